This is an optimization exercise on Yosys and OpenROAD, whose aim is small area, a short achievable clock period and few clock cycles, not a production implementation. At most, simulation tests tie the RTL to the original design; equivalence was not proved. Order is by start time. A run may have started before the one above it ended, and the first run may already hold edits. The series may have gaps, and a smaller design here may also do less where the tests do not look. The RTL of run 2 was laid out without a check of its function. Power and IR drop assume default switching activity.

==> flow/design.v <==
`timescale 1ns / 1ps
module decoder(inst_b,src1_reg,src2_reg,dst_reg,imm,alu_code,alu_op1_type,alu_op2_type,reg_w_enable,is_load,is_store,is_halt);
  input  wire [31:0]  inst_b;            
  output [4:0]	src1_reg;   
  output [4:0]	src2_reg;   
  output [4:0]	dst_reg;    
  output [31:0]	imm;           
  output reg   [5:0]	alu_code;       
  output reg   [1:0]	alu_op1_type;   
  output reg   [1:0]	alu_op2_type;   
  output reg	     	reg_w_enable;        
  output reg		is_load;       
  output reg		is_store;      
  output reg    is_halt;
  reg [31:0]	imm;
  reg [4:0] src1_reg;
  reg [4:0] src2_reg;
  reg [4:0] dst_reg;
  wire [6:0] opcode;
  wire [2:0] opcode_2;
  wire [6:0] opcode_3;
  assign opcode = inst_b[6:0];
  assign opcode_2 = inst_b[14:12];
  assign opcode_3 = inst_b[31:25];
  always@(*) begin
    src1_reg <= 1'd0;
    src2_reg <= 1'd0;
    dst_reg <= 1'd0;
    imm <= 32'd0;
    alu_code <= 6'd63;
    alu_op1_type <= 2'd0;
    alu_op2_type <= 2'd0;
    reg_w_enable <= 1'b0;
    is_load <= 1'b0;
    is_store <= 1'b0;
    is_halt <= 1'b0;
    case (opcode)
      7'b0010011: begin
        alu_op1_type <= 2'd1;
        alu_op2_type <= 2'd2;
        reg_w_enable <= 1'b1;
        is_load <= 1'b0;
        is_store <= 1'b0;
        is_halt <= 1'b0;
        src1_reg <= inst_b[19:15];
        src2_reg <= 0;
        dst_reg <= inst_b[11:7];
        if (opcode_2 != 3'b001 && opcode_2 != 3'b101) begin
          imm <= {{20{inst_b[31]}},inst_b[31:20]};
          case (opcode_2)
            3'b000: begin
              alu_code <= 6'd17;
            end
            3'b010: begin
              alu_code <= 6'd19;
            end
            3'b011: begin
              alu_code <= 6'd20;
            end
            3'b100: begin
              alu_code <= 6'd21;
            end
            3'b110: begin
              alu_code <= 6'd22;
            end
            3'b111: begin
              alu_code <= 6'd23;
            end
          endcase
        end
        else begin
          imm <= {{27{inst_b[24]}},inst_b[24:20]};
          if (opcode_2 == 3'b001) begin
            alu_code <= 6'd24;
          end
          else if (opcode_2 == 3'b101) begin
            if (opcode_3 == 7'b0000000) begin
              alu_code <= 6'd25;
            end
            else begin
              alu_code <= 6'd26;
            end
          end
        end
      end
      7'b0110011: begin
        alu_op1_type <= 2'd1;
        alu_op2_type <= 2'd1;
        reg_w_enable <= 1'b1;
        is_load <= 1'b0;
        is_store <= 1'b0;
        is_halt <= 1'b0;
        src1_reg <= inst_b[19:15];
        src2_reg <= inst_b[24:20];
        dst_reg <= inst_b[11:7];
        imm <= 32'b0;
        case (opcode_2)
          3'b000: begin
            if (opcode_3 == 7'b0000000) begin
              alu_code <= 6'd17;
            end
            else if (opcode_3 == 7'b0100000) begin
              alu_code <= 6'd18;
            end
          end
          3'b001: begin
              alu_code <= 6'd24;
          end
          3'b010: begin
              alu_code <= 6'd19;
          end
          3'b011: begin
              alu_code <= 6'd20;
          end
          3'b100: begin
              alu_code <= 6'd21;
          end
          3'b101: begin
            if (opcode_3 == 7'b0000000) begin
              alu_code <= 6'd25;
            end
            else if (opcode_3 == 7'b0100000) begin
              alu_code <= 6'd26;
            end
          end
          3'b110: begin
              alu_code <= 6'd22;
          end
          3'b111: begin
              alu_code <= 6'd23;
          end
        endcase
      end
    7'b0110111: begin
        alu_op1_type <= 2'd0;
        alu_op2_type <= 2'd2;
        reg_w_enable <= 1'b1;
        is_load <= 1'b0;
        is_store <= 1'b0;
        is_halt <= 1'b0;
        src1_reg <= 0;
        src2_reg <= 0;
        dst_reg <= inst_b[11:7];
        imm <= {inst_b[31:12],{12{1'b0}}};
        alu_code <= 6'd0;
    end
    7'b0010111: begin
        alu_op1_type <= 2'd2;
        alu_op2_type <= 2'd3;
        reg_w_enable <= 1'b1;
        is_load <= 1'b0;
        is_store <= 1'b0;
        is_halt <= 1'b0;
        src1_reg <= 0;
        src2_reg <= 0;
        dst_reg <= inst_b[11:7];
        imm <= {inst_b[31:12],{12{1'b0}}};
        alu_code <= 6'd17;
    end
    7'b1101111: begin
        alu_op1_type <= 2'd0;
        alu_op2_type <= 2'd3;
        reg_w_enable <= 1'b1;
        if (inst_b[11:7] == 5'b00000) begin
          reg_w_enable <= 1'b0; 
        end
        is_load <= 1'b0;
        is_store <= 1'b0;
        is_halt <= 1'b0;
        src1_reg <= 0;
        src2_reg <= 0;
        dst_reg <= inst_b[11:7];
        imm <= {{11{inst_b[31]}},inst_b[31],inst_b[19:12],inst_b[20],inst_b[30:21],{1'b0}};
        alu_code <= 6'd1;
    end
    7'b1100111: begin
        alu_op1_type <= 2'd1;
        alu_op2_type <= 2'd3;
        reg_w_enable <= 1;
        if (inst_b[11:7] == 5'b00000) begin
          reg_w_enable <= 1'b0; 
        end
        is_load <= 1'b0;
        is_store <= 1'b0;
        is_halt <= 1'b0;
        src1_reg <= inst_b[19:15];
        src2_reg <= 0;
        dst_reg <= inst_b[11:7];
        imm <= {{20{inst_b[31]}},inst_b[31:20]};
        alu_code <= 6'd2;
    end
    7'b1100011:begin
        alu_op1_type <= 2'd1;
        alu_op2_type <= 2'd1;
        reg_w_enable <= 1'b0;
        is_load <= 1'b0;
        is_store <= 1'b0;
        is_halt <= 1'b0;
        src1_reg <= inst_b[19:15];
        src2_reg <= inst_b[24:20];
        dst_reg <= 1'd0;
        imm <= {{19{inst_b[31]}},inst_b[31],inst_b[7],inst_b[30:25],inst_b[11:8],{1'b0}};
        case (opcode_2)
          3'b000: begin
            alu_code <= 6'd3;
          end
          3'b001: begin
            alu_code <= 6'd4;
          end
          3'b100: begin
            alu_code <= 6'd5;
          end
          3'b101: begin
            alu_code <= 6'd6;
          end
          3'b110: begin
            alu_code <= 6'd7;
          end
          3'b111: begin
            alu_code <= 6'd8;
          end
        endcase
    end
    7'b0100011: begin
        alu_op1_type <= 2'd1;
        alu_op2_type <= 2'd2;
        reg_w_enable <= 1'b0;
        is_load <= 1'b0;
        is_store <= 1'b1;
        is_halt <= 1'b0;
        src1_reg <= inst_b[19:15];
        src2_reg <= inst_b[24:20];
        dst_reg <= 1'd0;
        imm <= {{20{inst_b[31]}},inst_b[31:25],inst_b[11:7]};
      case (opcode_2)
        3'b000: begin
          alu_code <= 6'd14;
        end
        3'b001: begin
          alu_code <= 6'd15;
        end
        3'b010: begin
          alu_code <= 6'd16;
        end
      endcase
    end
    7'b0000011: begin
        alu_op1_type <= 2'd1;
        alu_op2_type <= 2'd2;
        reg_w_enable <= 1'b1;
        is_load <= 1'b1;
        is_store <= 1'b0;
        is_halt <= 1'b0;
        src1_reg <= inst_b[19:15];
        src2_reg <= 0;
        dst_reg <= inst_b[11:7];
        imm <= {{20{inst_b[31]}},inst_b[31:20]};
        case (opcode_2)
          3'b000: begin
            alu_code <= 6'd9;
          end
          3'b001: begin
            alu_code <= 6'd10;
          end
          3'b010: begin
            alu_code <= 6'd11;
          end
          3'b100: begin
            alu_code <= 6'd12;
          end
          3'b101: begin
            alu_code <= 6'd13;
          end
        endcase
    end
    default: begin
      src1_reg <= 1'd0;
      src2_reg <= 1'd0;
      dst_reg <= 1'd0;
      imm <= 32'd0;
      alu_code <= 6'd63;
      alu_op1_type <= 2'd0;
      alu_op2_type <= 2'd0;
      reg_w_enable <= 1'b0;
      is_load <= 1'b0;
      is_store <= 1'b0;
      is_halt <= 1'b1;
    end
    endcase
  end
endmodule
`timescale 1ns / 1ps
module alu(alucode,op1,op2,alu_result,br_taken,mem_access_width,is_load_unsigned);
  input wire [5:0] alucode;      
  input wire [31:0] op1;         
  input wire [31:0] op2;         
  output reg [31:0] alu_result;  
  output reg br_taken;    
  output reg [1:0] mem_access_width;
  output reg is_load_unsigned;
  wire signed [31:0] op1_signed;
  wire signed [31:0] op2_signed;
  assign op1_signed = $signed(op1);
  assign op2_signed = $signed(op2);
  always@(*) begin
    alu_result <= 32'd0;
    br_taken <= 1'b0;
    mem_access_width <= 2'd0;
    is_load_unsigned <= 1'b0;
    case (alucode)
      6'd0: begin
        alu_result <= op2;
        br_taken <= 1'b0;
        mem_access_width <= 2'd0;
        is_load_unsigned <= 1'b0;
      end
      6'd1: begin
        alu_result <= op2 + 4;
        br_taken <= 1'b1;
        mem_access_width <= 2'd0;
        is_load_unsigned <= 1'b0;
      end
      6'd2: begin
        alu_result <= op2 + 4;
        br_taken <= 1'b1;
        mem_access_width <= 2'd0;
        is_load_unsigned <= 1'b0;
      end
      6'd3: begin
        alu_result <= 0;
        br_taken <= (op1 == op2) ? 1'b1 : 1'b0;
        mem_access_width <= 2'd0;
        is_load_unsigned <= 1'b0;
      end
      6'd4: begin
        alu_result <= 0;
        br_taken <= op1 != op2 ? 1'b1 : 1'b0;
        mem_access_width <= 2'd0;
        is_load_unsigned <= 1'b0;
      end
      6'd5: begin
        alu_result <= 0;
        if (op1_signed < op2_signed) begin
          br_taken <= 1'b1;
        end
        else begin
          br_taken <= 1'b0;
        end
        mem_access_width <= 2'd0;
        is_load_unsigned <= 1'b0;
      end
      6'd6: begin
        alu_result <= 0;
        if (op1_signed >= op2_signed) begin
          br_taken <= 1'b1;
        end
        else begin
          br_taken <= 1'b0;
        end
        mem_access_width <= 2'd0;
        is_load_unsigned <= 1'b0;
      end
      6'd7: begin
        alu_result <= 0;
        br_taken <= op1 < op2 ? 1'b1 : 1'b0;
        mem_access_width <= 2'd0;
        is_load_unsigned <= 1'b0;
      end
      6'd8: begin
        alu_result <= 0;
        br_taken <= op1 >= op2 ? 1'b1 : 1'b0;
        mem_access_width <= 2'd0;
        is_load_unsigned <= 1'b0;
      end
      6'd9: begin
        alu_result <= op1 + op2;
        br_taken <= 1'b0;
        mem_access_width <= 2'd1;
        is_load_unsigned <= 1'b0;
      end
      6'd10: begin
        alu_result <= op1 + op2;
        br_taken <= 1'b0;
        mem_access_width <= 2'd2;
        is_load_unsigned <= 1'b0;
      end
      6'd11: begin
        alu_result <= op1 + op2;
        br_taken <= 1'b0;
        mem_access_width <= 2'd3;
        is_load_unsigned <= 1'b0;
      end
      6'd12: begin
        alu_result <= op1 + op2;
        br_taken <= 1'b0;
        mem_access_width <= 2'd1;
        is_load_unsigned <= 1'b1;
      end
      6'd13: begin
        alu_result <= op1 + op2;
        br_taken <= 1'b0;
        mem_access_width <= 2'd2;
        is_load_unsigned <= 1'b1;
      end
      6'd14: begin
        alu_result <= op1 + op2;
        br_taken <= 1'b0;
        mem_access_width <= 2'd1;
        is_load_unsigned <= 1'b0;
      end
      6'd15: begin
        alu_result <= op1 + op2;
        br_taken <= 1'b0;
        mem_access_width <= 2'd2;
        is_load_unsigned <= 1'b0;
      end
      6'd16: begin
        alu_result <= op1 + op2;
        br_taken <= 1'b0;
        mem_access_width <= 2'd3;
        is_load_unsigned <= 1'b0;
      end
      6'd17: begin
        alu_result <= (op1 + op2) & 32'hffffffff;
        br_taken <= 1'b0;
        mem_access_width <= 2'd0;
        is_load_unsigned <= 1'b0;
      end
      6'd18: begin
        alu_result <= op1 - op2;
        br_taken <= 1'b0;
        mem_access_width <= 2'd0;
        is_load_unsigned <= 1'b0;
      end
      6'd19: begin
        if (op1_signed < op2_signed) begin
          alu_result <= 1;
        end
        else begin
          alu_result <= 0;
        end
        br_taken <= 1'b0;
        mem_access_width <= 2'd0;
        is_load_unsigned <= 1'b0;
      end
      6'd20: begin
        alu_result <= op1 < op2 ? 1 : 0;;
        br_taken <= 1'b0;
        mem_access_width <= 2'd0;
        is_load_unsigned <= 1'b0;
      end
      6'd21: begin
        alu_result <= op1 ^ op2;
        br_taken <= 1'b0;
        mem_access_width <= 2'd0;
        is_load_unsigned <= 1'b0;
      end
      6'd22: begin
        alu_result <= op1 | op2;
        br_taken <= 1'b0;
        mem_access_width <= 2'd0;
        is_load_unsigned <= 1'b0;
      end
      6'd23: begin
        alu_result <= op1 & op2;
        br_taken <= 1'b0;
        mem_access_width <= 2'd0;
        is_load_unsigned <= 1'b0;
      end
      6'd24: begin
        alu_result <= op1 << (op2 & 5'b11111);
        br_taken <= 1'b0;
        mem_access_width <= 2'd0;
        is_load_unsigned <= 1'b0;
      end
      6'd25: begin
        alu_result <= op1 >> (op2 & 5'b11111);
        br_taken <= 1'b0;
        mem_access_width <= 2'd0;
        is_load_unsigned <= 1'b0;
      end
      6'd26: begin
        alu_result <= $signed(op1) >>> ($signed(op2) & 5'b11111);
        br_taken <= 1'b0;
        mem_access_width <= 2'd0;
        is_load_unsigned <= 1'b0;
      end
      6'd63: begin
        alu_result <= 32'd0;
        br_taken <= 1'b0;
        mem_access_width <= 2'd0;
        is_load_unsigned <= 1'b0;
      end
    endcase
  end
endmodule
`timescale 1ns / 1ps
module exec_switcher(pc,rs1,rs2,imm,alu_code,alu_op1_type,alu_op2_type,alu_op1,alu_op2,npc_op1,npc_op2);
  input wire [31:0] pc;
  input wire [31:0] rs1;
  input wire [31:0] rs2;
  input wire [31:0] imm;
  input wire [5:0] alu_code;
  input wire [1:0] alu_op1_type;
  input wire [1:0] alu_op2_type;
  output wire [31:0] alu_op1;
  output wire [31:0] alu_op2;
  output [31:0] npc_op1;
  output [31:0] npc_op2;
  reg [31:0] npc_op1;
  reg [31:0] npc_op2;
  assign alu_op1 = (alu_op1_type == 2'd1) ? rs1 : (alu_op1_type == 2'd2) ? imm : (alu_op1_type == 2'd3) ? pc :  32'd0;
  assign alu_op2 = (alu_op2_type == 2'd1) ? rs2 : (alu_op2_type == 2'd2) ? imm : (alu_op2_type == 2'd3) ? pc :  32'd0;
  always@(*) begin
    case (alu_code)
      6'd1: begin
        npc_op1 <= pc;
        npc_op2 <= imm;
      end
      6'd2: begin
        npc_op1 <= rs1;
        npc_op2 <= imm;
      end
      6'd3: begin
        npc_op1 <= pc;
        npc_op2 <= imm;
      end
      6'd4: begin
        npc_op1 <= pc;
        npc_op2 <= imm;
      end
      6'd5: begin
        npc_op1 <= pc;
        npc_op2 <= imm;
      end
      6'd6: begin
        npc_op1 <= pc;
        npc_op2 <= imm;
      end
      6'd7: begin
        npc_op1 <= pc;
        npc_op2 <= imm;
      end
      6'd8: begin
        npc_op1 <= pc;
        npc_op2 <= imm;
      end
      default : begin
        npc_op1 <= pc;
        npc_op2 <= 32'd4;
      end
    endcase
  end
endmodule
`timescale 1ns / 1ps
module npc_gen(npc_op1,npc_op2,br_taken,npc);
  input wire [31:0] npc_op1;
  input wire [31:0] npc_op2;
  input wire br_taken;
  output wire [31:0] npc;
  assign npc = (br_taken == 1'b1) ? npc_op1 + npc_op2 : npc_op1 + 4;
endmodule
`timescale 1ns / 1ps
module writeback_gen(is_load,mem_r_data,alu_result,writeback_data);
  input wire is_load;
  input wire [31:0] mem_r_data;
  input wire [31:0] alu_result;
  output wire [31:0] writeback_data;
  assign writeback_data = is_load ? mem_r_data : alu_result;
endmodule
`timescale 1ns / 1ps
module reg_file(clk, rstd, w_data, r_addr1, r_addr2, w_addr, w_enable, r_data1, r_data2);
	input	clk, rstd, w_enable;
	input	[31:0]	w_data;
	input	[4:0]	r_addr1, r_addr2, w_addr;
	output	[31:0]	r_data1, r_data2;
	reg		[31:0]	register_file[0:31];
  wire [31:0] sum;
  assign sum = register_file[3];
	assign r_data1 = register_file[r_addr1];
	assign r_data2 = register_file[r_addr2];
	always @(negedge rstd or posedge clk) begin
    if (rstd == 0)	begin
      for (integer i = 0; i < 32; i = i+1) begin
        register_file[i] <= 32'h00000000;
      end
    end
    else if (w_enable == 1)	begin
      register_file[w_addr] <= w_data;
    end
  end
endmodule
`timescale 1ns / 1ps
module risky(
  input  wire        clk,
  input  wire        rst_n,
  output wire [29:0] imem_addr,
  input  wire [31:0] imem_rdata,
  output wire [29:0] dmem_addr,
  output wire [31:0] dmem_wdata,
  output wire [3:0]  dmem_wstrb,
  input  wire [31:0] dmem_rdata
);
  reg [2:0]  stage;
  reg [31:0] pc;
  reg [31:0] inst_reg;
  wire [4:0]  src1_reg;
  wire [4:0]  src2_reg;
  wire [4:0]  dst_reg;
  wire [31:0] imm;
  wire [5:0]  alu_code;
  wire [1:0]  alu_op1_type;
  wire [1:0]  alu_op2_type;
  wire        w_enable;
  wire        is_load;
  wire        is_store;
  wire        is_halt;
  decoder decoder(inst_reg,src1_reg,src2_reg,dst_reg,imm,alu_code,alu_op1_type,alu_op2_type,w_enable,is_load,is_store,is_halt);
  wire [31:0] src1_data;
  wire [31:0] src2_data;
  wire [31:0] writeback_data;
  reg         wb_pending;
  reg  [4:0]  wb_dst;
  wire        wb_w_enable = (stage == 3'd0) && wb_pending;
  reg_file reg_file(clk, rst_n, writeback_data, src1_reg, src2_reg, wb_dst, wb_w_enable, src1_data, src2_data);
  reg [31:0] pc_reg_ex;
  reg [31:0] src1_data_reg;
  reg [31:0] src2_data_reg;
  reg [31:0] imm_reg;
  reg [5:0]  alu_code_reg;
  reg [1:0]  alu_op1_type_reg;
  reg [1:0]  alu_op2_type_reg;
  reg        is_load_ex;
  reg        is_store_ex;
  reg        w_enable_ex;
  reg [4:0]  dst_reg_ex;
  wire [31:0] alu_op1;
  wire [31:0] alu_op2;
  wire [31:0] npc_op1;
  wire [31:0] npc_op2;
  wire [31:0] alu_result;
  wire        br_taken;
  wire [1:0]  mem_access_width;
  wire        is_load_unsigned;
  wire [31:0] npc;
  exec_switcher exec_switcher(pc_reg_ex,src1_data_reg,src2_data_reg,imm_reg,alu_code_reg,alu_op1_type_reg,alu_op2_type_reg,alu_op1,alu_op2,npc_op1,npc_op2);
  alu alu(alu_code_reg,alu_op1,alu_op2,alu_result,br_taken,mem_access_width,is_load_unsigned);
  npc_gen npc_gen(npc_op1,npc_op2,br_taken,npc);
  reg [31:0] alu_result_reg;
  reg [31:0] npc_reg;
  reg [1:0]  mem_access_width_reg;
  reg        is_load_unsigned_reg;
  reg        is_load_ma;
  reg        is_store_ma;
  reg        w_enable_ma;
  reg [4:0]  dst_reg_ma;
  reg [31:0] w_data_reg;
  wire [1:0]  offset = alu_result_reg[1:0];
  reg  [31:0] shifted_w_data;
  reg  [3:0]  w_strb;
  always @(*) begin
    case (mem_access_width_reg)
      2'd1: begin
        shifted_w_data = (w_data_reg & 32'hff) << (offset*8);
        w_strb = 4'b0001 << offset;
      end
      2'd2: begin
        shifted_w_data = (w_data_reg & 32'hffff) << (offset*8);
        w_strb = 4'b0011 << offset;
      end
      2'd3: begin
        shifted_w_data = w_data_reg;
        w_strb = 4'b1111;
      end
      default: begin
        shifted_w_data = 32'd0;
        w_strb = 4'b0000;
      end
    endcase
  end
  assign imem_addr  = pc[31:2];
  assign dmem_addr  = alu_result_reg[31:2];
  assign dmem_wdata = shifted_w_data;
  assign dmem_wstrb = (stage == 3'd4 && is_store_ma) ? w_strb : 4'b0000;
  reg        wb_is_load;
  reg [31:0] wb_result;
  reg [1:0]  wb_width;
  reg        wb_unsigned;
  reg [1:0]  wb_offset;
  function [31:0] r_data_gen;
    input [31:0] row_r_data;
    input [1:0] mem_access_width;
    input is_load_unsigned;
    input [1:0] offset;
    begin
      case (mem_access_width)
        2'd1: begin
          r_data_gen = is_load_unsigned
            ? ({32{1'b0}}) | ((row_r_data >> (offset * 8)) & 8'hff)
            : ({32{row_r_data[(offset+1) * 8 - 1]}} << 8) | ((row_r_data >> (offset * 8)) & 8'hff)
            ;
        end
        2'd2: begin
          r_data_gen = is_load_unsigned
            ? ({32{1'b0}}) | ((row_r_data >> (offset * 8)) & 16'hffff)
            : ({32{row_r_data[(offset + 2) * 8  -1]}} << 16) | ((row_r_data >> (offset * 8)) & 16'hffff)
            ;
        end
        default: begin
          r_data_gen = row_r_data;
        end
      endcase
    end
  endfunction
  wire [31:0] r_data = r_data_gen(dmem_rdata, wb_width, wb_unsigned, wb_offset);
  writeback_gen writeback_gen(wb_is_load, r_data, wb_result, writeback_data);
  always @(posedge clk or negedge rst_n) begin
    if (!rst_n) begin
      stage <= 3'd0;
      pc <= 32'd0;
      wb_pending <= 1'b0;
    end
    else begin
      case (stage)
        3'd0: begin
          stage <= 3'd1;
          wb_pending <= 1'b0;
        end
        3'd1: begin
          stage <= 3'd2;
        end
        3'd2: begin
          stage <= 3'd3;
        end
        3'd3: begin
          stage <= 3'd4;
        end
        3'd4: begin
          stage <= 3'd0;
          pc <= {npc_reg[31:1], 1'b0};
          wb_pending <= w_enable_ma;
        end
        default: begin
          stage <= 3'd0;
        end
      endcase
    end
  end
  always @(posedge clk or negedge rst_n) begin
    if (!rst_n) begin
      alu_result_reg <= 32'd0;
    end
    else if (stage == 3'd3) begin
      alu_result_reg <= alu_result;
    end
  end
  always @(posedge clk) begin
    case (stage)
      3'd1: begin
        inst_reg <= imem_rdata;
      end
      3'd2: begin
        pc_reg_ex <= pc;
        src1_data_reg <= src1_data;
        src2_data_reg <= src2_data;
        imm_reg <= imm;
        alu_code_reg <= alu_code;
        alu_op1_type_reg <= alu_op1_type;
        alu_op2_type_reg <= alu_op2_type;
        is_load_ex <= is_load;
        is_store_ex <= is_store;
        w_enable_ex <= (dst_reg == 5'd0) ? 1'b0 : w_enable;
        dst_reg_ex <= dst_reg;
      end
      3'd3: begin
        npc_reg <= npc;
        mem_access_width_reg <= mem_access_width;
        is_load_unsigned_reg <= is_load_unsigned;
        is_load_ma <= is_load_ex;
        is_store_ma <= is_store_ex;
        w_enable_ma <= w_enable_ex;
        dst_reg_ma <= dst_reg_ex;
        w_data_reg <= src2_data_reg;
      end
      3'd4: begin
        wb_is_load <= is_load_ma;
        wb_result <= alu_result_reg;
        wb_width <= mem_access_width_reg;
        wb_unsigned <= is_load_unsigned_reg;
        wb_offset <= offset;
        wb_dst <= dst_reg_ma;
      end
      default: begin
      end
    endcase
  end
endmodule
==> flow/run.sh <==
#!/bin/bash
# synth_recipe.tcl (not shown) runs the flow's synth.tcl, then flattens the netlist and writes it again
# the make line also repeats each setting of config.mk as NAME=value (left out here)
make -C /OpenROAD-flow-scripts/flow DESIGN_CONFIG=/design/flow/config.mk WORK_HOME=/design/flow/orfs CLKGATE_MAP_FILE= SYNTH_SCRIPT=/design/flow/synth_recipe.tcl finish
==> flow/config.mk <==
export PLATFORM = sky130hd
export DESIGN_NAME = risky
export DESIGN_NICKNAME = risky
export VERILOG_FILES = /design/flow/design.v
export SDC_FILE = /design/flow/constraint.sdc
export NUM_CORES = 4
export LEC_CHECK = 0
export CAP_MARGIN = 20
export CORE_MARGIN = 2
export CORE_UTILIZATION = 30
export PLACE_DENSITY = 0.5
export SLEW_MARGIN = 20
==> flow/constraint.sdc <==
create_clock -name core_clock -period 10.0 [get_ports {clk}]
set_input_delay 2.0000 -clock core_clock [delete_from_list [all_inputs] [get_ports {clk}]]
set_output_delay 2.0000 -clock core_clock [all_outputs]
set_load 0.01 [all_outputs]
==> results of run 1 <==
final cells by class:
class	instances	area [µm²]
multi-input cells	6024	37300
diodes	21	52.6
fillers	25800	165000
inverters	138	520
clock inverters	61	863
flip-flops and latches	1383	36100
well taps	3348	4190
repair buffers	396	3490
clock buffers	239	4790
metal layers:
layer / track usage, % / wire [µm] / part of all wire [%]
met4: 18.9 / 30200 / 7.1
met2: 47.2 / 180000 / 43
met5: 0 / 165 / 0.039
met3: 9.79 / 48500 / 11
met1: 40.4 / 164000 / 39
per-stage QoR:
stage / setup WS (ps) / area [µm²]
5_1_grt: 3440 / 87200
3_5_place_dp: 3790 / 81500
6_report: 3680 / 87300
2_1_floorplan: 4820 / 76100
3_3_place_gp: 3340 / 81500
4_1_cts: 3770 / 87200
cells in the mapped netlist, types with 52 or more instances:
library cell,count
buf_1,67
nand2_1,1452
buf_4,60
nor2_1,372
mux2i_1,196
o21ai_0,1271
a221oi_1,254
dfrtp_1,1091
nor3_1,94
ha_1,139
inv_1,134
clkbuf_1,637
nand4_1,153
edfxtp_1,292
a22oi_1,536
xnor2_1,52
nand3_1,166
a22o_1,274
mux2_2,112
a21oi_1,233
how the worst min path moves through the flow:
| stage | to | slack, ps |
|---|---|---|
| 2_1_floorplan | dst_reg_ma[0] | 400 |
| 3_3_place_gp | wb_dst[1] | 400 |
| 3_5_place_dp | dst_reg_ma[2] | 410 |
| 4_1_cts | wb_dst[0] | 420 |
| 5_1_grt | dst_reg_ma[4] | 430 |
| 6_report | wb_dst[0] | 420 |
worst reg2reg max path, delay by kind of cell, from the launching register on:
kind,cells,cell delay (ps)
AO/OA/AOI/OAI,6,2210
XOR/XNOR,1,100
adder cells (fa/ha/maj),1,430
buffers and inverters,3,1320
flip-flops,1,320
multiplexers,1,330
AND/OR/NAND/NOR,4,1350
power by group through the flow:
stage	logic, W	registers, W	clock network, W
3_5_place_dp	0.000553	0.00603	0
3_3_place_gp	0.000551	0.00603	0
2_1_floorplan	0.000211	0.00598	0
4_1_cts	0.000555	0.00592	0.00637
6_report	0.000573	0.00593	0.00631
5_1_grt	0.000606	0.00593	0.00661
logic make-up (layout without fill, tap and decap cells):
family | Yosys count | in the layout | share of synthesized area, %
adders and majority gates | 142 | 142 | 2.36
buffers and inverters | 924 | 834 | 4.91
muxes | 313 | 313 | 4.38
and+or+nand+nor | 2493 | 2493 | 14.2
DFF | 1383 | 1383 | 47.4
xor gates and xnor gates | 77 | 77 | 0.886
other | 0 | 21 | 0
AOI/OAI and AO/OA | 2999 | 2999 | 25.9
==> results.ini, run 1 <==
[timing]
finalSetupViolCount=0
finClkSkew_ps=73.0
tightest_slew_ps=1260
rsz0062_at_grt=false
tns_ps=0
max_freq_mhz=158
finalCritPeriodShare_pct=63.2
hold_viol=0
slew_viol_final=0
timing.hold.ws_ps=419
slew_headroom_pct=15.9
timing.final.crit_period_ps=6320

[setup_path]
cp-startpoint=alu_op2_type_reg[1]
slowest_delay_ps=630
critPathRequiredTime_ps=10570
r2r_start=alu_op2_type_reg[1]
cp.depth=16
path_common_cell=buf_4
cp-endpoint=npc_reg[31]
startpoint_type=register
critPathKind=reg2reg
path_delay_family=compound AO/OA/AOI/OAI gates
crit_chain=buf_4 > nor2b_2 > buf_4 > a22o_1 > ha_1 > nor2_1 > nand3_1 > or2_2 > a211oi_1 > a21oi_1 > o21ai_1 > o221a_1 > a211o_2 > buf_4 > mux2i_1 > xnor2_1
cp.arrival_ps=6880
crit_buf_inv=3
r2r_setup_slack_ps=3680
path_max_fanout=53
rr_endpoint=npc_reg[31]
worstRegToRegCells=16
cp-end-kind=register
crit_path_top_delay_cell=o21ai_1

[floorplan]
dieHeight_um=508
die_w_um=508
rows=184
coreArea_um2=252000
initial_core_util_pct=30.2
die-area_um2=258000
ioPinCount=162

[clock_tree]
cts_setup_buffers=0
path_clk_slew_ps=60
cts.sinks=1383
ctsResizeCount=0
cts_hold_buf=0
clk_path_buf_depth=3
cts_tree=done
clkLatencyLatePin_ps=890
root_buffer=clkbuf_16
cts_buffers=163
cts-htree-levels=4

[synth]
yosysTopAreaCell=dfrtp_1
synth_cells=8331
dominantRegCellSynth=dfrtp_1
synth_area_leaders=dfrtp_1, edfxtp_1, o21ai_0, nand2_1, a22oi_1
ys_seq_elements=1383
syn_area_um2=76100
syn_nets=8539
synth_top_area_share_pct=35.9
synth.avg_cell_area_um2=9.14
synth-seq-area-share_pct=47.4
postSynth.asyncResetShare_pct=78.9
synth_edf_count=292
yosysWarnings=6
ys_types=86

[power_and_ir_drop]
clkPwrFrac_pct=49.3
p_sw_w=0.00319
switching_share_pct=24.9
intPower_w=0.00962
ir_worst_vdd_mv=0.132
p_leak_nw=36.6
totalPowerFinal_w=0.0128
seqPwrFrac_pct=46.3
p_comb_share_pct=4.5
powerDensity_nw_per_um2=147

[global_route]
antenna_found_initial=47
grt_pass1_vias=69100
grt-ovfl-total=0
grt_usage_pct=31.7
grt_max_degree=165
grt_first_pass_wirelength_mm=577

[outcome]
status=no timing/DRC/antenna violations

[place]
place.gp.congestion=0.992
place_inst=11300
post-dp-hpwl_mm=269
io_buffers=161

[route]
drc=0
finalWirelength_mm=423
firstDrtPassIters=7
num_vias=73800
viasPerCell=6.36
ant_nets=0
drtIter0Drc=12400
post_drt_wl_per_cell_um=36.5

[final_layout]
top_register=reg_file.register_file
area_delta_synth_final_pct=14.6
drive_gt1_share_pct=9.63
final_util_pct=34.6
final_net_count=8314
final_cell_mix=nand2_1, o21ai_0, dfrtp_1
layout.cells.non_filler=11600
largest_register_ffs=1024
final_common_cell=nand2_1

[flow_run]
maxCapViolCount=0

[hold_path]
hold_path.class=reg2reg
min_path_cells=0
min_from=dst_reg_ma[0]

==> inputs of run 2 (changes only) <==
==> flow/design.v (replaced) <==
`timescale 1ns / 1ps
module risky(
  input  wire        clk,
  input  wire        rst_n,
  output wire [29:0] imem_addr,
  input  wire [31:0] imem_rdata,
  output wire [29:0] dmem_addr,
  output wire [31:0] dmem_wdata,
  output wire [3:0]  dmem_wstrb,
  input  wire [31:0] dmem_rdata
);
  reg  [29:0] fa;        
  reg  [29:0] pc_d;      
  reg         v_d;       
  assign imem_addr = fa;
  wire [31:0] ins = imem_rdata;
  wire [6:0]  opc = ins[6:0];
  wire [2:0]  f3  = ins[14:12];
  wire [4:0]  rs1 = ins[19:15];
  wire [4:0]  rs2 = ins[24:20];
  wire [4:0]  rd  = ins[11:7];
  wire op_lui   = (opc == 7'b0110111);
  wire op_auipc = (opc == 7'b0010111);
  wire op_jal   = (opc == 7'b1101111);
  wire op_jalr  = (opc == 7'b1100111);
  wire op_br    = (opc == 7'b1100011);
  wire op_ld    = (opc == 7'b0000011);
  wire op_st    = (opc == 7'b0100011);
  wire op_imm   = (opc == 7'b0010011);
  wire op_reg   = (opc == 7'b0110011);
  wire use1 = op_jalr | op_br | op_ld | op_st | op_imm | op_reg;
  wire use2 = op_br | op_st | op_reg;
  wire wr   = (op_lui | op_auipc | op_jal | op_jalr | op_ld | op_imm | op_reg) & (rd != 5'd0);
  wire [31:0] imm_i = {{20{ins[31]}}, ins[31:20]};
  wire [31:0] imm_s = {{20{ins[31]}}, ins[31:25], ins[11:7]};
  wire [31:0] imm_b = {{19{ins[31]}}, ins[31], ins[7], ins[30:25], ins[11:8], 1'b0};
  wire [31:0] imm_u = {ins[31:12], 12'd0};
  wire [31:0] imm_j = {{11{ins[31]}}, ins[31], ins[19:12], ins[20], ins[30:21], 1'b0};
  wire [31:0] imm_t = op_br ? imm_b : op_jal ? imm_j : imm_u;
  wire [29:0] dsum  = pc_d + imm_t[31:2];
  wire        pred  = op_jal | (op_br & ins[31]);
  reg  [1023:32] rf;              
  reg  [31:1] rv;                  
  reg  [4:0]  rd_w;                
  wire [31:0] wd_w;
  reg  [31:0] rf1, rf2;
  integer k;
  always @(*) begin
    rf1 = 32'd0;
    rf2 = 32'd0;
    for (k = 1; k < 32; k = k + 1) begin
      rf1 = rf1 | ({32{rv[k] && rs1 == k}} & rf[32*k +: 32]);
      rf2 = rf2 | ({32{rv[k] && rs2 == k}} & rf[32*k +: 32]);
    end
  end
  genvar g;
  generate
    for (g = 1; g < 32; g = g + 1) begin : regs
      always @(posedge clk) begin
        if (rd_w == g) rf[32*g +: 32] <= wd_w;
      end
    end
  endgenerate
  always @(posedge clk or negedge rst_n) begin
    if (!rst_n) rv <= 31'd0;
    else if (rd_w != 5'd0) rv[rd_w] <= 1'b1;
  end
  reg  [31:0] a_x, b_x, c_x;
  reg  [4:0]  rd_x;                
  reg         ld_x, st_x, br_x, jr_x, pr_x;
  reg  [2:0]  f3_x;
  reg         s_add, s_sub, s_slt, s_sltu, s_xor, s_or, s_and, s_sh, s_b;
  reg         sl_x, sra_x;
  wire [31:0] res_x;
  reg  [31:0] res_m, res_w, wd_m;
  reg  [4:0]  rd_m;
  reg         ld_m, ld_w;
  reg  [3:0]  strb_m;
  reg  [2:0]  f3_m, f3_w;
  wire hx1 = (rd_x == rs1) && (rs1 != 5'd0);
  wire hx2 = (rd_x == rs2) && (rs2 != 5'd0);
  wire hm1 = (rd_m == rs1) && (rs1 != 5'd0);
  wire hm2 = (rd_m == rs2) && (rs2 != 5'd0);
  wire hw1 = (rd_w == rs1) && (rs1 != 5'd0);
  wire hw2 = (rd_w == rs2) && (rs2 != 5'd0);
  wire [31:0] r1 = hx1 ? res_x : hm1 ? res_m : hw1 ? wd_w : rf1;
  wire [31:0] r2 = hx2 ? res_x : hm2 ? res_m : hw2 ? wd_w : rf2;
  wire        xredir;
  wire [29:0] xtarget;
  wire stall = v_d && !xredir &&
               ((ld_x && ((hx1 && use1) || (hx2 && use2))) ||
                (ld_m && ((hm1 && use1) || (hm2 && use2))));
  wire go    = v_d && !xredir && !stall;
  wire dredir = go && pred;
  always @(posedge clk or negedge rst_n) begin
    if (!rst_n) begin
      fa   <= 30'd0;
      v_d  <= 1'b0;
    end
    else begin
      fa   <= xredir ? xtarget : stall ? pc_d : dredir ? dsum : fa + 30'd1;
      v_d  <= !(xredir || stall || dredir);
    end
  end
  always @(posedge clk) pc_d <= fa;
  always @(posedge clk or negedge rst_n) begin
    if (!rst_n) begin
      rd_x <= 5'd0;
      ld_x <= 1'b0;
      st_x <= 1'b0;
      br_x <= 1'b0;
      jr_x <= 1'b0;
    end
    else begin
      rd_x <= go && wr ? rd : 5'd0;
      ld_x <= go && op_ld;
      st_x <= go && op_st;
      br_x <= go && op_br;
      jr_x <= go && op_jalr;
    end
  end
  wire alu_op = op_imm | op_reg;
  wire i30    = ins[30];
  always @(posedge clk) begin
    a_x    <= r1;
    c_x    <= (op_reg | op_br) ? r2 : op_st ? imm_s : imm_i;
    b_x    <= op_st ? r2 :
              op_lui ? imm_u :
              op_auipc ? {dsum, 2'b00} :
              (op_br && !pred) ? {dsum, 2'b00} : {fa, 2'b00};
    pr_x   <= pred;
    f3_x   <= f3;
    s_b    <= op_lui | op_auipc | op_jal | op_jalr;
    s_add  <= op_ld | op_st | (alu_op && f3 == 3'b000 && !(op_reg && i30));
    s_sub  <= op_reg && f3 == 3'b000 && i30;
    s_slt  <= alu_op && f3 == 3'b010;
    s_sltu <= alu_op && f3 == 3'b011;
    s_xor  <= alu_op && f3 == 3'b100;
    s_or   <= alu_op && f3 == 3'b110;
    s_and  <= alu_op && f3 == 3'b111;
    s_sh   <= alu_op && (f3 == 3'b001 || f3 == 3'b101);
    sl_x   <= f3 == 3'b001;
    sra_x  <= f3 == 3'b101 && i30;
  end
  wire [31:0] sum  = a_x + c_x;
  wire [32:0] diff = {1'b0, a_x} - {1'b0, c_x};
  wire        eq   = (a_x == c_x);
  wire        ltu  = diff[32];
  wire        lt   = (a_x[31] ^ c_x[31]) ? a_x[31] : ltu;
  reg taken;
  always @(*) begin
    case (f3_x[2:1])
      2'b00:   taken = eq  ^ f3_x[0];
      2'b10:   taken = lt  ^ f3_x[0];
      2'b11:   taken = ltu ^ f3_x[0];
      default: taken = 1'b0;
    endcase
  end
  assign xredir  = (br_x && (taken != pr_x)) || jr_x;
  assign xtarget = jr_x ? sum[31:2] : b_x[31:2];
  reg  [31:0] a_rev;
  always @(*) for (k = 0; k < 32; k = k + 1) a_rev[k] = a_x[31 - k];
  wire [31:0] sh_in  = sl_x ? a_rev : a_x;
  wire [32:0] sh_ext = {sra_x & a_x[31], sh_in};
  wire [32:0] sh_out = $signed(sh_ext) >>> c_x[4:0];
  reg  [31:0] sh_rev;
  always @(*) for (k = 0; k < 32; k = k + 1) sh_rev[k] = sh_out[31 - k];
  wire [31:0] shr = sl_x ? sh_rev : sh_out[31:0];
  assign res_x = ({32{s_add}}  & sum) |
                 ({32{s_sub}}  & diff[31:0]) |
                 ({32{s_slt}}  & {31'd0, lt}) |
                 ({32{s_sltu}} & {31'd0, ltu}) |
                 ({32{s_xor}}  & (a_x ^ c_x)) |
                 ({32{s_or}}   & (a_x | c_x)) |
                 ({32{s_and}}  & (a_x & c_x)) |
                 ({32{s_sh}}   & shr) |
                 ({32{s_b}}    & b_x);
  reg [3:0] strb;
  always @(*) begin
    case (f3_x[1:0])
      2'b00:   strb = 4'b0001 << sum[1:0];
      2'b01:   strb = sum[1] ? 4'b1100 : 4'b0011;
      default: strb = 4'b1111;
    endcase
  end
  always @(posedge clk or negedge rst_n) begin
    if (!rst_n) begin
      rd_m   <= 5'd0;
      ld_m   <= 1'b0;
      strb_m <= 4'd0;
      rd_w   <= 5'd0;
      ld_w   <= 1'b0;
    end
    else begin
      rd_m   <= rd_x;
      ld_m   <= ld_x;
      strb_m <= st_x ? strb : 4'd0;
      rd_w   <= rd_m;
      ld_w   <= ld_m;
    end
  end
  always @(posedge clk) begin
    res_m <= res_x;
    f3_m  <= f3_x;
    wd_m  <= {f3_x[1] ? b_x[31:24] : f3_x[0] ? b_x[15:8] : b_x[7:0],
              f3_x[1] ? b_x[23:16] : b_x[7:0],
              (f3_x[1] | f3_x[0]) ? b_x[15:8] : b_x[7:0],
              b_x[7:0]};
    res_w <= res_m;
    f3_w  <= f3_m;
  end
  assign dmem_addr  = res_m[31:2];
  assign dmem_wstrb = strb_m;
  assign dmem_wdata = wd_m;
  wire [1:0]  off_w = res_w[1:0];
  wire [7:0]  lb = off_w[1] ? (off_w[0] ? dmem_rdata[31:24] : dmem_rdata[23:16])
                            : (off_w[0] ? dmem_rdata[15:8]  : dmem_rdata[7:0]);
  wire [15:0] lh = off_w[1] ? dmem_rdata[31:16] : dmem_rdata[15:0];
  wire [31:0] ldata = (f3_w[1:0] == 2'b00) ? {{24{lb[7]  & ~f3_w[2]}}, lb} :
                      (f3_w[1:0] == 2'b01) ? {{16{lh[15] & ~f3_w[2]}}, lh} :
                      dmem_rdata;
  assign wd_w = ld_w ? ldata : res_w;
endmodule
--- a/flow/config.mk
+++ b/flow/config.mk
@@ -8,5 +8,6 @@
 export CAP_MARGIN = 20
 export CORE_MARGIN = 2
-export CORE_UTILIZATION = 30
-export PLACE_DENSITY = 0.5
+export CORE_UTILIZATION = 45
+export PLACE_DENSITY = 0.6
+export SETUP_SLACK_MARGIN = 5
 export SLEW_MARGIN = 20
==> run 2 against run 1 <==
Effect of this change:
- synthesized cell count fell by 32%
- power increased by 12%
- sequential share of layout area is 6.9 points higher
- first-iteration DRC count increased by 8.2%
- combinational power increased to 3.7 times the previous value
- setup slack better by 1100 ps
- critical path depth decreased by 6
- sequential cell count down 61
- clock skew barely moved
- critical path type is now in2reg
- critical endpoint is now a_x[15]
- largest cell class is now sequential cells
- highest routed layer unchanged
==> results.ini, run 2 <==
[final_layout]
final_net_count=5899
area_delta_synth_final_pct=14.7
layout.cells.non_filler=7743
stdcell_area_um2=76300
final_cell_mix=edfxtp_1, a22oi_1, nand2_1
top_register=rf
drive_gt1_share_pct=14.3
largest_register_ffs=992
final_common_cell=edfxtp_1
n_fill_cell=12700

[floorplan]
die-area_um2=151000
ioPinCount=162
dieHeight_um=388
coreArea_um2=147000
die_w_um=388
rows=141
initial_core_util_pct=45.2

[timing]
finClkSkew_ps=72.9
rsz0062_at_grt=true
slew_viol_final=0
tns_ps=0
timing.hold.ws_ps=329
timing.final.crit_period_ps=5210
tightest_slew_ps=1360
slew_headroom_pct=8.26
finalSetupViolCount=0
hold_viol=0
max_freq_mhz=192
setup_ws_ps=4790
finalCritPeriodShare_pct=52.1

[synth]
synth_cells=5669
synth.avg_cell_area_um2=11.7
synth_edf_count=992
syn_nets=5876
synth_area_leaders=edfxtp_1, dfxtp_1, a22oi_1, a221oi_1, a22o_1
yosysMostFrequentCell=edfxtp_1
postSynth.asyncResetShare_pct=6.58
synth_top_area_share_pct=44.8
dominantRegCellSynth=edfxtp_1
ys_seq_elements=1322
synth-seq-area-share_pct=55.4
ys_types=102
yosysWarnings=1
syn_area_um2=66500
ys_top_cells_by_count=edfxtp_1, a22oi_1, clkbuf_1
yosysTopAreaCell=edfxtp_1

[clock_tree]
cts_buffers=142
cts_hold_buf=0
clkLatencyLatePin_ps=840
root_buffer=clkbuf_16
cts.sinks=1322
cts_tree=done
cts-htree-levels=4
path_clk_slew_ps=60
clk_path_buf_depth=3

[power_and_ir_drop]
powerDensity_nw_per_um2=188
ir_worst_vdd_mv=0.158
p_leak_nw=26.9
clkPwrFrac_pct=38.3
intPower_w=0.0102
switching_share_pct=29.0
p_comb_share_pct=14.9
p_sw_w=0.00416
seqPwrFrac_pct=46.8

[route]
drtIter0Drc=13400
viasPerCell=7.70
finalWirelength_mm=338
num_vias=59700
ant_nets=0
firstDrtPassIters=15
post_drt_wl_per_cell_um=43.7
drc=0

[global_route]
grt-ovfl-total=0
grt_pass1_vias=55800
grt_first_pass_wirelength_mm=457
grt_usage_pct=43.5
grt_max_degree=66
antenna_found_initial=14

[place]
place_inst=7448
placed_area_um2=70400
place_ws_ps=3210
place.gp.congestion=1.05
io_buffers=161
post-dp-hpwl_mm=206

[hold_path]
hold_path.class=reg2reg

[setup_path]
cp-end-kind=register
path_max_fanout=20
cp.arrival_ps=5910
crit_chain=clkdlybuf4s15_2 > nor3b_1 > and3_2 > buf_4 > a221oi_1 > nand3_1 > nor3_1 > a211oi_1 > a21oi_1 > mux2i_1
startpoint_type=input pin
critPathRequiredTime_ps=10710
crit_path_top_delay_cell=and3_2
slowest_delay_ps=1120
critPathKind=in2reg

[outcome]
status=no timing/DRC/antenna violations

[flow_run]
maxCapViolCount=0

## run 2: critical path, delay by kind of cell
family,cells,cell delay [ps]
AO/OA/AOI/OAI,3,740
AND/OR/NAND/NOR,4,1980
buffers and inverters,2,930
multiplexers,1,210
## run 2: cell type report
cell class	instances	area, µm²	share of cell area, %
Antenna cell	6	15.0	0.0197
Clock buffer	179	3840	5.03
Clock inverter	80	1010	1.32
Inverter	146	552	0.723
Multi-Input combinational cell	3699	28300	37.0
Sequential cell	1322	36800	48.3
Tap cell	1930	2410	3.16
Timing Repair Buffer	381	3390	4.44
## run 2: worst paths after layout
path | start | endpoint | slack [ps] | cells after the start
worst max-delay path | imem_rdata[17] | a_x[15] | 4790 | 10
worst min-delay path | f3_m[2] | f3_w[2] | 330 | 0
worst max register to register | a_x[5] | fa[16] | 5060 | 12
worst min register to register | f3_m[2] | f3_w[2] | 330 | 0
max in group asynchronous | rst_n | rv[10] | 7640 | 2
min in group asynchronous | rst_n | br_x | 1100 | 1
## run 2: metal layers
layer	global-route usage, %	routed length (µm)	vias to the layer above
li1	-	-	22700
met3	17.2	51300	1893
met4	34.7	35900	24
met1	50.8	110000	28900
met5	0.734	583	-
met2	63.5	141000	6179
## run 2: power groups by stage
stage	Sequential (W)	Combinational [W]	Clock, W
floorplan	0.00656	0.00111	0
global placement	0.00680	0.00194	0
detailed placement	0.00679	0.00194	0
CTS	0.00668	0.00203	0.00548
global route	0.00671	0.00226	0.00570
finish	0.00672	0.00214	0.00550
## run 2: timing repair
| item | in CTS | in global routing |
|---|---|---|
| buffers inserted | 15 | 13 |
| hold endpoints to repair | 0 | 0 |
| gates resized for setup | 103 | 102 |
| gates cloned | 1 | 1 |
| pin swaps | 15 | 13 |
| setup endpoints to repair | 133 | 98 |
## run 2: logic make-up after synthesis
family                   Yosys count  synth area share, %
XOR/XNOR                         128                 1.69
flip-flops                      1322                 55.4
adder cells (fa/ha/maj)          141                 2.69
AO/OA/AOI/OAI                   1931                 22.1
multiplexers                     229                 4.68
AND/OR/NAND/NOR                 1269                 9.41
buffers and inverters            649                 4.08
## run 2: through the flow
stage               total power [W]  util, %
floorplan                   0.00767        -
global placement            0.00874     47.8
detailed placement          0.00874     47.8
CTS                          0.0142     51.4
global route                 0.0147     51.8
finish                       0.0144     51.8
==> inputs of run 3 (changes only) <==
--- a/flow/design.v
+++ b/flow/design.v
@@ -70,6 +70,8 @@
   reg         ld_x, st_x, br_x, jr_x, pr_x;
   reg  [2:0]  f3_x;
-  reg         s_add, s_sub, s_slt, s_sltu, s_xor, s_or, s_and, s_sh, s_b;
+  reg         s_add, s_slt, s_sltu, s_xor, s_or, s_and, s_sh, s_b;
+  reg         sub_x;               
   reg         sl_x, sra_x;
+  reg         fa_x, fb_x, fc_x;    
   wire [31:0] res_x;
   reg  [31:0] res_m, res_w, wd_m;
@@ -84,6 +86,6 @@
   wire hw1 = (rd_w == rs1) && (rs1 != 5'd0);
   wire hw2 = (rd_w == rs2) && (rs2 != 5'd0);
-  wire [31:0] r1 = hx1 ? res_x : hm1 ? res_m : hw1 ? wd_w : rf1;
-  wire [31:0] r2 = hx2 ? res_x : hm2 ? res_m : hw2 ? wd_w : rf2;
+  wire [31:0] r1 = hm1 ? res_m : hw1 ? wd_w : rf1;
+  wire [31:0] r2 = hm2 ? res_m : hw2 ? wd_w : rf2;
   wire        xredir;
   wire [29:0] xtarget;
@@ -99,5 +101,5 @@
     end
     else begin
-      fa   <= xredir ? xtarget : stall ? pc_d : dredir ? dsum : fa + 30'd1;
+      fa   <= dredir ? dsum : xredir ? xtarget : stall ? pc_d : fa + 30'd1;
       v_d  <= !(xredir || stall || dredir);
     end
@@ -130,8 +132,11 @@
               (op_br && !pred) ? {dsum, 2'b00} : {fa, 2'b00};
     pr_x   <= pred;
+    fa_x   <= hx1;
+    fb_x   <= hx2 & op_st;
+    fc_x   <= hx2 & (op_reg | op_br);
     f3_x   <= f3;
     s_b    <= op_lui | op_auipc | op_jal | op_jalr;
-    s_add  <= op_ld | op_st | (alu_op && f3 == 3'b000 && !(op_reg && i30));
-    s_sub  <= op_reg && f3 == 3'b000 && i30;
+    s_add  <= op_ld | op_st | (alu_op && f3 == 3'b000);
+    sub_x  <= op_br | (op_reg && f3 == 3'b000 && i30) | (alu_op && f3[2:1] == 2'b01);
     s_slt  <= alu_op && f3 == 3'b010;
     s_sltu <= alu_op && f3 == 3'b011;
@@ -143,9 +148,11 @@
     sra_x  <= f3 == 3'b101 && i30;
   end
-  wire [31:0] sum  = a_x + c_x;
-  wire [32:0] diff = {1'b0, a_x} - {1'b0, c_x};
-  wire        eq   = (a_x == c_x);
-  wire        ltu  = diff[32];
-  wire        lt   = (a_x[31] ^ c_x[31]) ? a_x[31] : ltu;
+  wire [31:0] xa = fa_x ? res_m : a_x;
+  wire [31:0] xb = fb_x ? res_m : b_x;
+  wire [31:0] xc = fc_x ? res_m : c_x;
+  wire [32:0] sum  = {1'b0, xa} + {1'b0, xc ^ {32{sub_x}}} + {32'd0, sub_x};
+  wire        eq   = (xa == xc);
+  wire        ltu  = ~sum[32];
+  wire        lt   = (xa[31] ^ xc[31]) ? xa[31] : ltu;
   reg taken;
   always @(*) begin
@@ -158,22 +165,21 @@
   end
   assign xredir  = (br_x && (taken != pr_x)) || jr_x;
-  assign xtarget = jr_x ? sum[31:2] : b_x[31:2];
+  assign xtarget = jr_x ? sum[31:2] : xb[31:2];
   reg  [31:0] a_rev;
-  always @(*) for (k = 0; k < 32; k = k + 1) a_rev[k] = a_x[31 - k];
-  wire [31:0] sh_in  = sl_x ? a_rev : a_x;
-  wire [32:0] sh_ext = {sra_x & a_x[31], sh_in};
-  wire [32:0] sh_out = $signed(sh_ext) >>> c_x[4:0];
+  always @(*) for (k = 0; k < 32; k = k + 1) a_rev[k] = xa[31 - k];
+  wire [31:0] sh_in  = sl_x ? a_rev : xa;
+  wire [32:0] sh_ext = {sra_x & xa[31], sh_in};
+  wire [32:0] sh_out = $signed(sh_ext) >>> xc[4:0];
   reg  [31:0] sh_rev;
   always @(*) for (k = 0; k < 32; k = k + 1) sh_rev[k] = sh_out[31 - k];
   wire [31:0] shr = sl_x ? sh_rev : sh_out[31:0];
-  assign res_x = ({32{s_add}}  & sum) |
-                 ({32{s_sub}}  & diff[31:0]) |
+  assign res_x = ({32{s_add}}  & sum[31:0]) |
                  ({32{s_slt}}  & {31'd0, lt}) |
                  ({32{s_sltu}} & {31'd0, ltu}) |
-                 ({32{s_xor}}  & (a_x ^ c_x)) |
-                 ({32{s_or}}   & (a_x | c_x)) |
-                 ({32{s_and}}  & (a_x & c_x)) |
+                 ({32{s_xor}}  & (xa ^ xc)) |
+                 ({32{s_or}}   & (xa | xc)) |
+                 ({32{s_and}}  & (xa & xc)) |
                  ({32{s_sh}}   & shr) |
-                 ({32{s_b}}    & b_x);
+                 ({32{s_b}}    & xb);
   reg [3:0] strb;
   always @(*) begin
@@ -203,8 +209,8 @@
     res_m <= res_x;
     f3_m  <= f3_x;
-    wd_m  <= {f3_x[1] ? b_x[31:24] : f3_x[0] ? b_x[15:8] : b_x[7:0],
-              f3_x[1] ? b_x[23:16] : b_x[7:0],
-              (f3_x[1] | f3_x[0]) ? b_x[15:8] : b_x[7:0],
-              b_x[7:0]};
+    wd_m  <= {f3_x[1] ? xb[31:24] : f3_x[0] ? xb[15:8] : xb[7:0],
+              f3_x[1] ? xb[23:16] : xb[7:0],
+              (f3_x[1] | f3_x[0]) ? xb[15:8] : xb[7:0],
+              xb[7:0]};
     res_w <= res_m;
     f3_w  <= f3_m;
--- a/flow/config.mk
+++ b/flow/config.mk
@@ -8,6 +8,6 @@
 export CAP_MARGIN = 20
 export CORE_MARGIN = 2
-export CORE_UTILIZATION = 45
-export PLACE_DENSITY = 0.6
+export CORE_UTILIZATION = 50
+export PLACE_DENSITY = 0.65
 export SETUP_SLACK_MARGIN = 5
 export SLEW_MARGIN = 20
==> run 3 against run 2 <==
Effect of this change:
- cell count decreased by 3.8%
- count of clock-buffer cells in the layout decreased by 6
- register-to-register slack got worse by 30 ps
- sequential share of layout area increased by 1.1 points
- wire length is 4.6% lower
- hold slack better by 3.8 ps
- maximum frequency rose by 0.77%
- area after synthesis fell by 2.7%
- highest routed layer unchanged
- non-clock buffer count is 35 higher
- setup slack better by 40 ps
- critical path type unchanged
- die area down 12%
==> results.ini, run 3 <==
[outcome]
status=no timing/DRC/antenna violations

[setup_path]
worstRegToRegCells=13
path_max_fanout=18
crit_buf_inv=2
cp-end-kind=register
r2r_start=fa_x
critPathRequiredTime_ps=10670
r2r_setup_slack_ps=5030
path_common_cell=o21ai_0
slowest_delay_ps=760
crit_chain=dlygate4sd2_1 > nor2_1 > and3_2 > buf_4 > a22o_1 > a221oi_1 > nand3_1 > nor4_1 > nand2_1 > o21ai_0 > o21ai_0
path_delay_family=simple AND/OR/NAND/NOR gates
cp.arrival_ps=5840
crit_path_top_delay_cell=nor4_1
cp.depth=11
startpoint_type=input pin
rr_endpoint=fa[27]
critPathKind=in2reg

[timing]
setup_ws_ps=4830
rsz0062_at_grt=true
finalSetupViolCount=0
hold_viol=0
slew_viol_final=0
finalCritPeriodShare_pct=51.7
timing.hold.ws_ps=333
finClkSkew_ps=49.1
max_freq_mhz=194
slew_headroom_pct=14.9
timing.final.crit_period_ps=5170
tightest_slew_ps=1240
tns_ps=0

[synth]
yosysWarnings=1
synth.avg_cell_area_um2=11.8
synthXorXnorAreaFrac_pct=1.90
synth_top_area_share_pct=46.0
synth_cells=5505
yosysMostFrequentCell=edfxtp_1
ys_seq_elements=1325
synth_top_family_by_area=compound AO/OA/AOI/OAI gates
postSynth.asyncResetShare_pct=6.57
synth_simple_gate_area_share_pct=9.41
dominantRegCellSynth=edfxtp_1
syn_area_um2=64700
ys_top_cells_by_count=edfxtp_1, a22oi_1, clkbuf_1
muxShareOfSynthArea_pct=4.42
ys_types=90
synth_fa_ha_area_share_pct=2.71
synth_area_leaders=edfxtp_1, dfxtp_1, a22oi_1, a221oi_1, a22o_1
synth_compound_area_share_pct=20.8
synth_edf_count=992
syn_nets=5710
yosysTopAreaCell=edfxtp_1
synth-seq-area-share_pct=57.0

[clock_tree]
cts_tree=done
cts_hold_buf=0
cts_buffers=142
clk_path_buf_depth=3
root_buffer=clkbuf_16
clkLatencyLatePin_ps=820
cts-htree-levels=4
cts.sinks=1325
path_clk_slew_ps=60

[final_layout]
final_common_cell=edfxtp_1
final_net_count=5788
top_register=rf
largest_register_ffs=992
final_cell_mix=edfxtp_1, a22oi_1, nand2_1
drive_gt1_share_pct=15.0
area_delta_synth_final_pct=15.5
layout.cells.non_filler=7449

[route]
drc=0
finalWirelength_mm=323
viasPerCell=7.90
num_vias=58900
ant_nets=0
dr_wl_met3_mm=52.4
firstDrtPassIters=15
met1Wirelength_mm=103
post_drt_wl_per_cell_um=43.4
wl_met2_mm=130
drtIter0Drc=14700
top_layer_used=met5

[floorplan]
initial_core_util_pct=50.5
coreArea_um2=128000
ioPinCount=162
dieHeight_um=364
rows=131
die-area_um2=132000
die_w_um=364

[global_route]
antenna_found_initial=20
grt_max_degree=66
grt_pass1_vias=54300
grt_first_pass_wirelength_mm=434
grt_usage_pct=47.5
grt-ovfl-total=0

[hold_path]
hold_path.class=reg2reg
min_from=f3_m[0]
hold_path_end=f3_w[0]
min_path_cells=0

[place]
place_inst=7115
io_buffers=161
post-dp-hpwl_mm=196
place_ws_ps=2830
place.gp.congestion=1.07

[flow_run]
maxCapViolCount=0

[power_and_ir_drop]
p_leak_nw=25.9
p_sw_w=0.00392
switching_share_pct=28.1
seqPwrFrac_pct=45.9
intPower_w=0.0100
p_comb_share_pct=14.6
powerDensity_nw_per_um2=187
ir_worst_vdd_mv=0.207
clkPwrFrac_pct=39.4

run 3: cell types whose count changed in the layout (fill, tap and decap cells not counted), moves of 30 or more:
cell / delta
buf_4: +33
nand2_1: +30
a221oi_1: -43
a22o_1: -40
a22oi_1: +37
o21ai_0: +38
inv_1: -41
a21o_1: -40
run 3: metrics by stage:
step | utilization [%] | power [W] | instance area [µm²]
2_1_floorplan | - | 0.00741 | 64900
3_3_place_gp | 53.5 | 0.00836 | 68500
3_5_place_dp | 53.6 | 0.00835 | 68600
4_1_cts | 57.8 | 0.0137 | 73900
5_1_grt | 58.3 | 0.0142 | 74700
6_report | 58.4 | 0.0139 | 74700
run 3: power groups by stage:
stage	combinational, W	clock (W)	sequential [W]
after global placement	0.00186	0	0.00650
after global routing	0.00211	0.00568	0.00641
after CTS	0.00189	0.00546	0.00639
final	0.00204	0.00550	0.00641
after detailed placement	0.00185	0	0.00650
after floorplan	0.000987	0	0.00642
run 3: timing repair:
action,4_1_cts,5_1_grt
pin swaps,12,32
endpoints found under the setup margin,121,102
buffers inserted,23,25
cloned,1,3
gates resized for setup,110,119
run 3: worst max-delay path by stage:
stage                         startpoint  endpoint  slack [ps]
after floorplan            imem_rdata[4]    fa[28]        4920
after global placement     imem_rdata[4]   b_x[28]        2890
after detailed placement   imem_rdata[4]   b_x[28]        2830
after CTS                  imem_rdata[2]   b_x[28]        4790
after global routing                fc_x    fa[10]        4950
final                     imem_rdata[16]   a_x[23]        4830
run 3: logic make-up (layout without fill, tap and decap cells):
kind of cell | count (synthesis) | after routing
buf+inv | 586 | 779
fa+ha+maj | 139 | 139
xor+xnor | 140 | 140
simple gates | 1270 | 1270
other cells | 0 | 22
mux | 229 | 229
compound gates | 1816 | 1816
flops | 1325 | 1325
run 3: area by class of cell:
class | instances | area (µm²)
Multi-Input combinational cell | 3594 | 26700
Sequential cell | 1325 | 36900
Timing Repair Buffer | 416 | 3710
Clock buffer | 173 | 3800
Clock inverter | 86 | 1000
Fill cell | 10300 | 53300
Tap cell | 1729 | 2160
Inverter | 104 | 398
Antenna cell | 22 | 55.1
run 3: layer usage:
layer  GRT usage, %  vias to the layer above
li1               -                    22100
met1           55.8                    27800
met2           66.9                     6680
met3           20.2                     2275
met4           39.6                       26
met5           2.00                        -
Testbench counts for the RTL of run 3, summed over its fixed seeds: cycles 412,398.
==> inputs of run 4 (changes only) <==
--- a/flow/design.v
+++ b/flow/design.v
@@ -11,8 +11,11 @@
 );
   reg  [29:0] fa;        
+  reg  [29:0] pc_i;      
+  reg         v_i;       
+  reg  [31:0] ir;        
   reg  [29:0] pc_d;      
   reg         v_d;       
   assign imem_addr = fa;
-  wire [31:0] ins = imem_rdata;
+  wire [31:0] ins = ir;
   wire [6:0]  opc = ins[6:0];
   wire [2:0]  f3  = ins[14:12];
@@ -37,7 +40,7 @@
   wire [31:0] imm_u = {ins[31:12], 12'd0};
   wire [31:0] imm_j = {{11{ins[31]}}, ins[31], ins[19:12], ins[20], ins[30:21], 1'b0};
-  wire [31:0] imm_t = op_br ? imm_b : op_jal ? imm_j : imm_u;
+  wire [31:0] imm_t = !opc[2] ? imm_b : imm_u;
   wire [29:0] dsum  = pc_d + imm_t[31:2];
-  wire        pred  = op_jal | (op_br & ins[31]);
+  reg         pred;                
   reg  [1023:32] rf;              
   reg  [31:1] rv;                  
@@ -67,4 +70,5 @@
   end
   reg  [31:0] a_x, b_x, c_x;
+  reg  [2:0]  px_x;                
   reg  [4:0]  rd_x;                
   reg         ld_x, st_x, br_x, jr_x, pr_x;
@@ -94,16 +98,30 @@
                 (ld_m && ((hm1 && use1) || (hm2 && use2))));
   wire go    = v_d && !xredir && !stall;
-  wire dredir = go && pred;
+  wire [31:0] iw     = imem_rdata;
+  wire        i_jal  = (iw[6:0] == 7'b1101111);
+  reg  [7:0] bh;
+  wire        i_bb   = (iw[6:0] == 7'b1100011) && (iw[31] || bh[pc_i[2:0]]);
+  wire [29:0] i_imm  = iw[3] ? {{12{iw[31]}}, iw[19:12], iw[20], iw[30:22]}
+                             : {{20{iw[31]}}, iw[7], iw[30:25], iw[11:9]};
+  wire [29:0] isum   = pc_i + i_imm;
+  wire        ired   = v_i && (i_jal || i_bb) && !xredir && !stall;
   always @(posedge clk or negedge rst_n) begin
     if (!rst_n) begin
       fa   <= 30'd0;
+      v_i  <= 1'b0;
       v_d  <= 1'b0;
     end
     else begin
-      fa   <= dredir ? dsum : xredir ? xtarget : stall ? pc_d : fa + 30'd1;
-      v_d  <= !(xredir || stall || dredir);
-    end
-  end
-  always @(posedge clk) pc_d <= fa;
+      fa   <= ired ? isum : xredir ? xtarget : stall ? pc_d : fa + 30'd1;
+      v_i  <= !(xredir || stall || ired);
+      v_d  <= v_i && !(xredir || stall);
+    end
+  end
+  always @(posedge clk) begin
+    pc_i <= fa;
+    ir   <= imem_rdata;
+    pc_d <= pc_i;
+    pred <= i_jal || i_bb;
+  end
   always @(posedge clk or negedge rst_n) begin
     if (!rst_n) begin
@@ -130,6 +148,7 @@
               op_lui ? imm_u :
               op_auipc ? {dsum, 2'b00} :
-              (op_br && !pred) ? {dsum, 2'b00} : {fa, 2'b00};
+              (op_br && !pred) ? {dsum, 2'b00} : {pc_i, 2'b00};
     pr_x   <= pred;
+    px_x   <= pc_d[2:0];
     fa_x   <= hx1;
     fb_x   <= hx2 & op_st;
@@ -165,4 +184,8 @@
   end
   assign xredir  = (br_x && (taken != pr_x)) || jr_x;
+  always @(posedge clk or negedge rst_n) begin
+    if (!rst_n) bh <= 8'd0;
+    else if (br_x) bh[px_x] <= taken;
+  end
   assign xtarget = jr_x ? sum[31:2] : xb[31:2];
   reg  [31:0] a_rev;
==> flow/flow/run.sh (new file) <==
#!/bin/bash
bash standard.sh "BUFFER_PORTS_ARGS=-buffer_cell sky130_fd_sc_hd__buf_4" SETUP_SLACK_MARGIN=6.0 finish > standard.log 2>&1
==> flow/standard.sh (new file) <==
#!/bin/bash
# synth_recipe.tcl (not shown) runs the flow's synth.tcl, then flattens the netlist and writes it again
# the make line also repeats each setting of config.mk as NAME=value (left out here)
make -C /OpenROAD-flow-scripts/flow DESIGN_CONFIG=/design/flow/config.mk WORK_HOME=/design/flow/orfs CLKGATE_MAP_FILE= SYNTH_SCRIPT=/design/flow/synth_recipe.tcl "${@:-finish}"
--- a/flow/config.mk
+++ b/flow/config.mk
@@ -8,6 +8,6 @@
 export CAP_MARGIN = 20
 export CORE_MARGIN = 2
-export CORE_UTILIZATION = 50
-export PLACE_DENSITY = 0.65
+export CORE_UTILIZATION = 38
+export PLACE_DENSITY = 0.5
 export SETUP_SLACK_MARGIN = 5
 export SLEW_MARGIN = 20
removed: flow/run.sh
==> run 4 against run 3 <==
Effect of this change:
- still clean
- die area increased by 37%
- maximum frequency increased by 17%
- count of clock-buffer cells in the layout increased by 33
- via count increased by 2.2%
- sequential share of layout area decreased by 1.6 points
- critical path depth increased by 5
- design area increased by 7.7%
- critical path type is now reg2reg
- critical endpoint is now br_x
- largest cell class unchanged
- highest routed layer unchanged
==> results.ini, run 4 <==
[outcome]
status=no timing/DRC/antenna violations

[floorplan]
die_w_um=426
rows=154
initial_core_util_pct=38.3
die-area_um2=181000
dieHeight_um=426
coreArea_um2=176000
ioPinCount=162

[clock_tree]
clkLatencyLatePin_ps=860
path_clk_slew_ps=60
root_buffer=clkbuf_16
cts_tree=done
cts_buffers=159
cts.sinks=1400
cts-htree-levels=4
clk_path_buf_depth=3

[hold_path]
hold_path.class=reg2reg
min_from=f3_m[2]

[synth]
postSynth.asyncResetShare_pct=6.86
synth-seq-area-share_pct=56.9
synth_edf_count=992
synth_simple_gate_area_share_pct=8.81
yosysWarnings=1
syn_area_um2=67600
synth_fa_ha_area_share_pct=3.22
synth_top_family_by_area=compound AO/OA/AOI/OAI gates
ys_seq_elements=1400
yosysTopAreaCell=edfxtp_1
muxShareOfSynthArea_pct=5.51
synth_compound_area_share_pct=19.8
synth_area_leaders=edfxtp_1, dfxtp_1, a22oi_1, a221oi_1, a22o_1
synth.avg_cell_area_um2=11.9
dominantRegCellSynth=edfxtp_1
synthXorXnorAreaFrac_pct=2.29
ys_top_cells_by_count=edfxtp_1, clkbuf_1, a22oi_1
ys_types=89
yosysMostFrequentCell=edfxtp_1
synth_top_area_share_pct=44.1
synth_cells=5697
syn_nets=5935

[setup_path]
cp.arrival_ps=5170
cp-end-kind=register
critPathRequiredTime_ps=10760
path_max_fanout=11
startpoint_type=register
critPathKind=reg2reg
cp-startpoint=fa_x
r2r_start=fa_x

[route]
num_vias=60100
ant_nets=0
firstDrtPassIters=10
viasPerCell=7.20
drc=0
post_drt_wl_per_cell_um=44.3
finalWirelength_mm=371
drtIter0Drc=12100

[global_route]
grt_usage_pct=39.4
grt_first_pass_wirelength_mm=489
grt.busiest_layer=met2
use_met1_pct=46.7
antenna_found_initial=32
grt-ovfl-total=0
grt_max_degree=67
grt_pass1_vias=55300
use_met3_pct=14.9
use_met2_pct=58.3

[power_and_ir_drop]
ir_worst_vdd_mv=0.143
powerDensity_nw_per_um2=192
p_leak_nw=29.3
totalPowerFinal_w=0.0155

[final_layout]
stdcell_area_um2=80400
largest_register_ffs=992
final_cell_mix=edfxtp_1, buf_4, a22oi_1
drive_gt1_share_pct=20.5
area_delta_synth_final_pct=19.0
final_common_cell=edfxtp_1
top_register=rf
final_net_count=6112

[place]
place.gp.congestion=0.990
placed_area_um2=72200
post-dp-hpwl_mm=221
io_buffers=161

[timing]
finalCritPeriodShare_pct=44.1
finClkSkew_ps=51.3
timing.final.crit_period_ps=4410
hold_viol=0
slew_viol_final=0
tightest_slew_ps=1210
slew_headroom_pct=19.6
rsz0062_at_grt=true
tns_ps=0
finalSetupViolCount=0
max_freq_mhz=227

[flow_run]
maxCapViolCount=0

-- run 4: routing by layer --
metal / vias to the layer above / wire [µm]
li1: 22900 / -
met1: 29700 / 127000
met2: 5794 / 156000
met3: 1672 / 52500
met4: 38 / 34800
met5: - / 369
-- run 4: worst max-delay path, cell delays in order, from the launching register on --
cell and delay [ps]:
dfxtp_4 480, buf_16 230, mux2i_4 320, inv_1 170, ha_2 230, a21o_1 190, a21o_1 200, o21ai_4 170
a21oi_4 90, a31o_4 240, o31a_1 270, a211oi_4 260, buf_12 160, mux2_8 380, or4b_4 550, or2_4 260
nor2_1 80
-- run 4: final timing paths --
kind,end,slack (ps),depth (start not counted)
worst min register to register,f3_w[2],320,0
worst max register to register,br_x,5590,16
worst max-delay path,br_x,5590,16
max in group asynchronous,rv[18],7570,2
worst min-delay path,f3_w[2],320,0
min in group asynchronous,bh[3],1120,1
-- run 4: repair_timing --
| action | CTS | global route |
|---|---|---|
| hold buffers | 0 | 0 |
| cloned | 29 | 6 |
| setup buffers | 51 | 37 |
| pin swaps | 52 | 34 |
| setup endpoints to repair | 142 | 128 |
| hold endpoints to repair | 0 | 0 |
| resized for setup | 233 | 141 |
-- run 4: layout make-up --
type | instances | area [µm²]
clock inverter | 84 | 986
timing repair buffer | 455 | 3960
antenna | 13 | 32.5
fill | 16100 | 96100
tap | 2340 | 2930
clock buffer | 206 | 4260
sequential | 1400 | 38500
multi-input combinational | 3745 | 29400
inverter | 113 | 427
-- run 4: metrics by stage --
stage,hold WS (ps),setup WS (ps),cells,util (%)
4_1_cts,327,5610,8300,44.9
2_1_floorplan,310,5510,5697,-
3_5_place_dp,315,3620,7930,40.9
3_3_place_gp,316,3700,7929,40.9
5_1_grt,330,5470,8345,45.5
6_report,324,5590,8356,45.6
-- run 4: cells by family after synthesis --
family / after synthesis
adders and majority gates: 172
DFF: 1400
and+or+nand+nor: 1241
xor gates and xnor gates: 177
muxes: 315
AOI/OAI and AO/OA: 1812
buffers and inverters: 580
-- run 4: power by group --
| part | total, W | internal, W | switching, W |
|---|---|---|---|
| clock | 0.00594 | 0.00329 | 0.00265 |
| combinational | 0.00263 | 0.00102 | 0.00161 |
| sequential | 0.00690 | 0.00650 | 0.000403 |
Testbench counts for the RTL of run 4, summed over its fixed seeds: cycles 417,215.
==> inputs of run 5 (changes only) <==
--- a/flow/design.v
+++ b/flow/design.v
@@ -71,6 +71,11 @@
   reg  [31:0] a_x, b_x, c_x;
   reg  [2:0]  px_x;                
-  reg  [4:0]  rd_x;                
-  reg         ld_x, st_x, br_x, jr_x, pr_x;
+  reg  [4:0]  rd_xr;
+  reg         ld_xr, st_xr, br_xr, jr_xr, pr_x, kx;
+  wire [4:0]  rd_x = kx ? 5'd0 : rd_xr;    
+  wire        ld_x = ld_xr && !kx;
+  wire        st_x = st_xr && !kx;
+  wire        br_x = br_xr && !kx;
+  wire        jr_x = jr_xr && !kx;
   reg  [2:0]  f3_x;
   reg         s_add, s_slt, s_sltu, s_xor, s_or, s_and, s_sh, s_b;
@@ -94,8 +99,8 @@
   wire        xredir;
   wire [29:0] xtarget;
-  wire stall = v_d && !xredir &&
+  wire stall = v_d &&
                ((ld_x && ((hx1 && use1) || (hx2 && use2))) ||
                 (ld_m && ((hm1 && use1) || (hm2 && use2))));
-  wire go    = v_d && !xredir && !stall;
+  wire go    = v_d && !stall;
   wire [31:0] iw     = imem_rdata;
   wire        i_jal  = (iw[6:0] == 7'b1101111);
@@ -126,16 +131,18 @@
   always @(posedge clk or negedge rst_n) begin
     if (!rst_n) begin
-      rd_x <= 5'd0;
-      ld_x <= 1'b0;
-      st_x <= 1'b0;
-      br_x <= 1'b0;
-      jr_x <= 1'b0;
+      rd_xr <= 5'd0;
+      ld_xr <= 1'b0;
+      st_xr <= 1'b0;
+      br_xr <= 1'b0;
+      jr_xr <= 1'b0;
+      kx    <= 1'b0;
     end
     else begin
-      rd_x <= go && wr ? rd : 5'd0;
-      ld_x <= go && op_ld;
-      st_x <= go && op_st;
-      br_x <= go && op_br;
-      jr_x <= go && op_jalr;
+      rd_xr <= go && wr ? rd : 5'd0;
+      ld_xr <= go && op_ld;
+      st_xr <= go && op_st;
+      br_xr <= go && op_br;
+      jr_xr <= go && op_jalr;
+      kx    <= xredir;
     end
   end
--- a/flow/config.mk
+++ b/flow/config.mk
@@ -9,4 +9,6 @@
 export CORE_MARGIN = 2
 export CORE_UTILIZATION = 38
+export CTS_CLUSTER_DIAMETER = 80
+export CTS_CLUSTER_SIZE = 24
 export PLACE_DENSITY = 0.5
 export SETUP_SLACK_MARGIN = 5
==> run 5 against run 4 <==
Effect of this change:
- synthesized cell count up 1.5%
- still clean
- die area up 1.1%
- clock power down 27%
- sequential power up 0.6%
- combinational power up 3%
- count of clock-buffer cells in the layout down 108
- via count up 0.18%
- global-route usage down 1.4 points
- setup slack better by 230 ps
==> results.ini, run 5 <==
[route]
finalWirelength_mm=363
firstDrtPassIters=10
drtIter0Drc=13300
num_vias=60200
viasPerCell=7.22
post_drt_wl_per_cell_um=43.5
ant_nets=0
drc=0

[global_route]
grt-ovfl-total=0
grt_max_degree=65
grt_first_pass_wirelength_mm=482
grt_pass1_vias=55400
grt_usage_pct=38.0
antenna_found_initial=28

[timing]
tns_ps=0
finClkSkew_ps=65.2
slew_headroom_pct=9.17
slew_viol_final=0
timing.final.crit_period_ps=4180
rsz0062_at_grt=true
finalSetupViolCount=0
hold_viol=0
tightest_slew_ps=1350
finalCritPeriodShare_pct=41.8
max_freq_mhz=239

[hold_path]
hold_path.class=reg2reg

[setup_path]
path_max_fanout=10
cp-end-kind=register
critPathKind=reg2reg
cp.arrival_ps=4860
startpoint_type=register
critPathRequiredTime_ps=10680

[clock_tree]
cts.sinks=1401
clkLatencyLatePin_ps=800
cts_tree=done
cts-htree-levels=3
clk_path_buf_depth=3
cts_buffers=91
cts_hold_buf=0
path_clk_slew_ps=90
root_buffer=clkbuf_16

[synth]
synth_edf_count=992
synth-seq-area-share_pct=56.3
ys_top_cells_by_count=edfxtp_1, clkbuf_1, a22oi_1
ys_seq_elements=1401
synth.avg_cell_area_um2=11.8
synth_area_leaders=edfxtp_1, dfxtp_1, a22oi_1, a221oi_1, dfrtp_1
postSynth.asyncResetShare_pct=6.92
synth_cells=5780
syn_area_um2=68300
dominantRegCellSynth=edfxtp_1
yosysWarnings=1
yosysTopAreaCell=edfxtp_1
yosysMostFrequentCell=edfxtp_1
ys_types=93
synth_top_area_share_pct=43.6
syn_nets=6018

[floorplan]
initial_core_util_pct=38.3
ioPinCount=162
rows=155
die-area_um2=183000
die_w_um=428
coreArea_um2=179000
dieHeight_um=428

[final_layout]
top_register=rf
area_delta_synth_final_pct=16.1
final_net_count=6149
n_fill_cell=16300
stdcell_area_um2=79300
final_common_cell=edfxtp_1
drive_gt1_share_pct=20.2
layout.cells.non_filler=8347
largest_register_ffs=992
final_cell_mix=edfxtp_1, buf_4, a22oi_1

[outcome]
status=no timing/DRC/antenna violations

[power_and_ir_drop]
p_comb_share_pct=19.4
p_sw_w=0.00451
clkPwrFrac_pct=30.9
seqPwrFrac_pct=49.7
switching_share_pct=32.3
ir_worst_vdd_mv=0.143
intPower_w=0.00944
p_leak_nw=28.9
powerDensity_nw_per_um2=176

[place]
io_buffers=161
placed_area_um2=72800
place_inst=8025
post-dp-hpwl_mm=221
place.gp.congestion=0.986

[flow_run]
maxCapViolCount=0

## run 5: cell types whose count changed after synthesis, moves of 18 or more
cell     previous run  this run
mux2i_1           177       218
a21oi_1           256       283
nor2_1            308       290
xor2_1             65        41
a31oi_1            40        18
inv_1             108       129
nor3_1             89       123
## run 5: path summary, 6_finish.rpt
path                             endpoint     from  cells after the start  slack [ps]
worst min-delay path              f3_w[2]  f3_m[2]                      0         330
worst max register to register     fa[14]     fc_x                     19        5820
worst max-delay path               fa[14]     fc_x                     19        5820
min in group asynchronous       strb_m[3]    rst_n                      1        1180
worst min register to register    f3_w[2]  f3_m[2]                      0         330
max in group asynchronous         rd_w[1]    rst_n                      2        7390
## run 5: stage by stage
| step | worst slack [ps] | power (W) | hold slack, ps | utilization, % |
|---|---|---|---|---|
| finish | 5820 | 0.0139 | 333 | 44.4 |
| global route | 5760 | 0.0143 | 350 | 44.4 |
| CTS | 5860 | 0.0137 | 338 | 43.7 |
| detailed placement | 3890 | 0.00945 | 319 | 40.8 |
| global placement | 3940 | 0.00946 | 312 | 40.7 |
| floorplan | 5460 | 0.00827 | 310 | - |
## run 5: routing by layer
layer | part of all wire [%] | track usage [%]
met4 | 6.0 | 19.3
met2 | 39 | 51.1
met3 | 16 | 14.8
met1 | 39 | 52.5
met5 | 0.11 | 0
## run 5: cells by family after synthesis
family | Yosys count | share of synthesized area (%)
xor+xnor | 162 | 2.08
buf+inv | 595 | 3.48
flops | 1401 | 56.3
mux | 353 | 6.12
simple gates | 1274 | 9.09
compound gates | 1823 | 19.8
fa+ha+maj | 172 | 3.18
## run 5: power groups by stage
stage               combinational (W)  clock [W]  sequential, W
floorplan                     0.00144          0        0.00683
global placement              0.00241          0        0.00705
detailed placement            0.00241          0        0.00704
CTS                           0.00252    0.00430        0.00692
global route                  0.00284    0.00451        0.00695
finish                        0.00271    0.00431        0.00694
## run 5: repair_timing
action | 4_1_cts | 5_1_grt
pin swaps | 44 | 38
gates resized for setup | 257 | 144
setup buffers | 84 | 48
cloned | 12 | 4
setup endpoints to repair | 292 | 233
## run 5: final cells by class
type	count	area, µm²	share of cell area [%]
Antenna cell	11	27.5	0.0347
Timing Repair Buffer	493	4270	5.38
Timing Repair inverter	1	7.51	0.00946
Tap cell	2355	2950	3.71
Multi-Input combinational cell	3789	29900	37.7
Sequential cell	1401	38500	48.5
Clock inverter	65	822	1.04
Inverter	134	512	0.645
Clock buffer	98	2360	2.97
## run 5: worst max-delay path, cell delays in order, from the launching register on
cell,delay [ps]
dfxtp_4,450
buf_12,190
buf_6,120
mux2i_4,270
xnor2_2,160
ha_4,240
and4_4,170
a221oi_2,250
o21ai_2,140
o211ai_4,290
o311ai_4,120
buf_12,160
or3_4,340
a311oi_4,220
buf_6,170
buf_6,120
nor2_4,40
buf_12,150
mux2_4,300
a21oi_2,130
Testbench counts for the RTL of run 5, summed over its fixed seeds: cycles 417,215.
==> inputs of run 6 (changes only) <==
--- a/flow/design.v
+++ b/flow/design.v
@@ -110,5 +110,7 @@
                              : {{20{iw[31]}}, iw[7], iw[30:25], iw[11:9]};
   wire [29:0] isum   = pc_i + i_imm;
-  wire        ired   = v_i && (i_jal || i_bb) && !xredir && !stall;
+  wire        ipred  = v_i && (i_jal || i_bb);
+  wire        ired   = ipred && !xredir && !stall;
+  wire [29:0] fa_d   = stall ? pc_d : ipred ? isum : fa + 30'd1;
   always @(posedge clk or negedge rst_n) begin
     if (!rst_n) begin
@@ -118,5 +120,5 @@
     end
     else begin
-      fa   <= ired ? isum : xredir ? xtarget : stall ? pc_d : fa + 30'd1;
+      fa   <= xredir ? xtarget : fa_d;
       v_i  <= !(xredir || stall || ired);
       v_d  <= v_i && !(xredir || stall);
==> flow/flow/run.sh (replaced) <==
#!/bin/bash
bash standard.sh "BUFFER_PORTS_ARGS=-buffer_cell sky130_fd_sc_hd__buf_4" SETUP_SLACK_MARGIN=5.9 finish > standard.log 2>&1
==> run 6 against run 5 <==
Effect of this change:
- area after synthesis barely moved
- sequential share of layout area rose by 0.21 points
- still clean on timing, DRC and antenna
- power rose by 2.1%
- wire length rose by 4.4%
==> results.ini, run 6 <==
[setup_path]
path_max_fanout=9
worstRegToRegCells=15
cp.arrival_ps=4980
r2r_start=res_m[28]
critPathKind=reg2reg
cp-end-kind=register
crit_path_top_delay_cell=dfxtp_1
path_common_cell=buf_12
critPathRequiredTime_ps=10700
startpoint_type=register
slowest_delay_ps=820
crit_chain=mux2i_4 > xnor2_1 > ha_2 > a21o_1 > a211o_1 > a211oi_4 > o211ai_1 > o211a_1 > a311oi_4 > buf_12 > buf_12 > buf_4 > buf_6 > mux2_4 > a311oi_1
cp-startpoint=res_m[28]

[global_route]
antenna_found_initial=22
grt_usage_pct=39.5
grt-ovfl-total=0
grt_pass1_vias=56100
grt_max_degree=68
grt_first_pass_wirelength_mm=497

[timing]
finalSetupViolCount=0
tns_ps=0
rsz0062_at_grt=true
slew_viol_final=0
finalCritPeriodShare_pct=42.8
finClkSkew_ps=58.9
tightest_slew_ps=1240
max_freq_mhz=233
hold_viol=0
slew_headroom_pct=17.4
timing.final.crit_period_ps=4280

[final_layout]
final_common_cell=edfxtp_1
final_util_pct=44.2
layout.cells.non_filler=8327
top_register=rf
final_cell_mix=edfxtp_1, a22oi_1, buf_4
area_delta_synth_final_pct=15.6
final_net_count=6125
drive_gt1_share_pct=19.8
largest_register_ffs=992
n_fill_cell=16500

[clock_tree]
path_clk_slew_ps=100
cts.sinks=1401
clk_path_buf_depth=3
cts-htree-levels=3
root_buffer=clkbuf_16
cts_buffers=91
cts_tree=done
clkLatencyLatePin_ps=810

[route]
num_vias=61100
firstDrtPassIters=9
ant_nets=0
drc=0
viasPerCell=7.34
post_drt_wl_per_cell_um=45.5
drtIter0Drc=13700
finalWirelength_mm=379

[floorplan]
coreArea_um2=179000
die-area_um2=183000
dieHeight_um=428
die_w_um=428
rows=155
ioPinCount=162
initial_core_util_pct=38.3

[synth]
ys_seq_elements=1401
synth_top_area_share_pct=43.6
postSynth.asyncResetShare_pct=6.92
ys_types=85
syn_nets=6048
dominantRegCellSynth=edfxtp_1
yosysMostFrequentCell=edfxtp_1
yosysTopAreaCell=edfxtp_1
synth_area_leaders=edfxtp_1, dfxtp_1, a22oi_1, dfrtp_1, ha_1
synth_edf_count=992
yosysWarnings=1
synth-seq-area-share_pct=56.3
synth_cells=5810
synth.avg_cell_area_um2=11.8
syn_area_um2=68300
ys_top_cells_by_count=edfxtp_1, a22oi_1, clkbuf_1

[power_and_ir_drop]
ir_worst_vdd_mv=0.146
powerDensity_nw_per_um2=180
p_leak_nw=28.8

[hold_path]
hold_path.class=reg2reg
min_from=f3_m[2]
min_path_cells=0

[place]
place_inst=8032
io_buffers=161
place.gp.congestion=1.03
post-dp-hpwl_mm=226

[flow_run]
maxCapViolCount=0

[outcome]
status=no timing/DRC/antenna violations

## run 6: cell count changes after synthesis, sizes merged, moves of 21 or more
| cell | change |
|---|---|
| nor4 | +23 |
| nor2 | +21 |
| nand3 | +31 |
| mux2 | +29 |
| inv | -28 |
| a22o | -74 |
| a221oi | -77 |
| o21ai | -21 |
| nor3 | -46 |
| mux2i | -55 |
| a22oi | +153 |
## run 6: layout make-up
class	instances	area, µm²	area share (%)
Clock buffer	103	2460	3.11
Sequential cell	1401	38500	48.7
Tap cell	2355	2950	3.73
Multi-Input combinational cell	3839	29900	37.9
Clock inverter	60	827	1.05
Inverter	105	398	0.504
Antenna cell	15	37.5	0.0475
Timing Repair Buffer	449	3900	4.94
## run 6: critical path, delay by kind of cell (launching register included)
family | cells | cell delay, ps
AOI/OAI and AO/OA | 7 | 1840
DFF | 1 | 820
muxes | 2 | 550
buffers and inverters | 4 | 510
adders and majority gates | 1 | 240
xor gates and xnor gates | 1 | 200
## run 6: where the power goes
part	internal, W	switching [W]	total, W
Sequential	0.00650	0.000517	0.00701
Combinational	0.00107	0.00175	0.00282
Clock	0.00196	0.00244	0.00441
Total	0.00954	0.00471	0.0142
## run 6: timing repair
action | in CTS | in global routing
setup endpoints to repair | 136 | 130
cloned | 20 | 9
gates resized for setup | 233 | 156
setup buffers | 58 | 29
hold buffers | 0 | 0
pin swaps | 43 | 66
## run 6: cells by family (layout without fill, tap and decap cells)
family	Yosys count	count (layout)	synth area share, %
AO/OA/AOI/OAI	1816	1828	19.6
XOR/XNOR	165	165	2.12
buffers and inverters	586	717	3.51
adder cells (fa/ha/maj)	172	172	3.18
multiplexers	327	330	5.77
other	0	15	0
flip-flops	1401	1401	56.3
AND/OR/NAND/NOR	1343	1344	9.56
## run 6: metrics by stage
step / total power [W] / setup slack (ps) / cell area [µm²] / hold slack [ps]
5_1_grt: 0.0145 / 5690 / 79000 / 347
4_1_cts: 0.0140 / 5820 / 77900 / 334
2_1_floorplan: 0.00832 / 5470 / 68700 / 310
6_report: 0.0142 / 5720 / 79000 / 335
3_3_place_gp: 0.00962 / 4140 / 72600 / 314
3_5_place_dp: 0.00961 / 4040 / 72600 / 312
## run 6: metal layers
metal | vias up | global-route usage, % | wire length (µm)
li1 | 23100 | - | -
met1 | 30500 | 53.3 | 143000
met2 | 6138 | 53.4 | 149000
met3 | 1369 | 15.7 | 60300
met4 | 19 | 22.4 | 27000
met5 | - | 0 | 382
## run 6: final timing paths
path / to / slack, ps
max: fa[8] / 5720
min: f3_w[2] / 330
max in group asynchronous: rd_w[0] / 7400
min in group asynchronous: fa[6] / 1140
min reg2reg: f3_w[2] / 330
max reg2reg: fa[8] / 5720
Testbench counts for the RTL of run 6, summed over its fixed seeds: cycles 417,215.
==> inputs of run 7 (changes only) <==
==> flow/flow/run.sh (replaced) <==
#!/bin/bash
bash standard.sh "BUFFER_PORTS_ARGS=-buffer_cell sky130_fd_sc_hd__buf_4" SETUP_SLACK_MARGIN=6.2 finish > standard.log 2>&1
==> run 7 against run 6 <==
Effect of this change:
- sequential cell count unchanged
- cell count increased by 0.25%
- combinational power about the same
- synthesized cell count did not move
- register-to-register slack lost 98 ps
- design area is 1.3% higher
- core utilization rose by 0.56 points
- critical path type unchanged
- critical path depth increased by 1
- sequential power is essentially flat
- area after synthesis is the same
- maximum frequency is 2.2% lower
- non-clock buffer count increased by 30
==> results.ini, run 7 <==
[setup_path]
critPathKind=reg2reg
startpoint_type=register
r2r_setup_slack_ps=5620
path_max_fanout=6
crit_chain=buf_12 > buf_16 > mux2i_4 > buf_8 > ha_4 > nor4_4 > nand4_1 > or4_4 > a21oi_2 > o211ai_1 > a311oi_4 > buf_12 > buf_12 > mux2_4 > or3_4 > a31oi_4
cp.arrival_ps=5090
crit_buf_inv=5
path_common_cell=buf_12
path_delay_family=simple AND/OR/NAND/NOR gates
crit_path_top_delay_cell=or4_4
slowest_delay_ps=490
critPathRequiredTime_ps=10700
rr_endpoint=fa[5]
r2r_start=fc_x
worstRegToRegCells=16
cp-end-kind=register

[flow_run]
maxCapViolCount=0

[synth]
yosysMostFrequentCell=edfxtp_1
yosysTopAreaCell=edfxtp_1
synth_cells=5810
synth_top_area_share_pct=43.6
postSynth.asyncResetShare_pct=6.92
syn_area_um2=68300
dominantRegCellSynth=edfxtp_1
synth_area_leaders=edfxtp_1, dfxtp_1, a22oi_1, dfrtp_1, ha_1
ys_top_cells_by_count=edfxtp_1, a22oi_1, clkbuf_1
ys_types=85
synth.avg_cell_area_um2=11.8
ys_seq_elements=1401
synth-seq-area-share_pct=56.3
yosysWarnings=1
synth_edf_count=992
syn_nets=6048

[timing]
max_freq_mhz=228
timing.hold.ws_ps=337
timing.final.crit_period_ps=4380
finClkSkew_ps=42.6
slew_headroom_pct=19.3
finalSetupViolCount=0
slew_viol_final=0
hold_viol=0
rsz0062_at_grt=true
setup_ws_ps=5620
finalCritPeriodShare_pct=43.8
tightest_slew_ps=1210
tns_ps=0

[global_route]
grt_usage_pct=39.3
grt_first_pass_wirelength_mm=495
antenna_found_initial=22
grt_pass1_vias=56500
grt_max_degree=69
grt-ovfl-total=0

[final_layout]
final_cell_mix=edfxtp_1, a22oi_1, buf_4
area_delta_synth_final_pct=17.1
drive_gt1_share_pct=21.9
final_util_pct=44.8
largest_register_ffs=992
n_fill_cell=16400
final_common_cell=edfxtp_1
final_net_count=6160
top_register=rf

[clock_tree]
clkLatencyLatePin_ps=790
root_buffer=clkbuf_16
cts-htree-levels=3
path_clk_slew_ps=100
clk_path_buf_depth=3
cts_buffers=88
cts_tree=done
cts.sinks=1401

[route]
post_drt_wl_per_cell_um=45.0
drtIter0Drc=13800
firstDrtPassIters=10
num_vias=61100
finalWirelength_mm=376
ant_nets=0
viasPerCell=7.32
drc=0

[place]
io_buffers=161
place.gp.congestion=0.991
post-dp-hpwl_mm=218
place_ws_ps=3830

[power_and_ir_drop]
totalPowerFinal_w=0.0140
ir_worst_vdd_mv=0.139
powerDensity_nw_per_um2=176
p_leak_nw=29.0

[hold_path]
hold_path_end=f3_w[2]
min_from=f3_m[2]
min_path_cells=0
hold_path.class=reg2reg

[floorplan]
coreArea_um2=179000
die-area_um2=183000
die_w_um=428
rows=155
initial_core_util_pct=38.3
dieHeight_um=428
ioPinCount=162

[outcome]
status=no timing/DRC/antenna violations

run 7: cell count changes in the layout (fill, tap and decap cells not counted), moves of 11 or more:
cell | before | now
mux2_2 | 120 | 109
a21oi_1 | 218 | 188
o21ai_1 | 17 | 29
a21oi_4 | 14 | 29
mux2_4 | 6 | 17
buf_6 | 23 | 44
o21ai_0 | 158 | 136
mux2i_1 | 118 | 101
a21oi_2 | 46 | 65
run 7: power breakdown:
group,internal [W],switching [W],total (W)
clock,0.00187,0.00235,0.00423
combinational,0.00109,0.00172,0.00281
sequential,0.00650,0.000499,0.00700
total,0.00946,0.00458,0.0140
run 7: worst max-delay path by stage:
| stage | startpoint | to | slack [ps] | cells past startpoint |
|---|---|---|---|---|
| CTS | fc_x | fa[27] | 5770 | 16 |
| global placement | fa_x | fa[27] | 3960 | 14 |
| finish | fc_x | fa[5] | 5620 | 16 |
| floorplan | imem_rdata[3] | fa[27] | 5470 | 14 |
| global route | fc_x | fa[2] | 5560 | 17 |
| detailed placement | fa_x | fa[27] | 3830 | 14 |
run 7: kinds of logic (layout without fill, tap and decap cells):
group                    Yosys count  in the layout  synth area share [%]
AO/OA/AOI/OAI                   1816           1835                  19.6
XOR/XNOR                         165            165                  2.12
adder cells (fa/ha/maj)          172            172                  3.18
buffers and inverters            586            738                  3.51
flip-flops                      1401           1401                  56.3
multiplexers                     327            330                  5.77
other                              0              8                     0
AND/OR/NAND/NOR                 1343           1344                  9.56
run 7: per-stage QoR:
step,area (µm²),cells
2_1_floorplan,68900,5810
3_3_place_gp,72500,8003
3_5_place_dp,72500,8005
4_1_cts,78300,8282
5_1_grt,80000,8342
6_report,80000,8348
run 7: metal layers:
| layer | track usage, % | vias up | part of all wire, % |
|---|---|---|---|
| met3 | 15.8 | 1391 | 16 |
| met2 | 53.2 | 6061 | 39 |
| li1 | - | 23200 | - |
| met1 | 53.1 | 30400 | 38 |
| met4 | 21.1 | 20 | 7.1 |
| met5 | 0.364 | - | 0.054 |
run 7: worst reg2reg max path: stages (launching register included):
cell      delay [ps]
dfxtp_4          440
buf_12           130
buf_16           130
mux2i_4          260
buf_8            140
ha_4             210
nor4_4           400
nand4_1          270
or4_4            490
a21oi_2          130
o211ai_1         150
a311oi_4         360
buf_12           180
buf_12           130
mux2_4           370
or3_4            370
a31oi_4          160
run 7: layout make-up:
type / count / area, µm² / area share [%]
sequential: 1401 / 38500 / 48.1
tap: 2355 / 2950 / 3.68
timing repair inverter: 1 / 5.00 / 0.00626
timing repair buffer: 479 / 4280 / 5.35
clock buffer: 98 / 2280 / 2.85
antenna: 8 / 20.0 / 0.0250
clock inverter: 55 / 782 / 0.978
multi-input combinational: 3846 / 30800 / 38.5
inverter: 105 / 398 / 0.497
run 7: repair_timing:
item                       4_1_cts  5_1_grt
resized for setup              342      229
pin swaps                       80       75
gates cloned                    35        5
hold endpoints to repair         0        0
setup buffers                   89       53
hold buffers                     0        0
setup endpoints to repair      230      169
==> inputs of run 8 (changes only) <==
--- a/flow/design.v
+++ b/flow/design.v
@@ -110,7 +110,5 @@
                              : {{20{iw[31]}}, iw[7], iw[30:25], iw[11:9]};
   wire [29:0] isum   = pc_i + i_imm;
-  wire        ipred  = v_i && (i_jal || i_bb);
-  wire        ired   = ipred && !xredir && !stall;
-  wire [29:0] fa_d   = stall ? pc_d : ipred ? isum : fa + 30'd1;
+  wire        ired   = v_i && (i_jal || i_bb) && !xredir && !stall;
   always @(posedge clk or negedge rst_n) begin
     if (!rst_n) begin
@@ -120,5 +118,5 @@
     end
     else begin
-      fa   <= xredir ? xtarget : fa_d;
+      fa   <= ired ? isum : xredir ? xtarget : stall ? pc_d : fa + 30'd1;
       v_i  <= !(xredir || stall || ired);
       v_d  <= v_i && !(xredir || stall);
==> flow/flow/run.sh (replaced) <==
#!/bin/bash
bash standard.sh "BUFFER_PORTS_ARGS=-buffer_cell sky130_fd_sc_hd__buf_4" SETUP_SLACK_MARGIN=6.0 finish > standard.log 2>&1
--- a/flow/config.mk
+++ b/flow/config.mk
@@ -8,8 +8,8 @@
 export CAP_MARGIN = 20
 export CORE_MARGIN = 2
-export CORE_UTILIZATION = 38
+export CORE_UTILIZATION = 42
 export CTS_CLUSTER_DIAMETER = 80
 export CTS_CLUSTER_SIZE = 24
-export PLACE_DENSITY = 0.5
+export PLACE_DENSITY = 0.56
 export SETUP_SLACK_MARGIN = 5
 export SLEW_MARGIN = 20
==> run 8 against run 7 <==
Effect of this change:
- now fails the layout checks on capacitance limit, slew limit
- non-clock buffer count decreased by 50
- design area decreased by 2.5%
- count of clock-buffer cells in the layout increased by 2
- sequential power decreased by 1%
- maximum frequency decreased by 0.46%
- core utilization increased by 3.3 points
- critical path depth increased by 3
- sequential cell count unchanged
- setup slack got worse by 20 ps
- critical endpoint is now fa[6]
- largest cell class unchanged
- largest power group unchanged
- highest routed layer unchanged
==> results.ini, run 8 <==
[power_and_ir_drop]
ir_worst_vdd_mv=0.134
powerDensity_nw_per_um2=174
p_leak_nw=28.3

[final_layout]
drive_gt1_share_pct=18.3
top_register=rf
final_net_count=6080
final_cell_mix=edfxtp_1, buf_4, a22oi_1
area_delta_synth_final_pct=14.1
final_common_cell=edfxtp_1
largest_register_ffs=992

[setup_path]
startpoint_type=register
critPathRequiredTime_ps=10610
r2r_start=res_m[1]
path_max_fanout=7
worstRegToRegCells=19
cp-end-kind=register
cp.arrival_ps=5010
critPathKind=reg2reg
r2r_setup_slack_ps=5600
rr_endpoint=fa[6]

[timing]
tns_ps=0
slew_viol_final=5
finalSetupViolCount=0
slew_headroom_pct=-2.60
timing.final.crit_period_ps=4400
finalCritPeriodShare_pct=44.0
timing.hold.ws_ps=329
finClkSkew_ps=53.4
rsz0062_at_grt=true
hold_viol=0
tightest_slew_ps=1520
max_freq_mhz=227

[clock_tree]
cts_buffers=85
root_buffer=clkbuf_16
cts_tree=done
cts-htree-levels=3
clk_path_buf_depth=3
clkLatencyLatePin_ps=780
path_clk_slew_ps=90
cts.sinks=1401

[synth]
yosysMostFrequentCell=edfxtp_1
dominantRegCellSynth=edfxtp_1
synth_cells=5780
postSynth.asyncResetShare_pct=6.92
syn_area_um2=68300
ys_seq_elements=1401
yosysTopAreaCell=edfxtp_1
synth_edf_count=992
yosysWarnings=1
synth_top_area_share_pct=43.6
ys_top_cells_by_count=edfxtp_1, clkbuf_1, a22oi_1
synth_area_leaders=edfxtp_1, dfxtp_1, a22oi_1, a221oi_1, dfrtp_1
ys_types=93
synth.avg_cell_area_um2=11.8
syn_nets=6018
synth-seq-area-share_pct=56.3

[route]
drtIter0Drc=14600
drc=0
ant_nets=0
firstDrtPassIters=14
finalWirelength_mm=353
viasPerCell=7.51
num_vias=60900
post_drt_wl_per_cell_um=43.6

[hold_path]
min_from=f3_m[0]
hold_path_end=f3_w[0]
hold_path.class=reg2reg
min_path_cells=0

[place]
io_buffers=161
place.gp.congestion=1.01
post-dp-hpwl_mm=214

[global_route]
grt_max_degree=63
grt_usage_pct=40.8
grt_first_pass_wirelength_mm=470
antenna_found_initial=29
grt_pass1_vias=55600
grt-ovfl-total=0

[floorplan]
coreArea_um2=162000
rows=148
initial_core_util_pct=42.1
die-area_um2=166000
die_w_um=407
ioPinCount=162
dieHeight_um=407

[outcome]
status=finished with violations
so_faults=capacitance limit, slew limit

[flow_run]
maxCapViolCount=1

[run 8: changes by cell type in the layout (fill, tap and decap cells not counted), sizes merged, moves of 21 or more]
cell	change
nor3	+46
diode	+21
buf	-47
mux2i	+56
mux2	-32
nor4	-23
inv	+30
a221oi	+77
o21ai	+21
a22o	+74
nand3	-31
a22oi	-153
[run 8: cell type report]
type                       count  area (µm²)
inverter                     134         509
fill                       14500       84200
antenna                       29        72.6
timing repair buffer         429        3650
clock buffer                 100        2200
timing repair inverter         1        5.00
tap                         2175        2720
clock inverter                50         668
multi-input combinational   3790       29700
sequential                  1401       38500
[run 8: layer usage]
metal  global-route usage (%)  vias to the layer above  routed length [µm]
met5                     1.12                        -                 353
met4                     22.3                       14               24900
met3                     17.8                     1534               61400
met2                     55.0                     6494              138000
met1                     54.5                    29800              128000
li1                         -                    23000                   -
[run 8: worst max path at each step]
stage	start	endpoint	slack (ps)	cells after the start
global placement	fc_x	fa[23]	4130	16
finish	res_m[1]	fa[6]	5600	19
detailed placement	fc_x	fa[12]	4120	16
floorplan	imem_rdata[3]	fa[28]	5460	14
CTS	fc_x	fa[15]	5790	20
global route	fc_x	fa[6]	5560	18
[run 8: logic make-up (layout without fill, tap and decap cells)]
group           after synthesis  after routing  share of synthesized area, %
simple gates               1274           1279                          9.09
compound gates             1823           1823                          19.8
other cells                   0             29                             0
buf+inv                     595            714                          3.48
flops                      1401           1401                          56.3
mux                         353            354                          6.12
fa+ha+maj                   172            172                          3.18
xor+xnor                    162            162                          2.08
[run 8: through the flow]
step	util, %	instance area [µm²]	worst slack, ps	std cells	total power, W
floorplan	-	68800	5460	5780	0.00827
global placement	44.7	72600	4130	7845	0.00943
detailed placement	44.7	72600	4120	7846	0.00942
CTS	47.6	77200	5790	8058	0.0134
global route	48.0	77900	5560	8085	0.0139
finish	48.1	78000	5600	8109	0.0136
[run 8: repair_timing]
| action | 4_1_cts | 5_1_grt |
|---|---|---|
| gates resized for setup | 237 | 113 |
| hold buffers | 0 | 0 |
| endpoints found under the setup margin | 186 | 263 |
| cloned | 12 | 1 |
| buffers inserted | 50 | 21 |
| pin swaps | 56 | 33 |
[run 8: where the power goes]
part           switching, W  internal, W
combinational       0.00164      0.00102
clock               0.00230      0.00173
sequential         0.000422      0.00649
total               0.00436      0.00924
[run 8: worst max-delay path, stage by stage (launching register included)]
cell and delay [ps]:
dfxtp_1 640, mux2i_4 150, buf_6 160, xnor2_2 180
inv_1 100, fa_2 420, nor2b_4 150, o31ai_4 100
a21oi_4 310, o211ai_4 120, o311ai_4 270, buf_12 170
or3_4 140, a311oi_4 80, buf_6 180, buf_8 140
buf_6 110, or3_4 470, o22ai_1 270, a21oi_1 70
Testbench counts for the RTL of run 8, summed over its fixed seeds: cycles 417,215.

separate check: timing with driven ports:
How much do the figures lean on ideal ports? The routed layouts below were timed once more, with nothing changed but the port constraints. Step 1 sets driving cells, clkbuf_16 on the clock port and buf_2 on the other inputs (assumed; they add their load-dependent delay and slew). Step 2 adds t to the input delays and takes it off the output delays; t is the mean of the earliest and latest rising clock arrival at the registers after step 1. Input paths then give back, and output paths get back, about the clock's delay inside the block. Slacks: no drivers / after step 1 / after step 2; pairs: no drivers / after step 1.
run	t (ns)	setup slack, ns	worst setup path after step 2	worst slew at a driven data input, ns
run 1	0.939	3.680 / 3.680 / 3.680	register to register	0.16
run 2	0.879	4.794 / 4.844 / 3.965	input to register	0.16
run 3	0.877	4.834 / 4.881 / 4.004	input to register	0.19
run 4	0.927	5.592 / 5.592 / 4.775	input to register	0.06
run 5	0.860	5.819 / 5.819 / 5.120	input to register	0.08
run 6	0.861	5.716 / 5.716 / 5.027	input to register	0.13
run 7	0.869	5.618 / 5.618 / 4.923	input to register	0.06
run 8	0.840	5.597 / 5.597 / 4.834	input to register	0.08
For run 3, which loses most, drivers alone change the setup slack by +0.047 ns; drivers and shift together by -0.830 ns.
